Source: an optimization exercise on an open RTL-to-GDS flow (aim: small area). Production flows keep margins and buffers that such runs may drop.
Function was checked by simulation only, so behaviour that the tests miss may differ from the original.
Order is by start time. A run may have started before the one above it ended, and the first run may already hold edits.
Not every run is shown, and edits may drop behaviour that the tests do not exercise.
The clock cells of runs 7 to 16 come from the design's own scripts or RTL, not from TritonCTS.
The clock input has no modelled driver; a real chip could not lean on it and would need a root buffer or a full tree.

$ cat design/flow/run.sh
#!/bin/bash
# synth_recipe.tcl (not shown) runs the flow's synth.tcl, then flattens the netlist and writes it again
# the make line also repeats each setting of config.mk as NAME=value (left out here)
make -C /OpenROAD-flow-scripts/flow DESIGN_CONFIG=/design/flow/config.mk WORK_HOME=/design/flow/orfs CLKGATE_MAP_FILE= SYNTH_SCRIPT=/design/flow/synth_recipe.tcl finish
$ cat design/flow/config.mk
export PLATFORM = sky130hd
export DESIGN_NAME = traffic_light_controller
export DESIGN_NICKNAME = traffic_light_controller
export VERILOG_FILES = /design/flow/design.v
export SDC_FILE = /design/flow/constraint.sdc
export NUM_CORES = 4
export LEC_CHECK = 0
export CAP_MARGIN = 20
export CORE_MARGIN = 2
export CORE_UTILIZATION = 40
export SLEW_MARGIN = 20
$ cat design/flow/constraint.sdc
create_clock -name core_clock -period 7.0 [get_ports {clk}]
set_input_delay 1.4000 -clock core_clock [delete_from_list [all_inputs] [get_ports {clk}]]
set_output_delay 1.4000 -clock core_clock [all_outputs]
set_load 0.01 [all_outputs]
$ cat design/flow/design.v
package light_package;
  typedef enum logic[1:0] {red, yellow, green} colors;
endpackage
import light_package ::*;            
module traffic_light_controller(
  input         clk, reset,
                e_left_sensor,   
                 e_str_sensor,
                w_left_sensor,
                 w_str_sensor,
                    ns_sensor,
  output light_package::colors e_left_light ,   
                 e_str_light ,
                w_left_light ,
                 w_str_light ,
                    ns_light );
  typedef enum {GRRRR, YRRRR, ZRRRR, HRRRR,
                RGRRR, RYRRR, RZRRR, RHRRR,
                RRGRR, RRYRR, RRZRR, RRHRR,
                RRRGR, RRRYR, RRRZR, RRRHR,
                RRRRG, RRRRY, RRRRZ, RRRRH} tlc_states;
  tlc_states    present_state, next_state;
  integer ctr5,  next_ctr5,       
          ctr10, next_ctr10;      
  always_ff @(posedge clk)
    if(reset) begin
      present_state <= RRRRH;       
      ctr5          <= 0;
      ctr10         <= 0;
    end
    else begin
      present_state <= next_state;
      ctr5          <= next_ctr5;
      ctr10         <= next_ctr10;
    end
logic  s_sn,  e_sn,  w_sn,  l_sn,  n_sn,
      sx_sn, ex_sn, wx_sn, lx_sn, nx_sn;
  always_comb begin
    next_state = HRRRR;           
    next_ctr5  = 0;
    next_ctr10 = 0;
     s_sn =  e_str_sensor &&  w_str_sensor ;
     e_sn = e_left_sensor &&  e_str_sensor ;
     w_sn = w_left_sensor &&  w_str_sensor ;
     l_sn = e_left_sensor && w_left_sensor ;
     n_sn = ns_sensor;
    sx_sn =  e_str_sensor ||  w_str_sensor ;
    ex_sn = e_left_sensor ||  e_str_sensor ;
    wx_sn = w_left_sensor ||  w_str_sensor ;
    lx_sn = e_left_sensor || w_left_sensor ;
    nx_sn = ns_sensor;
    case(present_state)
      GRRRR: begin
        next_ctr5  = ctr5  + (!s_sn || ctr5 > 0);
        next_ctr10 = ctr10 + (ex_sn || wx_sn || lx_sn || nx_sn || ctr10 > 0);
        next_state = (next_ctr5 == 5 || next_ctr10 == 10) ? YRRRR : GRRRR;
      end
      YRRRR: next_state = ZRRRR;
      ZRRRR: next_state = HRRRR;
      HRRRR: begin
             if (ex_sn) next_state = RGRRR;
        else if (wx_sn) next_state = RRGRR;
        else if (lx_sn) next_state = RRRGR;
        else if (nx_sn) next_state = RRRRG;
        else            next_state = HRRRR;
      end
      RGRRR: begin
        next_ctr5  = ctr5  + (!e_sn || ctr5 > 0);
        next_ctr10 = ctr10 + (wx_sn || lx_sn || nx_sn || sx_sn || ctr10 > 0);
        next_state = (next_ctr5 == 5 || next_ctr10 == 10) ? RYRRR : RGRRR;
      end
      RYRRR: next_state = RZRRR;
      RZRRR: next_state = RHRRR;
      RHRRR: begin
             if (wx_sn) next_state = RRGRR;
        else if (lx_sn) next_state = RRRGR;
        else if (nx_sn) next_state = RRRRG;
        else if (sx_sn) next_state = GRRRR;
        else            next_state = RHRRR;
      end
      RRGRR: begin
        next_ctr5  = ctr5  + (!w_sn || ctr5 > 0);
        next_ctr10 = ctr10 + (lx_sn || nx_sn || sx_sn || ex_sn || ctr10 > 0);
        next_state = (next_ctr5 == 5 || next_ctr10 == 10) ? RRYRR : RRGRR;
      end
      RRYRR: next_state = RRZRR;
      RRZRR: next_state = RRHRR;
      RRHRR: begin
             if (lx_sn) next_state = RRRGR;
        else if (nx_sn) next_state = RRRRG;
        else if (sx_sn) next_state = GRRRR;
        else if (ex_sn) next_state = RGRRR;
        else            next_state = RRHRR;
      end
      RRRGR: begin
        next_ctr5  = ctr5  + (!l_sn || ctr5 > 0);
        next_ctr10 = ctr10 + (nx_sn || sx_sn || ex_sn || wx_sn || ctr10 > 0);
        next_state = (next_ctr5 == 5 || next_ctr10 == 10) ? RRRYR : RRRGR;
      end
      RRRYR: next_state = RRRZR;
      RRRZR: next_state = RRRHR;
      RRRHR: begin
             if (nx_sn) next_state = RRRRG;
        else if (sx_sn) next_state = GRRRR;
        else if (ex_sn) next_state = RGRRR;
        else if (wx_sn) next_state = RRGRR;
        else            next_state = RRRHR;
      end
      RRRRG: begin
        next_ctr5  = ctr5  + (!n_sn || ctr5 > 0);
        next_ctr10 = ctr10 + (sx_sn || ex_sn || wx_sn || lx_sn || ctr10 > 0);
        next_state = (next_ctr5 == 5 || next_ctr10 == 10) ? RRRRY : RRRRG;
      end
      RRRRY: next_state = RRRRZ;
      RRRRZ: next_state = RRRRH;
      RRRRH: begin
             if (sx_sn) next_state = GRRRR;
        else if (ex_sn) next_state = RGRRR;
        else if (wx_sn) next_state = RRGRR;
        else if (lx_sn) next_state = RRRGR;
        else            next_state = RRRRH;
      end
    endcase
  end
  always_comb begin
    e_left_light = red;                  
     e_str_light = red;
    w_left_light = red;
     w_str_light = red;
        ns_light = red;
    case(present_state)       
      GRRRR: begin
          e_str_light = green;
          w_str_light = green;
        end
      YRRRR,ZRRRR: begin
          e_str_light = yellow;
          w_str_light = yellow;
        end
      RGRRR: begin
          e_left_light = green;
           e_str_light = green;
        end
      RYRRR,RZRRR: begin
          e_left_light = yellow;
           e_str_light = yellow;
        end
      RRGRR: begin
          w_left_light = green;
           w_str_light = green;
        end
      RRYRR,RRZRR: begin
          w_left_light = yellow;
           w_str_light = yellow;
        end
      RRRGR: begin
          e_left_light = green;
          w_left_light = green;
        end
      RRRYR,RRRZR: begin
          e_left_light = yellow;
          w_left_light = yellow;
        end
      RRRRG: begin
          ns_light = green;
        end
      RRRRY,RRRRZ: begin
          ns_light = yellow;
        end
    endcase
  end
endmodule
==> results.py, run 1 <==
metrics = {
    "global_route": {
        "grtUsageTotal_pct": 39.1,
        "grt.overflow.total": 0,
        "antenna_found_initial": 1,
        "grt_first_pass_wirelength_um": 87000,
        "grt_max_degree": 34,
        "grt_pass1_vias": 13600,
    },
    "critical_path": {
        "arrival_ps": 6400,
        "crit_required_ps": 7220,
        "end_kind": "flop",
        "r2r_slack_ps": 980,
        "cp_max_fo": 10,
        "crit_type": "in -> reg",
        "start_kind": "primary input",
    },
    "synth": {
        "yosysSeqAreaShare_pct": 13.9,
        "ys_warn_count": 1,
        "netlist_instances": 1760,
        "netlist_top_cells_count": "nor2_1, nand2_1, clkbuf_1",
        "synthFlopType": "dfxtp_1",
        "synth_nets": 1792,
        "synth_top_area_share_pct": 13.9,
        "ys_types": 75,
        "ys_ff_latch": 79,
        "synth_top_cells_by_area": "dfxtp_1, nor2_1, xnor2_1",
        "netlist.top_cell.by_area": "dfxtp_1",
        "netlist_area_mm2": 0.0113,
        "synth_edf_count": 0,
        "yosysMostFrequentCell": "nor2_1",
        "synth.avg_cell_area_um2": 6.45,
        "async_flop_share_pct": 0,
    },
    "routing": {
        "num_vias": 14800,
        "viasPerCell": 7.17,
        "first_iter_violations": 2268,
        "drc_errors": 0,
        "drtAntennaViolNets": 0,
        "routed_wl_um": 58600,
        "post_drt_wl_per_cell_um": 28.4,
        "dr.pass1.iters": 8,
    },
    "floorplan": {
        "row_count": 61,
        "die_x_um": 172,
        "die_area_mm2": 0.0297,
        "initial_utilization_pct": 40.7,
        "core-area_mm2": 0.0279,
        "io_pins": 17,
        "fp.dieH_um": 172,
    },
    "timing": {
        "final-setup-viol-count": 0,
        "finalCriticalPeriod_ps": 6180,
        "hold_viol_final": 0,
        "drv_slew": 0,
        "worstMarginPinSlew_ps": 1100,
        "post-route-period-util_pct": 88.2,
        "rsz0062_at_grt": "false",
        "tns_ps": 0,
        "skew_ps": 11.0,
        "fmaxAchievable_mhz": 162,
        "relSlewSlack_pct": 25.1,
    },
    "clocking": {
        "cts.reportedPaths.clkPinSlew_ps": 60,
        "cts.repair.resized": 0,
        "cts_buffer_depth": 2,
        "h-tree-depth": 3,
        "tritoncts.num_buffers": 9,
        "cts.sink_count": 79,
        "cts_hold_buf": 0,
        "insertion_delay_ps": 360,
        "post_cts_buffers": 0,
        "cts_tree": "yes",
        "cts_root_buffer": "clkbuf_16",
    },
    "cells_and_area": {
        "multi_input_area_mm2": 0.00905,
        "diodes": 0,
        "fill_cells": 2979,
        "drive_gt1_share_pct": 7.60,
        "area.growth.synth_to_final_pct": 7.39,
        "layout.area.seq_mm2": 0.00158,
        "fin_nets": 1714,
    },
    "outcome": {
        "status": "finished clean",
    },
    "hold_path": {
        "hold_path_class": "reg -> reg",
    },
    "placement": {
        "port_buffers": 16,
        "hpwl_um": 42000,
        "gp_congestion": 1.10,
    },
    "run": {
        "drv_cap": 0,
    },
}
[path summary, 6_finish.rpt]
check / startpoint / end / cells after the start
max: w_str_sensor / e_str_light[0] / 19
min: ctr10[30] / ctr10[30] / 2
max reg2reg: ctr5[14] / e_str_light[0] / 21
min reg2reg: ctr10[30] / ctr10[30] / 2
[final cells by class]
| class | count | area share (%) |
|---|---|---|
| clock buffer | 10 | 1.96 |
| clock inverter | 4 | 0.390 |
| inverter | 14 | 0.431 |
| multi-input combinational | 1485 | 74.3 |
| sequential | 79 | 13.0 |
| tap | 378 | 3.88 |
| timing repair buffer | 93 | 6.06 |
[layout by cell type, fill, tap and decap left out, types with 16 or more instances in the layout]
| cell type | count |
|---|---|
| o31ai_1 | 17 |
| ha_1 | 25 |
| and3_1 | 29 |
| buf_4 | 77 |
| a31oi_1 | 38 |
| nor3_1 | 94 |
| a21oi_1 | 132 |
| and4_1 | 23 |
| xnor2_1 | 76 |
| nand2_1 | 156 |
| mux2i_1 | 20 |
| o21ai_0 | 91 |
| nor4_1 | 50 |
| dfxtp_1 | 78 |
| or2_2 | 17 |
| o22ai_1 | 26 |
| a311oi_1 | 17 |
| a211oi_1 | 35 |
| nand3_1 | 84 |
| xor2_1 | 52 |
| and2_1 | 29 |
| nand4_1 | 85 |
| nor2_1 | 196 |
| clkdlybuf4s50_1 | 16 |
[cells by family after synthesis]
family / after synthesis / synth area share [%]
compound gates: 479 / 27.4
mux: 24 / 2.16
buf+inv: 196 / 6.70
flops: 79 / 13.9
xor+xnor: 128 / 9.88
fa+ha+maj: 25 / 2.76
simple gates: 829 / 37.2
[metrics by stage]
stage          cell area [µm²]  setup WS [ps]  hold slack (ps)  cells  util, %
2_1_floorplan            11300           1530              638   1760        -
3_3_place_gp             11900            650              614   2049     42.6
3_5_place_dp             11900            550              618   2049     42.6
4_1_cts                  12200            919              628   2063     43.7
5_1_grt                  12200            491              657   2063     43.7
6_report                 12200            824              633   2063     43.7
[state kept, by name (all words and copies together) (netlist names)]
name,count
ns_light,2
ctr5,32
w_left_light,2
w_str_light,2
e_left_light,2
present_state,5
ctr10,32
e_str_light,2
[routing by layer]
metal,vias up,global-route usage (%),wire length [µm]
met3,331,7.94,6450
li1,6463,-,-
met2,1127,60.6,25400
met5,-,0,13
met4,2,27.5,4880
met1,6869,48.5,21800
[worst max-delay path: stages]
cell,delay [ps]
clkdlybuf4s50_1,500
or2_2,380
or3_1,410
o21bai_1,260
or2_2,320
ha_1,260
ha_1,350
nand2_1,120
or3_1,230
nor3_2,110
a211oi_1,260
o2111ai_1,140
or4_1,530
o32a_1,350
nand4_1,130
a31oi_1,120
ha_1,380
nand2_1,100
nor2_1,50
Power of run 1 is not shown: the default activity estimate is doubtful for this run.
==> inputs of run 2 (changes only) <==
==> design/flow/design.v (replaced) <==
package light_package;
  typedef enum logic[1:0] {red, yellow, green} colors;
endpackage
import light_package ::*;
module traffic_light_controller(
  input         clk, reset,
                e_left_sensor,   
                 e_str_sensor,
                w_left_sensor,
                 w_str_sensor,
                    ns_sensor,
  output light_package::colors e_left_light ,   
                 e_str_light ,
                w_left_light ,
                 w_str_light ,
                    ns_light );
  localparam logic [2:0] MS = 3'b000, ME = 3'b001, MW = 3'b010,
                         ML = 3'b011, MN = 3'b111;
  localparam logic [3:0] PH = 4'd0, PZ = 4'd1, PY = 4'd2, PIDLE = 4'd12;
  logic [2:0] mov, next_mov;
  logic [3:0] ph,  next_ph;
  always_ff @(posedge clk)
    if (reset) begin
      mov <= MN;
      ph  <= PH;
    end else begin
      mov <= next_mov;
      ph  <= next_ph;
    end
  wire el = e_left_sensor, es = e_str_sensor, wl = w_left_sensor,
       ws = w_str_sensor,  ns = ns_sensor;
  wire sx = es | ws, ex = el | es, wx = wl | ws, lx = el | wl, nx = ns;
  logic own_all, other_any;
  always_comb begin
    case (mov)
      MS:      own_all = es & ws;
      ME:      own_all = el & es;
      MW:      own_all = wl & ws;
      ML:      own_all = el & wl;
      default: own_all = ns;
    endcase
    other_any = el | es | wl | ws | (ns & (mov != MN));
  end
  always_comb begin
    next_mov = mov;
    next_ph  = ph;
    if (ph == PH) begin
      next_ph = PIDLE;
      case (mov)
        MS:      if (ex) next_mov = ME; else if (wx) next_mov = MW; else if (lx) next_mov = ML; else if (nx) next_mov = MN; else next_ph = PH;
        ME:      if (wx) next_mov = MW; else if (lx) next_mov = ML; else if (nx) next_mov = MN; else if (sx) next_mov = MS; else next_ph = PH;
        MW:      if (lx) next_mov = ML; else if (nx) next_mov = MN; else if (sx) next_mov = MS; else if (ex) next_mov = ME; else next_ph = PH;
        ML:      if (nx) next_mov = MN; else if (sx) next_mov = MS; else if (ex) next_mov = ME; else if (wx) next_mov = MW; else next_ph = PH;
        default: if (sx) next_mov = MS; else if (ex) next_mov = ME; else if (wx) next_mov = MW; else if (lx) next_mov = ML; else next_ph = PH;
      endcase
    end else if (ph == PIDLE) begin
      if (!own_all)       next_ph = 4'd6;    
      else if (other_any) next_ph = 4'd11;   
    end else if (!own_all && ph > 4'd7)
      next_ph = 4'd6;
    else
      next_ph = ph - 4'd1;
  end
  wire g  = ph >= 4'd3;
  wire yz = (ph == PY) || (ph == PZ);
  wire a = mov[0], b = mov[1], n = mov[2];
  assign e_left_light = light_package::colors'({g & a & ~n, yz & a & ~n});
  assign w_left_light = light_package::colors'({g & b & ~n, yz & b & ~n});
  assign e_str_light  = light_package::colors'({g & ~b, yz & ~b});
  assign w_str_light  = light_package::colors'({g & ~a, yz & ~a});
  assign ns_light     = light_package::colors'({g & n, yz & n});
endmodule
==> design/flow/flow/run.sh (new file) <==
#!/bin/bash
# Standard ORFS layout with two changes:
#  - synthesis maps the logic with an area-oriented ABC script (flow/abc.script)
#    in place of ORFS's own; everything else in synthesis is the standard script;
#  - port buffers are sky130_fd_sc_hd__buf_1 cells.
set -euo pipefail
cd "$(dirname "$0")/.."
W=$PWD
rm -rf "$W/scripts_synth"
cp -r "$FLOW_HOME/scripts" "$W/scripts_synth"
cp "$W/flow/abc.script" "$W/scripts_synth/abc_area.script"
SCRIPTS_DIR="$W/scripts_synth" ABC_AREA=1 bash standard.sh synth > "$W/synth.log" 2>&1
export BUFFER_PORTS_ARGS="-buffer_cell sky130_fd_sc_hd__buf_1"
bash standard.sh > "$W/layout.log" 2>&1
==> design/flow/flow/abc.script (new file) <==
strash
&get -n
&deepsyn -T 30
&put
dch
amap
topo
stime -c
==> design/flow/standard.sh (new file) <==
#!/bin/bash
# synth_recipe.tcl (not shown) runs the flow's synth.tcl, then flattens the netlist and writes it again
# the make line also repeats each setting of config.mk as NAME=value (left out here)
make -C /OpenROAD-flow-scripts/flow DESIGN_CONFIG=/design/flow/config.mk WORK_HOME=/design/flow/orfs CLKGATE_MAP_FILE= SYNTH_SCRIPT=/design/flow/synth_recipe.tcl "${@:-finish}"
--- a/design/flow/config.mk
+++ b/design/flow/config.mk
@@ -8,4 +8,6 @@
 export CAP_MARGIN = 20
-export CORE_MARGIN = 2
+export CORE_AREA = 2.3 2.72 57.7 57.28
 export CORE_UTILIZATION = 40
+export CTS_BUF_LIST = sky130_fd_sc_hd__clkbuf_1
+export DIE_AREA = 0 0 60 60
 export SLEW_MARGIN = 20
removed: design/flow/run.sh
==> run 2 against run 1 <==
Compared with the run above: the run now fails in floorplan (2_1_floorplan).
==> results.py, run 2 <==
metrics = {
    "outcome": {
        "haltStage": "floorplan (2_1_floorplan)",
        "status": "aborted with a tool error",
        "tool.error": "Error: Floorplan initialization methods are mutually exclusive, pick one.",
    },
    "synth": {
        "ys_warn_count": 1,
    },
}
==> inputs of run 3 (changes only) <==
--- a/design/flow/config.mk
+++ b/design/flow/config.mk
@@ -9,4 +9,3 @@
 export CORE_AREA = 2.3 2.72 57.7 57.28
-export CORE_UTILIZATION = 40
-export CTS_BUF_LIST = sky130_fd_sc_hd__clkbuf_1
+export CTS_BUF_LIST = sky130_fd_sc_hd__clkbuf_2
 export DIE_AREA = 0 0 60 60
==> run 3 against run 2 <==
Compared with the run above: the run now finishes clean.
==> results.py, run 3 <==
metrics = {
    "global_route": {
        "grt_max_degree": 12,
        "antenna_found_initial": 0,
        "grt_pass1_vias": 513,
        "grt_first_pass_wirelength_um": 2040,
        "grtUsageTotal_pct": 7.94,
        "grt.overflow.total": 0,
    },
    "critical_path": {
        "cpLargestDelayFamily": "compound AO/OA/AOI/OAI gates",
        "cp.buffers_inverters": 2,
        "arrival_ps": 1600,
        "start_kind": "flop",
        "end_kind": "output pin",
        "cp_max_fo": 5,
        "cpPeakStageDelay_ps": 410,
        "crit_required_ps": 5600,
        "cp_slowest_cell": "o21ai_0",
        "cp_cell_sequence": "clkinv_1 -> ha_1 -> o21ai_0 -> nor2_1 -> buf_1",
        "crit_type": "reg -> out",
    },
    "timing": {
        "relSlewSlack_pct": 66.5,
        "fmaxAchievable_mhz": 333,
        "post-route-period-util_pct": 42.8,
        "tns_ps": 0,
        "skew_ps": 6.75,
        "final-setup-viol-count": 0,
        "rsz0062_at_grt": "false",
        "worstMarginPinSlew_ps": 497,
        "drv_slew": 0,
        "hold_viol_final": 0,
        "finalCriticalPeriod_ps": 3000,
    },
    "synth": {
        "yosys.area_share.adder_pct": 9.37,
        "ys_warn_count": 1,
        "netlist_instances": 80,
        "netlist.top_cell.by_area": "dfxtp_1",
        "synth.area.mux_share_pct": 0,
        "synth_xor_area_share_pct": 0,
        "synth_top_family_by_area": "simple AND/OR/NAND/NOR gates",
        "synth.avg_cell_area_um2": 6.68,
        "synth_top_cells_by_area": "dfxtp_1, nor2_1, ha_1",
        "synth-simple-area-share_pct": 29.7,
        "ys_ff_latch": 7,
        "synth_nets": 91,
        "netlist_top_cells_count": "nor2_1, clkinv_1, dfxtp_1",
        "synth_edf_count": 0,
        "yosysSeqAreaShare_pct": 26.2,
        "yosysMostFrequentCell": "nor2_1",
        "synth_compound_area_share_pct": 28.3,
        "netlist_area_um2": 534,
        "async_flop_share_pct": 0,
        "synthFlopType": "dfxtp_1",
        "ys_types": 24,
        "synth_top_area_share_pct": 26.2,
    },
    "cells_and_area": {
        "mostFrequentLayoutCells": "nor2_1, buf_1, clkinv_1",
        "largest_reg_flops": 4,
        "layout_commonest_cell": "nor2_1",
        "multi_input_area_um2": 360,
        "layout.area.seq_um2": 140,
        "drive_gt1_share_pct": 4.00,
        "fill_cells": 342,
        "largest_registers": "ph (4), mov (3)",
        "diodes": 0,
        "area.growth.synth_to_final_pct": 22.7,
        "regMostFlops": "ph",
        "fin_nets": 112,
    },
    "floorplan": {
        "fp.dieH_um": 60,
        "initial_utilization_pct": 17.8,
        "row_count": 20,
        "die_x_um": 60,
        "io_pins": 17,
        "core-area_mm2": 0.00300,
        "die_area_mm2": 0.00360,
    },
    "hold_path": {
        "hold_path_class": "reg -> reg",
    },
    "routing": {
        "drtAntennaViolNets": 0,
        "dr.pass1.iters": 4,
        "viasPerCell": 4.65,
        "drc_errors": 0,
        "num_vias": 619,
        "first_iter_violations": 43,
        "routed_wl_um": 1290,
        "post_drt_wl_per_cell_um": 9.71,
    },
    "clocking": {
        "cts.reportedPaths.clkPinSlew_ps": 70,
        "tritoncts.num_buffers": 3,
        "post_cts_buffers": 0,
        "cts_tree": "yes",
        "insertion_delay_ps": 240,
        "cts_hold_buf": 0,
        "cts.repair.resized": 0,
        "cts_buffer_depth": 2,
        "cts_root_buffer": "clkbuf_2",
        "cts.sink_count": 7,
        "h-tree-depth": 1,
    },
    "outcome": {
        "status": "finished clean",
    },
    "run": {
        "drv_cap": 0,
    },
    "placement": {
        "port_buffers": 16,
        "hpwl_um": 1030,
        "gp_congestion": 0.877,
    },
}
run 3: cell families (layout without fill, tap and decap cells):
group	Yosys count	count (layout)
DFF	7	7
and+or+nand+nor	38	38
buffers and inverters	9	29
adders and majority gates	4	4
AOI/OAI and AO/OA	22	22
run 3: metrics by stage:
stage | std cells | hold WS [ps] | setup slack (ps) | utilization, % | cell area, µm²
after floorplan | 80 | 538 | 4350 | - | 534
after global placement | 129 | 598 | 4140 | 21.2 | 636
after detailed placement | 129 | 590 | 4070 | 21.2 | 636
after CTS | 133 | 598 | 3990 | 21.8 | 656
after global routing | 133 | 634 | 3780 | 21.8 | 656
final | 133 | 596 | 4000 | 21.8 | 656
run 3: tightest hold or removal path, delay by kind of cell, from the launching register on:
kind,cells,cell delay (ps)
AOI/OAI and AO/OA,2,210
DFF,1,350
run 3: worst paths after layout:
check / start / end / slack, ps / depth (start not counted)
worst min register to register: ph[1] / ph[1] / 600 / 2
worst min-delay path: ph[1] / ph[1] / 600 / 2
worst max register to register: ph[0] / mov[1] / 5090 / 9
worst max-delay path: ph[0] / e_left_light[0] / 4000 / 5
run 3: layout make-up:
cell class	instances	area share, %
multi-input cells	64	55.0
clock buffers	4	3.05
well taps	33	6.30
repair buffers	16	9.16
inverters	9	5.15
flip-flops and latches	7	21.4
run 3: layer usage:
| layer | routed length (µm) | share of wire, % | global-route usage [%] | up-vias |
|---|---|---|---|---|
| met2 | 596 | 46 | 11.2 | 21 |
| met4 | 17 | 1.3 | 4.44 | 0 |
| met5 | 0 | 0 | 0 | - |
| met1 | 579 | 45 | 8.97 | 281 |
| li1 | - | - | - | 315 |
| met3 | 98 | 7.6 | 5.19 | 2 |
Power of run 3 is not shown: the default activity estimate is doubtful for this run.
==> inputs of run 4 (changes only) <==
--- a/design/flow/config.mk
+++ b/design/flow/config.mk
@@ -9,3 +9,3 @@
 export CORE_AREA = 2.3 2.72 57.7 57.28
-export CTS_BUF_LIST = sky130_fd_sc_hd__clkbuf_2
+export CTS_BUF_LIST = sky130_fd_sc_hd__clkbuf_1 sky130_fd_sc_hd__clkbuf_2
 export DIE_AREA = 0 0 60 60
==> run 4 against run 3 <==
Compared with the run above: sequential share of layout area about the same; global-route usage unchanged; still clean; critical endpoint unchanged; non-clock buffer count unchanged.
==> results.py, run 4 <==
metrics = {
    "outcome": {
        "status": "finished clean",
    },
    "placement": {
        "hpwl_um": 1030,
        "port_buffers": 16,
        "pre_cts_ws_ps": 4070,
        "place_area_um2": 636,
        "gp_congestion": 0.877,
    },
    "clocking": {
        "post_cts_buffers": 0,
        "cts_buffer_depth": 2,
        "cts_hold_buf": 0,
        "cts.reportedPaths.clkPinSlew_ps": 70,
        "cts.repair.resized": 0,
        "insertion_delay_ps": 240,
        "cts.sink_count": 7,
        "cts_tree": "yes",
        "cts_root_buffer": "clkbuf_2",
        "h-tree-depth": 1,
        "tritoncts.num_buffers": 3,
    },
    "routing": {
        "met2_length_um": 570,
        "drc_errors": 0,
        "routed_wl_um": 1310,
        "drtAntennaViolNets": 0,
        "dr.pass1.iters": 6,
        "dr.max_layer_used": "met4",
        "num_vias": 598,
        "post_drt_wl_per_cell_um": 9.87,
        "viasPerCell": 4.50,
        "wl_met1_um": 632,
        "first_iter_violations": 37,
        "routed-wl-met3_um": 84,
    },
    "timing": {
        "hold_viol_final": 0,
        "rsz0062_at_grt": "false",
        "worstMarginPinSlew_ps": 502,
        "tns_ps": 0,
        "post-route-period-util_pct": 42.9,
        "fmaxAchievable_mhz": 333,
        "relSlewSlack_pct": 66.2,
        "finalCriticalPeriod_ps": 3000,
        "final-setup-viol-count": 0,
        "drv_slew": 0,
        "skew_ps": 6.06,
        "setup_slack_ps": 4000,
    },
    "critical_path": {
        "end_kind": "output pin",
        "arrival_ps": 1600,
        "cp_slowest_cell": "o21ai_0",
        "cp_max_fo": 5,
        "cp_cell_sequence": "clkinv_1 -> ha_1 -> o21ai_0 -> nor2_1 -> buf_1",
        "cpPeakStageDelay_ps": 410,
        "crit_type": "reg -> out",
        "start_kind": "flop",
        "crit_required_ps": 5600,
    },
    "cells_and_area": {
        "final_util_pct": 21.8,
        "finalInstanceArea_um2": 654,
        "drive_gt1_share_pct": 3.00,
        "diodes": 0,
        "mostFrequentLayoutCells": "nor2_1, buf_1, clkinv_1",
        "layout_commonest_cell": "nor2_1",
        "area.growth.synth_to_final_pct": 22.5,
        "largest_reg_flops": 4,
        "largest_registers": "ph (4), mov (3)",
        "regMostFlops": "ph",
        "fin_nets": 112,
    },
    "global_route": {
        "grt_max_degree": 12,
        "grt_first_pass_wirelength_um": 2040,
        "grt_pass1_vias": 510,
        "antenna_found_initial": 0,
        "grt.overflow.total": 0,
        "grtUsageTotal_pct": 7.94,
    },
    "synth": {
        "netlist.top_cell.by_area": "dfxtp_1",
        "netlist_area_um2": 534,
        "yosysSeqAreaShare_pct": 26.2,
        "synth_nets": 91,
        "netlist_top_cells_count": "nor2_1, clkinv_1, dfxtp_1",
        "yosysMostFrequentCell": "nor2_1",
        "ys_warn_count": 1,
        "ys_types": 24,
        "synth.avg_cell_area_um2": 6.68,
        "synth_edf_count": 0,
        "async_flop_share_pct": 0,
        "synth_top_cells_by_area": "dfxtp_1, nor2_1, ha_1",
        "ys_ff_latch": 7,
        "netlist_instances": 80,
        "synthFlopType": "dfxtp_1",
        "synth_top_area_share_pct": 26.2,
    },
    "floorplan": {
        "core-area_mm2": 0.00300,
        "row_count": 20,
        "fp.dieH_um": 60,
        "die_area_mm2": 0.00360,
        "initial_utilization_pct": 17.8,
        "io_pins": 17,
        "die_x_um": 60,
    },
    "run": {
        "drv_cap": 0,
    },
    "hold_path": {
        "hold_path_class": "reg -> reg",
    },
}
## run 4: worst paths after layout
kind | cells past startpoint | end | start | slack [ps]
setup / recovery | 5 | e_left_light[0] | ph[0] | 4000
hold / removal | 2 | ph[1] | ph[1] | 590
setup reg to reg | 9 | mov[1] | ph[0] | 5060
hold reg to reg | 2 | ph[1] | ph[1] | 590
## run 4: critical path, delay by kind of cell (launching register included)
kind	cells	cell delay (ps)
AO/OA/AOI/OAI	1	410
flip-flops	1	360
AND/OR/NAND/NOR	1	100
adder cells (fa/ha/maj)	1	210
buffers and inverters	2	290
## run 4: per-layer routing
layer / track usage (%) / vias to the layer above
li1: - / 315
met2: 11.2 / 14
met4: 4.44 / 0
met1: 8.97 / 265
met3: 5.19 / 4
met5: 0 / -
## run 4: logic make-up (layout without fill, tap and decap cells)
group                      count (synthesis)  count (layout)  share of synthesized area [%]
and+or+nand+nor                           38              38                           29.7
adders and majority gates                  4               4                           9.37
AOI/OAI and AO/OA                         22              22                           28.3
DFF                                        7               7                           26.2
buffers and inverters                      9              29                           6.32
## run 4: area by class of cell
class,instances,area (µm²)
Clock buffer,4,18.8
Inverter,9,33.8
Multi-Input combinational cell,64,360
Timing Repair Buffer,16,60.1
Sequential cell,7,140
Fill cell,344,2350
Tap cell,33,41.3
## run 4: stage by stage
stage	hold slack (ps)	instances
after floorplan	538	80
after global placement	598	129
after detailed placement	590	129
after CTS	598	133
after global routing	634	133
final	595	133
Power of run 4 is not shown: the default activity estimate is doubtful for this run.
==> inputs of run 5 (changes only) <==
--- a/design/flow/config.mk
+++ b/design/flow/config.mk
@@ -10,2 +10,4 @@
 export CTS_BUF_LIST = sky130_fd_sc_hd__clkbuf_1 sky130_fd_sc_hd__clkbuf_2
+export CTS_CLUSTER_DIAMETER = 100
+export CTS_CLUSTER_SIZE = 10
 export DIE_AREA = 0 0 60 60
==> run 5 against run 4 <==
Compared with the run above: still clean; global-route usage did not move; cell count did not move; worst setup slack did not move; cell area did not move; core utilization did not move; clock-buffer cell count did not move; non-clock buffer count did not move; first-iteration DRC count did not move; worst hold slack did not move.
==> results.py, run 5 <==
metrics = {
    "floorplan": {
        "io_pins": 17,
        "fp.dieH_um": 60,
        "die_x_um": 60,
        "core-area_mm2": 0.00300,
        "row_count": 20,
        "initial_utilization_pct": 17.8,
        "die_area_mm2": 0.00360,
    },
    "cells_and_area": {
        "area.growth.synth_to_final_pct": 22.5,
        "regMostFlops": "ph",
        "fill_cells": 344,
        "largest_registers": "ph (4), mov (3)",
        "layout.area.seq_um2": 140,
        "diodes": 0,
        "mostFrequentLayoutCells": "nor2_1, buf_1, clkinv_1",
        "finalInstanceArea_um2": 654,
        "fin_nets": 112,
        "stdcell_count": 133,
        "layout_commonest_cell": "nor2_1",
        "multi_input_area_um2": 360,
        "largest_reg_flops": 4,
        "drive_gt1_share_pct": 3.00,
    },
    "run": {
        "drv_cap": 0,
    },
    "clocking": {
        "cts_tree": "yes",
        "post_cts_buffers": 0,
        "cts_root_buffer": "clkbuf_2",
        "cts_buffer_depth": 2,
        "cts_hold_buf": 0,
        "h-tree-depth": 1,
        "cts.sink_count": 7,
        "cts.repair.resized": 0,
        "insertion_delay_ps": 240,
        "tritoncts.num_buffers": 3,
        "cts.reportedPaths.clkPinSlew_ps": 70,
    },
    "critical_path": {
        "regToRegStartpoint": "ph[0]",
        "arrival_ps": 1600,
        "cp-startpoint": "ph[0]",
        "start_kind": "flop",
        "cp_slowest_cell": "o21ai_0",
        "crit_type": "reg -> out",
        "end_kind": "output pin",
        "crit_required_ps": 5600,
        "cpPeakStageDelay_ps": 410,
        "cp_max_fo": 5,
        "cp_cell_sequence": "clkinv_1 -> ha_1 -> o21ai_0 -> nor2_1 -> buf_1",
    },
    "outcome": {
        "status": "finished clean",
    },
    "timing": {
        "hold_viol_final": 0,
        "skew_ps": 6.06,
        "worstMarginPinSlew_ps": 502,
        "tns_ps": 0,
        "relSlewSlack_pct": 66.2,
        "drv_slew": 0,
        "final-setup-viol-count": 0,
        "finalCriticalPeriod_ps": 3000,
        "rsz0062_at_grt": "false",
        "fmaxAchievable_mhz": 333,
        "post-route-period-util_pct": 42.9,
    },
    "synth": {
        "yosysMostFrequentCell": "nor2_1",
        "ys_types": 24,
        "ys_warn_count": 1,
        "async_flop_share_pct": 0,
        "synth_edf_count": 0,
        "ys_ff_latch": 7,
        "netlist_instances": 80,
        "yosysSeqAreaShare_pct": 26.2,
        "synth_top_cells_by_area": "dfxtp_1, nor2_1, ha_1",
        "netlist_top_cells_count": "nor2_1, clkinv_1, dfxtp_1",
        "synthFlopType": "dfxtp_1",
        "netlist_area_um2": 534,
        "synth_top_area_share_pct": 26.2,
        "synth_nets": 91,
        "synth.avg_cell_area_um2": 6.68,
        "netlist.top_cell.by_area": "dfxtp_1",
    },
    "routing": {
        "first_iter_violations": 37,
        "routed_wl_um": 1310,
        "num_vias": 598,
        "drc_errors": 0,
        "drtAntennaViolNets": 0,
        "post_drt_wl_per_cell_um": 9.87,
        "dr.pass1.iters": 6,
        "viasPerCell": 4.50,
    },
    "global_route": {
        "grt_first_pass_wirelength_um": 2040,
        "grtUsageTotal_pct": 7.94,
        "grt.overflow.total": 0,
        "grt_pass1_vias": 510,
        "antenna_found_initial": 0,
        "grt_max_degree": 12,
    },
    "hold_path": {
        "hold_path_class": "reg -> reg",
        "min_from": "ph[1]",
    },
    "placement": {
        "place_area_um2": 636,
        "port_buffers": 16,
        "dp_cells": 129,
        "gp_congestion": 0.877,
        "hpwl_um": 1030,
    },
}
run 5: cell counts after synthesis:
Identical to the previous run, type by type.
run 5: critical path: cells and delay by family (launching register included):
kind,cells,cell delay (ps)
adder cells (fa/ha/maj),1,210
AO/OA/AOI/OAI,1,410
buffers and inverters,2,290
flip-flops,1,360
AND/OR/NAND/NOR,1,100
run 5: routing by layer:
layer	up-vias	track usage [%]	wire, µm
met5	-	0	0
met4	0	4.44	26
met3	4	5.19	84
met2	14	11.2	570
met1	265	8.97	632
li1	315	-	-
run 5: layout make-up:
cell class | count | area share (%)
inverter | 9 | 5.16
sequential | 7 | 21.4
tap | 33 | 6.31
multi-input combinational | 64 | 55.1
timing repair buffer | 16 | 9.18
clock buffer | 4 | 2.87
run 5: stage by stage:
stage | setup WS, ps | hold WS (ps) | util (%)
after detailed placement | 4070 | 590 | 21.2
after global placement | 4140 | 598 | 21.2
final | 4000 | 595 | 21.8
after CTS | 3990 | 598 | 21.8
after floorplan | 4350 | 538 | -
after global routing | 3780 | 634 | 21.8
run 5: kinds of logic after synthesis:
| kind of cell | Yosys count | share of synthesized area [%] |
|---|---|---|
| simple gates | 38 | 29.7 |
| compound gates | 22 | 28.3 |
| buf+inv | 9 | 6.32 |
| flops | 7 | 26.2 |
| fa+ha+maj | 4 | 9.37 |
run 5: path summary, 6_finish.rpt:
kind / slack, ps / endpoint / cells after the start
min: 590 / ph[1] / 2
min reg2reg: 590 / ph[1] / 2
max reg2reg: 5060 / mov[1] / 9
max: 4000 / e_left_light[0] / 5
Power of run 5 is not shown: the default activity estimate is doubtful for this run.
==> inputs of run 6 (changes only) <==
--- a/design/flow/flow/run.sh
+++ b/design/flow/flow/run.sh
@@ -13,2 +13,3 @@
 export BUFFER_PORTS_ARGS="-buffer_cell sky130_fd_sc_hd__buf_1"
+export CTS_ARGS="-buf_list sky130_fd_sc_hd__clkbuf_2 -root_buf sky130_fd_sc_hd__clkbuf_2 -repair_clock_nets"
 bash standard.sh > "$W/layout.log" 2>&1
--- a/design/flow/config.mk
+++ b/design/flow/config.mk
@@ -10,4 +10,2 @@
 export CTS_BUF_LIST = sky130_fd_sc_hd__clkbuf_1 sky130_fd_sc_hd__clkbuf_2
-export CTS_CLUSTER_DIAMETER = 100
-export CTS_CLUSTER_SIZE = 10
 export DIE_AREA = 0 0 60 60
==> run 6 against run 5 <==
Compared with the run above: still clean on timing, DRC and antenna; first-iteration DRC count rose by 16%; worst setup slack better by 1.6 ps; non-clock buffer count unchanged; routed wire length fell by 1.7%; worst hold slack improved by 1.2 ps; via count rose by 3.5%; clock skew rose by 0.69 ps; critical path type unchanged; critical endpoint unchanged; highest routed layer unchanged.
==> results.py, run 6 <==
metrics = {
    "routing": {
        "viasPerCell": 4.65,
        "first_iter_violations": 43,
        "drtAntennaViolNets": 0,
        "post_drt_wl_per_cell_um": 9.71,
        "drc_errors": 0,
        "num_vias": 619,
        "dr.pass1.iters": 4,
        "routed_wl_um": 1290,
    },
    "cells_and_area": {
        "fin_nets": 112,
        "drive_gt1_share_pct": 4.00,
        "layout_commonest_cell": "nor2_1",
        "area.growth.synth_to_final_pct": 22.7,
        "regMostFlops": "ph",
        "mostFrequentLayoutCells": "nor2_1, buf_1, clkinv_1",
        "diodes": 0,
        "largest_registers": "ph (4), mov (3)",
        "fill_cells": 342,
        "largest_reg_flops": 4,
    },
    "critical_path": {
        "end_kind": "output pin",
        "crit_required_ps": 5600,
        "arrival_ps": 1600,
        "worstReg2RegEnd": "mov[1]",
        "cp_slowest_cell": "o21ai_0",
        "cp_max_fo": 5,
        "cp.buffers_inverters": 2,
        "start_kind": "flop",
        "endpoint": "e_left_light[0]",
        "cpLargestDelayFamily": "compound AO/OA/AOI/OAI gates",
        "crit_type": "reg -> out",
        "cp_cell_sequence": "clkinv_1 -> ha_1 -> o21ai_0 -> nor2_1 -> buf_1",
        "regToRegStartpoint": "ph[0]",
        "cp-startpoint": "ph[0]",
        "cp.depth": 5,
        "cpPeakStageDelay_ps": 410,
        "r2r_cells": 9,
        "r2r_slack_ps": 5090,
    },
    "global_route": {
        "grt_first_pass_wirelength_um": 2040,
        "grt_pass1_vias": 513,
        "grt.overflow.total": 0,
        "grtUsageTotal_pct": 7.94,
        "antenna_found_initial": 0,
        "grt_max_degree": 12,
    },
    "synth": {
        "synthFlopType": "dfxtp_1",
        "synth_nets": 91,
        "netlist_instances": 80,
        "netlist_top_cells_count": "nor2_1, clkinv_1, dfxtp_1",
        "synth_top_area_share_pct": 26.2,
        "synth_top_cells_by_area": "dfxtp_1, nor2_1, ha_1",
        "async_flop_share_pct": 0,
        "ys_ff_latch": 7,
        "synth_edf_count": 0,
        "netlist_area_um2": 534,
        "netlist.top_cell.by_area": "dfxtp_1",
        "yosysSeqAreaShare_pct": 26.2,
        "yosysMostFrequentCell": "nor2_1",
        "ys_types": 24,
        "synth.avg_cell_area_um2": 6.68,
        "ys_warn_count": 1,
    },
    "clocking": {
        "cts_hold_buf": 0,
        "cts.sink_count": 7,
        "tritoncts.num_buffers": 3,
        "cts_tree": "yes",
        "post_cts_buffers": 0,
        "cts.reportedPaths.clkPinSlew_ps": 70,
        "cts_root_buffer": "clkbuf_2",
        "h-tree-depth": 1,
        "insertion_delay_ps": 240,
        "cts_buffer_depth": 2,
        "cts.repair.resized": 0,
    },
    "timing": {
        "worstMarginPinSlew_ps": 497,
        "finalCriticalPeriod_ps": 3000,
        "rsz0062_at_grt": "false",
        "final-setup-viol-count": 0,
        "tns_ps": 0,
        "skew_ps": 6.75,
        "drv_slew": 0,
        "hold_viol_final": 0,
        "setup_slack_ps": 4000,
        "post-route-period-util_pct": 42.8,
        "fmaxAchievable_mhz": 333,
        "relSlewSlack_pct": 66.5,
    },
    "placement": {
        "port_buffers": 16,
        "pre_cts_ws_ps": 4070,
        "gp_congestion": 0.877,
        "hpwl_um": 1030,
    },
    "floorplan": {
        "initial_utilization_pct": 17.8,
        "die_area_mm2": 0.00360,
        "core-area_mm2": 0.00300,
        "io_pins": 17,
        "fp.dieH_um": 60,
        "row_count": 20,
        "die_x_um": 60,
    },
    "outcome": {
        "status": "finished clean",
    },
    "run": {
        "drv_cap": 0,
    },
    "hold_path": {
        "hold_path_class": "reg -> reg",
    },
}
==> run 6: changes by cell type in the layout (fill, tap and decap cells not counted) <==
| cell | delta |
|---|---|
| clkbuf_1 | -1 |
| clkbuf_2 | +1 |
==> run 6: layout make-up <==
type	count	area (µm²)	area share, %
Timing Repair Buffer	16	60.1	9.16
Inverter	9	33.8	5.15
Tap cell	33	41.3	6.30
Sequential cell	7	140	21.4
Multi-Input combinational cell	64	360	55.0
Clock buffer	4	20.0	3.05
==> run 6: cell families after synthesis <==
family,share of synthesized area [%]
buf+inv,6.32
compound gates,28.3
fa+ha+maj,9.37
flops,26.2
simple gates,29.7
==> run 6: metal layers <==
layer	up-vias	track usage, %	part of all wire, %
met1	281	8.97	45
met2	21	11.2	46
met5	-	0	0
li1	315	-	-
met4	0	4.44	1.3
met3	2	5.19	7.6
==> run 6: how the worst min path moves through the flow <==
stage	slack, ps	end	start	cells past startpoint
after global routing	630	ph[1]	ph[1]	2
after CTS	600	ph[1]	ph[1]	2
after global placement	600	ph[1]	ph[1]	2
after detailed placement	590	ph[1]	ph[2]	2
after floorplan	540	ph[1]	ph[2]	2
final	600	ph[1]	ph[1]	2
==> run 6: worst min-delay path, cell delays in order (launching register included) <==
cell and delay [ps]:
dfxtp_1 350, o21ai_0 170, a31oi_1 40
==> run 6: stage by stage <==
step           hold slack [ps]  area (µm²)  instances  utilization [%]
2_1_floorplan              538         534         80                -
6_report                   596         656        133             21.8
4_1_cts                    598         656        133             21.8
5_1_grt                    634         656        133             21.8
3_3_place_gp               598         636        129             21.2
3_5_place_dp               590         636        129             21.2
Power of run 6 is not shown: the default activity estimate is doubtful for this run.
==> inputs of run 7 (changes only) <==
==> design/flow/flow/run.sh (replaced) <==
#!/bin/bash
# Standard ORFS layout with three changes:
#  - synthesis maps the logic with an area-oriented ABC script (flow/abc.script)
#    in place of ORFS's own; everything else in synthesis is the standard script;
#  - port buffers are sky130_fd_sc_hd__buf_1 cells;
#  - the clock tree is a single buffer (flow/cts_simple.tcl) in place of
#    TritonCTS's tree; the rest of the CTS step (repair, placement) is standard.
set -euo pipefail
cd "$(dirname "$0")/.."
W=$PWD
rm -rf "$W/scripts_mod"
cp -r "$FLOW_HOME/scripts" "$W/scripts_mod"
cp "$W/flow/abc.script" "$W/scripts_mod/abc_area.script"
python3 - "$W/scripts_mod/cts.tcl" "$W/flow/cts_simple.tcl" <<'PY'
import sys
p, s = sys.argv[1], sys.argv[2]
t = open(p).read()
old = "log_cmd clock_tree_synthesis {*}$cts_args"
assert old in t
open(p, "w").write(t.replace(old, "source " + s))
PY
export SCRIPTS_DIR="$W/scripts_mod"
export SIMPLE_CTS_BUF=sky130_fd_sc_hd__clkbuf_4
export BUFFER_PORTS_ARGS="-buffer_cell sky130_fd_sc_hd__buf_1"
ABC_AREA=1 bash standard.sh synth > "$W/synth.log" 2>&1
bash standard.sh > "$W/layout.log" 2>&1
==> design/flow/flow/cts_simple.tcl (new file) <==
# Clock tree for a handful of flip-flops: one clock buffer, placed at the
# centroid of the flip-flops, drives every clock pin.
set block [ord::get_db_block]
set sx 0.0; set sy 0.0; set n 0
foreach inst [$block getInsts] {
  if {[string match "sky130_fd_sc_hd__df*" [[$inst getMaster] getName]]} {
    set loc [$inst getLocation]
    set sx [expr {$sx + [lindex $loc 0]}]
    set sy [expr {$sy + [lindex $loc 1]}]
    incr n
  }
}
set dbu [$block getDbUnitsPerMicron]
set x [expr {$sx / $n / $dbu}]
set y [expr {$sy / $n / $dbu}]
puts "simple CTS: $n flip-flops, buffer at $x $y"
insert_buffer -buffer_cell $::env(SIMPLE_CTS_BUF) -net [get_nets clk] -location [list $x $y] -buffer_name clkbuf_root -net_name clk_root
set_propagated_clock [all_clocks]
report_clock_skew
==> run 7 against run 6 <==
Compared with the run above: die area unchanged; global-route usage down 1.2 points; cell area down 1.9%; area after synthesis unchanged; worst hold slack better by 5.1 ps; critical path type unchanged; routed wire length up 0.23%.
==> results.py, run 7 <==
metrics = {
    "outcome": {
        "status": "finished clean",
    },
    "synth": {
        "synth_edf_count": 0,
        "netlist_top_cells_count": "nor2_1, clkinv_1, dfxtp_1",
        "ys_warn_count": 1,
        "synth_top_area_share_pct": 26.2,
        "netlist_area_um2": 534,
        "netlist.top_cell.by_area": "dfxtp_1",
        "async_flop_share_pct": 0,
        "synth_nets": 91,
        "ys_types": 24,
        "synth.avg_cell_area_um2": 6.68,
        "ys_ff_latch": 7,
        "yosysMostFrequentCell": "nor2_1",
        "yosysSeqAreaShare_pct": 26.2,
        "netlist_instances": 80,
        "synth_top_cells_by_area": "dfxtp_1, nor2_1, ha_1",
        "synthFlopType": "dfxtp_1",
    },
    "timing": {
        "setup_slack_ps": 4070,
        "skew_ps": 0.0945,
        "fmaxAchievable_mhz": 341,
        "worstMarginPinSlew_ps": 499,
        "post-route-period-util_pct": 41.9,
        "tns_ps": 0,
        "hold_viol_final": 0,
        "finalCriticalPeriod_ps": 2930,
        "final-setup-viol-count": 0,
        "rsz0062_at_grt": "false",
        "drv_slew": 0,
        "relSlewSlack_pct": 66.4,
    },
    "critical_path": {
        "cp_slowest_cell": "o21ai_0",
        "cpPeakStageDelay_ps": 410,
        "cpLargestDelayFamily": "compound AO/OA/AOI/OAI gates",
        "cp_max_fo": 5,
        "r2r_slack_ps": 5070,
        "crit_required_ps": 5600,
        "cp_cell_sequence": "clkinv_1 -> ha_1 -> o21ai_0 -> nor2_1 -> buf_1",
        "arrival_ps": 1530,
        "end_kind": "output pin",
        "crit_type": "reg -> out",
        "cp.buffers_inverters": 2,
        "start_kind": "flop",
    },
    "cells_and_area": {
        "largest_registers": "ph (4), mov (3)",
        "regMostFlops": "ph",
        "drive_gt1_share_pct": 1.03,
        "finalInstanceArea_um2": 643,
        "largest_reg_flops": 4,
        "stdcell_count": 130,
        "diodes": 0,
        "area.growth.synth_to_final_pct": 20.4,
        "layout_commonest_cell": "nor2_1",
        "mostFrequentLayoutCells": "nor2_1, buf_1, clkinv_1",
        "fin_nets": 110,
    },
    "floorplan": {
        "initial_utilization_pct": 17.8,
        "core-area_mm2": 0.00300,
        "fp.dieH_um": 60,
        "row_count": 20,
        "io_pins": 17,
        "die_area_mm2": 0.00360,
        "die_x_um": 60,
    },
    "routing": {
        "first_iter_violations": 43,
        "drtAntennaViolNets": 0,
        "dr.pass1.iters": 4,
        "num_vias": 598,
        "post_drt_wl_per_cell_um": 9.95,
        "viasPerCell": 4.60,
        "routed_wl_um": 1290,
        "drc_errors": 0,
    },
    "placement": {
        "hpwl_um": 1030,
        "port_buffers": 16,
        "gp_congestion": 0.877,
        "place_area_um2": 636,
        "pre_cts_ws_ps": 4070,
        "dp_cells": 129,
    },
    "global_route": {
        "grt_max_degree": 12,
        "grt.overflow.total": 0,
        "grt_pass1_vias": 494,
        "antenna_found_initial": 0,
        "grt_first_pass_wirelength_um": 1990,
        "grtUsageTotal_pct": 6.79,
    },
    "clocking": {
        "cts_hold_buf": 0,
        "cts.repair.resized": 0,
        "insertion_delay_ps": 150,
        "post_cts_buffers": 0,
        "cts.reportedPaths.clkPinSlew_ps": 90,
    },
    "hold_path": {
        "hold_path_class": "reg -> reg",
    },
    "run": {
        "drv_cap": 0,
    },
}
==> run 7: cell counts after synthesis <==
Identical to the previous run, type by type.
==> run 7: cell families (layout without fill, tap and decap cells) <==
kind of cell	Yosys count	in the layout	synth area share, %
and+or+nand+nor	38	38	29.7
AOI/OAI and AO/OA	22	22	28.3
buffers and inverters	9	26	6.32
DFF	7	7	26.2
adders and majority gates	4	4	9.37
==> run 7: worst paths after layout <==
path | from | cells past startpoint | endpoint
min | ph[1] | 2 | ph[1]
max | ph[0] | 5 | e_left_light[0]
max reg2reg | ph[0] | 9 | mov[1]
min reg2reg | ph[1] | 2 | ph[1]
==> run 7: final cells by class, without the clock buffers <==
| class | instances | area [µm²] |
|---|---|---|
| Inverter | 9 | 33.8 |
| Timing Repair Buffer | 16 | 60.1 |
| Tap cell | 33 | 41.3 |
| Sequential cell | 7 | 140 |
| Multi-Input combinational cell | 64 | 360 |
| Fill cell | 347 | 2360 |
==> run 7: through the flow <==
stage               hold WS [ps]  utilization, %
detailed placement           590            21.2
global route                 634            21.4
global placement             598            21.2
finish                       601            21.4
CTS                          600            21.4
floorplan                    538               -
==> run 7: metal layers <==
| layer | global-route usage (%) | vias up | routed length (µm) |
|---|---|---|---|
| met5 | 0 | - | 0 |
| met4 | 1.59 | 0 | 17 |
| met3 | 1.08 | 2 | 48 |
| met2 | 11.5 | 6 | 611 |
| met1 | 8.97 | 274 | 617 |
| li1 | - | 316 | - |
==> run 7: worst min-delay path, stage by stage (launching register included) <==
cell and delay [ps]:
dfxtp_1 350, o21ai_0 170, a31oi_1 40
Power of run 7 is not shown: the default activity estimate is doubtful for this run.
==> inputs of run 8 (changes only) <==
==> design/flow/design.v (replaced) <==
package light_package;
  typedef enum logic[1:0] {red, yellow, green} colors;
endpackage
import light_package ::*;
module traffic_light_controller(
  input         clk, reset,
                e_left_sensor,   
                 e_str_sensor,
                w_left_sensor,
                 w_str_sensor,
                    ns_sensor,
  output light_package::colors e_left_light ,   
                 e_str_light ,
                w_left_light ,
                 w_str_light ,
                    ns_light );
  logic [2:0] mov, next_mov;
  logic [3:0] ph,  next_ph;
  always_ff @(posedge clk)
    if (reset) begin
      mov <= 3'd3;
      ph  <= 4'd0;
    end else begin
      mov <= next_mov;
      ph  <= next_ph;
    end
  wire el = e_left_sensor, es = e_str_sensor, wl = w_left_sensor,
       ws = w_str_sensor,  ns = ns_sensor;
  wire h = (~ph[0] & ~ph[1] & ~ph[3]);
  wire g = (ph[0]) | (ph[1]);
  wire yz = (~ph[0] & ~ph[1] & ph[3]);
  wire not_n = (~mov[1]) | (~mov[0]) | (mov[2]);
  wire own_all = (mov[0] & mov[1] & ~mov[2] & ns) | (~mov[0] & mov[1] & el & es) | (mov[2] & el & wl) | (mov[0] & ~mov[1] & es & ws) | (~mov[0] & ~mov[1] & wl & ws);
  wire other_any = el | es | wl | ws | (ns & not_n);
  assign next_ph[0] = (ph[0] & ~ph[2]) | (~ph[0] & ph[2] & ~ph[3]) | (ph[0] & ph[1] & ph[3]) | (~ph[1] & ~ph[3] & other_any) | (ph[0] & ~ph[1] & ~own_all) | (~ph[1] & ph[2] & ~ph[3]);
  assign next_ph[1] = (ph[0] & ~own_all) | (ph[0] & ph[2]) | (ph[0] & ~ph[1] & other_any) | (~ph[0] & ph[1] & ~ph[3]);
  assign next_ph[2] = (ph[1] & ~ph[2]) | (ph[0] & ph[3]) | (~ph[0] & ph[1]) | (ph[0] & ~ph[1] & ~own_all);
  assign next_ph[3] = (~ph[0] & ph[1]) | (~ph[1] & ph[2] & ~ph[3]) | (~ph[0] & ph[2]) | (ph[0] & ~ph[2] & ~own_all) | (ph[1] & ~ph[2] & ph[3]) | (~ph[1] & ph[2] & ~own_all);
  assign next_mov[0] = (mov[0] & ~h) | (mov[0] & ~el & ~es & ~wl & ~ws) | (~mov[0] & el & ~wl & ~ws & h) | (~mov[0] & ~mov[1] & wl & h) | (mov[0] & mov[1] & es) | (~mov[0] & ~mov[1] & ws & h) | (mov[0] & mov[1] & ws) | (mov[2] & ns) | (~mov[0] & ~wl & ~ws & ns & h) | (~mov[0] & es & ~wl & ~ws & h);
  assign next_mov[1] = (mov[1] & ~h) | (mov[1] & ~es & ~wl & ~ws) | (mov[0] & ~mov[1] & es & h) | (~mov[0] & ~mov[1] & wl & h) | (~mov[1] & el & h) | (mov[2] & ns) | (~mov[0] & ~mov[1] & ns & h) | (mov[0] & mov[1] & el & ~es & ~ws) | (~mov[0] & el & ~wl & ~ws & h) | (~mov[0] & mov[1] & ~wl & ~ws & ns) | (~mov[1] & ~wl & ~ws & ns & h);
  assign next_mov[2] = (mov[2] & ~h) | (mov[2] & ~el & ~es & ~wl & ~ws & ~ns) | (~mov[0] & el & ~wl & ~ws & h) | (~mov[0] & ~mov[1] & wl & h) | (~mov[0] & ~mov[1] & el & h);
  wire u_el = (~mov[0] & mov[1]) | (mov[2]);
  wire u_es = (mov[0] & ~mov[1]) | (~mov[0] & mov[1]);
  wire u_wl = (~mov[0] & ~mov[1]) | (mov[2]);
  wire u_ws = (~mov[1]);
  wire u_ns = (mov[0] & mov[1] & ~mov[2]);
  assign e_left_light = light_package::colors'({g & u_el, yz & u_el});
  assign e_str_light  = light_package::colors'({g & u_es, yz & u_es});
  assign w_left_light = light_package::colors'({g & u_wl, yz & u_wl});
  assign w_str_light  = light_package::colors'({g & u_ws, yz & u_ws});
  assign ns_light     = light_package::colors'({g & u_ns, yz & u_ns});
endmodule
==> run 8 against run 7 <==
Compared with the run above: still clean; core utilization increased by 0.46 points; clock skew about the same; worst hold slack lost 79 ps; worst setup slack better by 68 ps; die area is the same; cell count is 2.3% higher; synthesized cell count up 3.8%; routed wire length grew 3.9%; fmax up 2.4%; largest cell class unchanged; highest routed layer unchanged.
==> results.py, run 8 <==
metrics = {
    "synth": {
        "netlist_top_cells_count": "nor2_1, clkinv_1, a21oi_1",
        "ys_types": 20,
        "ys_warn_count": 1,
        "netlist.top_cell.by_area": "dfxtp_1",
        "synthFlopType": "dfxtp_1",
        "netlist_instances": 83,
        "synth_edf_count": 0,
        "netlist_area_um2": 548,
        "synth.avg_cell_area_um2": 6.60,
        "async_flop_share_pct": 0,
        "ys_ff_latch": 7,
        "synth_top_cells_by_area": "dfxtp_1, nor2_1, a21oi_1",
        "synth_top_area_share_pct": 25.6,
        "synth_nets": 94,
        "yosysSeqAreaShare_pct": 25.6,
        "yosysMostFrequentCell": "nor2_1",
    },
    "timing": {
        "drv_slew": 0,
        "finalCriticalPeriod_ps": 2860,
        "relSlewSlack_pct": 73.5,
        "tns_ps": 0,
        "worstMarginPinSlew_ps": 387,
        "skew_ps": 0.180,
        "hold_viol_final": 0,
        "worst_hold_slack_ps": 523,
        "final-setup-viol-count": 0,
        "fmaxAchievable_mhz": 349,
        "post-route-period-util_pct": 40.9,
        "rsz0062_at_grt": "false",
    },
    "cells_and_area": {
        "largest_reg_flops": 4,
        "regMostFlops": "ph",
        "final_util_pct": 21.9,
        "largest_registers": "ph (4), mov (3)",
        "fin_nets": 113,
        "layout_commonest_cell": "nor2_1",
        "drive_gt1_share_pct": 1.00,
        "mostFrequentLayoutCells": "nor2_1, buf_1, clkinv_1",
        "fill_cells": 342,
        "area.growth.synth_to_final_pct": 19.9,
        "diodes": 0,
    },
    "placement": {
        "gp_congestion": 0.879,
        "port_buffers": 16,
        "hpwl_um": 1160,
    },
    "critical_path": {
        "cp_slowest_cell": "a222oi_1",
        "cpLargestDelayFamily": "compound AO/OA/AOI/OAI gates",
        "crit_type": "in -> reg",
        "arrival_ps": 2880,
        "cpPeakStageDelay_ps": 340,
        "cp_cell_sequence": "buf_1 -> a22o_1 -> a222oi_1 -> or2_0 -> o22ai_1 -> nor2b_1 -> a2111oi_0",
        "cp_max_fo": 6,
        "crit_required_ps": 7010,
        "start_kind": "primary input",
        "cp.buffers_inverters": 1,
        "end_kind": "flop",
    },
    "clocking": {
        "cts_hold_buf": 0,
        "cts.repair.resized": 0,
        "insertion_delay_ps": 140,
        "cts.reportedPaths.clkPinSlew_ps": 80,
        "post_cts_buffers": 0,
    },
    "routing": {
        "dr.pass1.iters": 4,
        "drc_errors": 0,
        "viasPerCell": 4.67,
        "routed_wl_um": 1350,
        "drtAntennaViolNets": 0,
        "first_iter_violations": 19,
        "post_drt_wl_per_cell_um": 10.1,
        "num_vias": 621,
    },
    "floorplan": {
        "fp.dieH_um": 60,
        "die_x_um": 60,
        "core-area_mm2": 0.00300,
        "die_area_mm2": 0.00360,
        "initial_utilization_pct": 18.3,
        "io_pins": 17,
        "row_count": 20,
    },
    "run": {
        "drv_cap": 0,
    },
    "global_route": {
        "grt_max_degree": 9,
        "grtUsageTotal_pct": 8.34,
        "grt_pass1_vias": 563,
        "antenna_found_initial": 0,
        "grt.overflow.total": 0,
        "grt_first_pass_wirelength_um": 2420,
    },
    "hold_path": {
        "hold_path_class": "reg -> reg",
    },
    "outcome": {
        "status": "finished clean",
    },
}
==> run 8: changes by cell type in the layout (fill, tap and decap cells not counted), sizes merged, moves of 2 or more <==
cell	change
a2111oi	+2
a211oi	-2
a21oi	+11
a22o	+2
clkinv	+5
nor2	-7
nor3	+3
o22a	-2
o22ai	-2
==> run 8: path summary, 6_finish.rpt <==
path                      start  slack, ps  cells past startpoint      to
setup / recovery  w_left_sensor       4140                      7   ph[3]
hold / removal           mov[2]        520                      2  mov[2]
setup reg to reg         mov[1]       4720                      8   ph[3]
hold reg to reg          mov[2]        520                      2  mov[2]
==> run 8: kinds of logic after synthesis <==
family          synth area share, %
simple gates                   22.6
compound gates                 33.1
buf+inv                        9.59
flops                          25.6
fa+ha+maj                      9.13
==> run 8: cell type report, without the clock buffers <==
cell class | count | area (µm²) | share of cell area, %
multi-input combinational | 62 | 355 | 54.1
sequential | 7 | 140 | 21.3
tap | 33 | 41.3 | 6.29
inverter | 14 | 52.6 | 8.00
timing repair buffer | 16 | 60.1 | 9.14
==> run 8: routing by layer <==
| layer | wire (µm) | GRT usage (%) | vias up |
|---|---|---|---|
| met1 | 688 | 12.4 | 269 |
| li1 | - | - | 322 |
| met2 | 564 | 14.0 | 28 |
| met3 | 65 | 0 | 2 |
| met4 | 27 | 0.952 | 0 |
| met5 | 0 | 0 | - |
==> run 8: worst min-delay path, stage by stage, from the launching register on <==
cell,delay [ps]
dfxtp_1,330
nor2_1,100
nor3_1,50
==> run 8: metrics by stage <==
| stage | area, µm² | instances | setup WS, ps |
|---|---|---|---|
| 2_1_floorplan | 548 | 83 | 4350 |
| 3_5_place_dp | 649 | 132 | 4000 |
| 6_report | 657 | 133 | 4140 |
| 4_1_cts | 657 | 133 | 4160 |
| 3_3_place_gp | 649 | 132 | 4090 |
| 5_1_grt | 657 | 133 | 3880 |
Power of run 8 is not shown: the default activity estimate is doubtful for this run.
==> inputs of run 9 (changes only) <==
--- a/design/flow/flow/run.sh
+++ b/design/flow/flow/run.sh
@@ -24,3 +24,3 @@
 export BUFFER_PORTS_ARGS="-buffer_cell sky130_fd_sc_hd__buf_1"
-ABC_AREA=1 bash standard.sh synth > "$W/synth.log" 2>&1
+ADDER_MAP_FILE= ABC_AREA=1 bash standard.sh synth > "$W/synth.log" 2>&1
 bash standard.sh > "$W/layout.log" 2>&1
==> run 9 against run 8 <==
Compared with the run above: still clean on timing, DRC and antenna; cell count is 9.0% lower; flip-flop and latch count stayed put; die area stayed put; sequential share of layout area is 3.4 points higher; synthesized cell count is 14% lower; area after synthesis is 16% lower; critical path type is now reg -> out.
==> results.py, run 9 <==
metrics = {
    "outcome": {
        "status": "finished clean",
    },
    "cells_and_area": {
        "finalInstanceArea_um2": 567,
        "largest_reg_flops": 4,
        "drive_gt1_share_pct": 1.14,
        "area.growth.synth_to_final_pct": 23.8,
        "diodes": 0,
        "regMostFlops": "ph",
        "largest_registers": "ph (4), mov (3)",
        "layout_commonest_cell": "nor2_1",
        "mostFrequentLayoutCells": "nor2_1, buf_1, clkinv_1, dfxtp_1, a21oi_1",
        "stdcell_count": 121,
        "fin_nets": 97,
    },
    "synth": {
        "synth_nets": 78,
        "synth_top_area_share_pct": 30.6,
        "netlist.top_cell.by_area": "dfxtp_1",
        "yosysSeqAreaShare_pct": 30.6,
        "synthFlopType": "dfxtp_1",
        "ys_types": 21,
        "synth_top_cells_by_area": "dfxtp_1, nor2_1, clkinv_1",
        "netlist_area_um2": 458,
        "synth_edf_count": 0,
        "synth.avg_cell_area_um2": 6.45,
        "netlist_top_cells_count": "nor2_1, clkinv_1, dfxtp_1",
        "netlist_instances": 71,
        "async_flop_share_pct": 0,
        "ys_ff_latch": 7,
        "yosysMostFrequentCell": "nor2_1",
        "ys_warn_count": 1,
    },
    "clocking": {
        "cts.repair.resized": 0,
        "post_cts_buffers": 0,
        "insertion_delay_ps": 140,
        "cts_hold_buf": 0,
        "cts.reportedPaths.clkPinSlew_ps": 80,
    },
    "routing": {
        "num_vias": 539,
        "first_iter_violations": 16,
        "dr.pass1.iters": 4,
        "drc_errors": 0,
        "routed_wl_um": 1100,
        "viasPerCell": 4.45,
        "drtAntennaViolNets": 0,
        "post_drt_wl_per_cell_um": 9.09,
    },
    "floorplan": {
        "row_count": 20,
        "die_x_um": 60,
        "initial_utilization_pct": 15.2,
        "fp.dieH_um": 60,
        "die_area_mm2": 0.00360,
        "io_pins": 17,
        "core-area_mm2": 0.00300,
    },
    "critical_path": {
        "cp-startpoint": "ph[1]",
        "end_kind": "output pin",
        "arrival_ps": 1450,
        "regToRegStartpoint": "mov[0]",
        "crit_type": "reg -> out",
        "start_kind": "flop",
        "crit_required_ps": 5600,
        "cp_max_fo": 8,
    },
    "placement": {
        "port_buffers": 16,
        "dp_cells": 120,
        "place_area_um2": 559,
        "gp_congestion": 0.820,
        "hpwl_um": 933,
    },
    "global_route": {
        "grt_first_pass_wirelength_um": 1820,
        "grt_pass1_vias": 451,
        "antenna_found_initial": 0,
        "grt_max_degree": 9,
        "grt.overflow.total": 0,
        "grtUsageTotal_pct": 6.21,
    },
    "timing": {
        "skew_ps": 0.254,
        "hold_viol_final": 0,
        "tns_ps": 0,
        "rsz0062_at_grt": "false",
        "finalCriticalPeriod_ps": 2850,
        "fmaxAchievable_mhz": 350,
        "final-setup-viol-count": 0,
        "drv_slew": 0,
        "post-route-period-util_pct": 40.8,
        "worstMarginPinSlew_ps": 496,
        "relSlewSlack_pct": 66.8,
    },
    "hold_path": {
        "min_from": "ph[2]",
        "hold_path_class": "reg -> reg",
    },
    "run": {
        "drv_cap": 0,
    },
}
## run 9: changes by cell type in the layout (fill, tap and decap cells not counted), moves of 2 or more
cell | previous run | this run
o22a_1 | 0 | 2
nor2_1 | 19 | 29
clkinv_1 | 14 | 7
a22o_1 | 2 | 0
a21oi_1 | 11 | 5
ha_1 | 4 | 0
o21ai_0 | 5 | 1
nor3_1 | 3 | 0
## run 9: final cells by class, without the clock buffers
cell class | count | area [µm²]
Fill cell | 344 | 2440
Multi-Input combinational cell | 57 | 292
Sequential cell | 7 | 140
Timing Repair Buffer | 16 | 60.1
Tap cell | 33 | 41.3
Inverter | 7 | 26.3
## run 9: worst max-delay path, cell delays in order, from the launching register on
cell     delay, ps
dfxtp_1        380
nor2_1         430
nand2_1        210
nor2_1         140
buf_1          150
## run 9: cell families after synthesis
logic type / share of synthesized area (%)
AND/OR/NAND/NOR: 35.2
AO/OA/AOI/OAI: 28.4
flip-flops: 30.6
buffers and inverters: 5.74
## run 9: worst paths after layout
kind / slack, ps / cells past startpoint / end
setup / recovery: 4150 / 4 / w_left_light[0]
hold / removal: 530 / 2 / ph[3]
setup reg to reg: 4990 / 7 / ph[3]
hold reg to reg: 530 / 2 / ph[3]
## run 9: through the flow
| step | hold slack, ps | utilization (%) | setup slack (ps) |
|---|---|---|---|
| finish | 527 | 18.9 | 4150 |
| global route | 550 | 18.9 | 4000 |
| CTS | 519 | 18.9 | 4140 |
| detailed placement | 506 | 18.6 | 4190 |
| global placement | 513 | 18.6 | 4260 |
| floorplan | 484 | - | 4450 |
## run 9: routing by layer
metal / track usage (%) / vias to the layer above / wire length, µm
met3: 0.866 / 0 / 77
met1: 8.45 / 239 / 522
met5: 0 / - / 0
met4: 0.317 / 0 / 0
li1: - / 281 / -
met2: 10.9 / 19 / 500
Power of run 9 is not shown: the default activity estimate is doubtful for this run.
==> inputs of run 10 (changes only) <==
==> design/flow/design.v: back to that of run 2 <==
==> run 10 against run 9 <==
Compared with the run above: register-to-register slack better by 100 ps; via count down 1.7%; sequential share of layout area is 0.39 points higher; critical path depth stayed put; largest cell class unchanged.
==> results.py, run 10 <==
metrics = {
    "outcome": {
        "status": "finished clean",
    },
    "critical_path": {
        "arrival_ps": 1670,
        "end_kind": "output pin",
        "cp_max_fo": 6,
        "start_kind": "flop",
        "r2r_cells": 9,
        "crit_required_ps": 5600,
        "crit_type": "reg -> out",
    },
    "synth": {
        "synth_top_cells_by_area": "dfxtp_1, nor2_1, clkinv_1",
        "yosys.area_share.adder_pct": 0,
        "yosysMostFrequentCell": "nor2_1",
        "synth_nets": 78,
        "synth_edf_count": 0,
        "yosysSeqAreaShare_pct": 31.2,
        "synth_top_family_by_area": "simple AND/OR/NAND/NOR gates",
        "netlist_top_cells_count": "nor2_1, clkinv_1, nand2_1",
        "synth.area.mux_share_pct": 0,
        "ys_ff_latch": 7,
        "ys_warn_count": 1,
        "synth_compound_area_share_pct": 28.4,
        "synth.avg_cell_area_um2": 6.33,
        "ys_types": 19,
        "async_flop_share_pct": 0,
        "synth_top_area_share_pct": 31.2,
        "netlist.top_cell.by_area": "dfxtp_1",
        "synthFlopType": "dfxtp_1",
        "synth_xor_area_share_pct": 0,
        "synth-simple-area-share_pct": 32.9,
        "netlist_instances": 71,
        "netlist_area_um2": 449,
    },
    "timing": {
        "tns_ps": 0,
        "drv_slew": 0,
        "finalCriticalPeriod_ps": 3070,
        "fmaxAchievable_mhz": 326,
        "post-route-period-util_pct": 43.8,
        "worstMarginPinSlew_ps": 676,
        "skew_ps": 0.138,
        "hold_viol_final": 0,
        "relSlewSlack_pct": 54.7,
        "final-setup-viol-count": 0,
        "rsz0062_at_grt": "false",
    },
    "routing": {
        "routed_wl_um": 1110,
        "post_drt_wl_per_cell_um": 9.20,
        "first_iter_violations": 47,
        "dr.pass1.iters": 4,
        "num_vias": 530,
        "viasPerCell": 4.38,
        "drtAntennaViolNets": 0,
        "drc_errors": 0,
    },
    "cells_and_area": {
        "layout.area.seq_um2": 140,
        "final_util_pct": 18.6,
        "multi_input_area_um2": 275,
        "fin_nets": 97,
        "largest_reg_flops": 4,
        "drive_gt1_share_pct": 1.14,
        "regMostFlops": "ph",
        "layout_commonest_cell": "nor2_1",
        "diodes": 0,
        "fill_cells": 351,
        "largest_registers": "ph (4), mov (3)",
        "mostFrequentLayoutCells": "nor2_1, buf_1, clkinv_1, nand2_1, dfxtp_1",
        "stdcell_count": 121,
        "area.growth.synth_to_final_pct": 24.2,
    },
    "global_route": {
        "grt.overflow.total": 0,
        "met3_usage_pct": 1.30,
        "met1_usage_pct": 8.56,
        "grt_first_pass_wirelength_um": 1840,
        "use_met2_pct": 9.94,
        "antenna_found_initial": 0,
        "grtUsageTotal_pct": 6.16,
        "grt_max_degree": 10,
        "busiest_layer": "met2",
        "grt_pass1_vias": 456,
    },
    "placement": {
        "port_buffers": 16,
        "hpwl_um": 948,
        "dp_cells": 120,
        "gp_congestion": 0.821,
    },
    "floorplan": {
        "io_pins": 17,
        "die_area_mm2": 0.00360,
        "fp.dieH_um": 60,
        "initial_utilization_pct": 15.0,
        "row_count": 20,
        "core-area_mm2": 0.00300,
        "die_x_um": 60,
    },
    "hold_path": {
        "hold_path_class": "reg -> reg",
        "whs_path_depth": 2,
    },
    "clocking": {
        "cts.repair.resized": 0,
        "cts_hold_buf": 0,
        "cts.reportedPaths.clkPinSlew_ps": 70,
        "post_cts_buffers": 0,
        "insertion_delay_ps": 140,
    },
    "run": {
        "drv_cap": 0,
    },
}
==> run 10: cell types whose count changed after synthesis, sizes merged, moves of 2 or more <==
cell    previous run  this run
nand2              4         9
o21ai              1         4
clkinv             7         9
a21oi              5         2
nor2              29        23
o21bai             2         0
nor3               0         2
o21a               0         2
nor2b              2         0
o22a               2         0
==> run 10: cells by family (layout without fill, tap and decap cells) <==
kind of cell           after synthesis  count (layout)
AOI/OAI and AO/OA                   18              18
buffers and inverters                9              26
DFF                                  7               7
and+or+nand+nor                     37              37
==> run 10: worst max-delay path, stage by stage (launching register included) <==
cell and delay (ps):
dfxtp_1 360, a211oi_1 600, nand2_1 250, nor2_1 150
buf_1 170
==> run 10: path summary, 6_finish.rpt <==
check,startpoint,endpoint,slack (ps)
max,ph[3],e_left_light[0],3930
min,ph[2],ph[2],520
max reg2reg,ph[0],mov[0],5090
min reg2reg,ph[2],ph[2],520
==> run 10: per-stage QoR <==
stage	hold WS, ps	cell area (µm²)	setup slack (ps)
5_1_grt	559	558	3780
6_report	524	558	3930
4_1_cts	516	558	3930
3_5_place_dp	505	551	3980
3_3_place_gp	497	551	4010
2_1_floorplan	473	449	4330
==> run 10: metal layers <==
layer  routed length (µm)  vias up
met5                    0        -
met2                  459       20
li1                     -      279
met3                  100        2
met1                  544      229
met4                    8        0
==> run 10: final cells by class, without the clock buffers <==
cell class / instances / area share, %
Inverter: 9 / 6.05
Multi-Input combinational cell: 55 / 49.3
Sequential cell: 7 / 25.1
Tap cell: 33 / 7.40
Timing Repair Buffer: 16 / 10.8
Power of run 10 is not shown: the default activity estimate is doubtful for this run.
==> inputs of run 11 (changes only) <==
--- a/design/flow/design.v
+++ b/design/flow/design.v
@@ -21,9 +21,15 @@
   logic [3:0] ph,  next_ph;
+  localparam logic [2:0] MOV_INV = 3'd0;
+  localparam logic [3:0] PH_INV  = 4'd15;
+  logic [2:0] mov_q;
+  logic [3:0] ph_q;
+  assign mov = mov_q ^ MOV_INV;
+  assign ph  = ph_q  ^ PH_INV;
   always_ff @(posedge clk)
     if (reset) begin
-      mov <= MN;
-      ph  <= PH;
+      mov_q <= MN ^ MOV_INV;
+      ph_q  <= PH ^ PH_INV;
     end else begin
-      mov <= next_mov;
-      ph  <= next_ph;
+      mov_q <= next_mov ^ MOV_INV;
+      ph_q  <= next_ph ^ PH_INV;
     end
==> design/flow/flow/abc.script (replaced) <==
strash
&get -n
&deepsyn -J 100 -S 1
&put
dch
amap
topo
stime -c
--- a/design/flow/config.mk
+++ b/design/flow/config.mk
@@ -9,3 +9,2 @@
 export CORE_AREA = 2.3 2.72 57.7 57.28
-export CTS_BUF_LIST = sky130_fd_sc_hd__clkbuf_1 sky130_fd_sc_hd__clkbuf_2
 export DIE_AREA = 0 0 60 60
==> run 11 against run 10 <==
Compared with the run above: global-route usage is 0.44 points higher; cell count is 1.7% higher; still clean; core utilization is 0.58 points higher; clock skew hardly changed; register-to-register slack better by 30 ps; via count is 3.8% higher; worst hold slack worse by 3.1 ps; die area stayed put.
==> results.py, run 11 <==
metrics = {
    "critical_path": {
        "r2r_slack_ps": 5120,
        "start_kind": "primary input",
        "cp-startpoint": "w_left_sensor",
        "regToRegStartpoint": "mov_q[1]",
        "arrival_ps": 3190,
        "crit_type": "in -> reg",
        "r2r_cells": 6,
        "crit_required_ps": 7030,
        "endpoint": "ph_q[0]",
        "end_kind": "flop",
        "worstReg2RegEnd": "ph_q[0]",
        "cp_max_fo": 4,
    },
    "timing": {
        "worstMarginPinSlew_ps": 594,
        "rsz0062_at_grt": "false",
        "skew_ps": 0.208,
        "fmaxAchievable_mhz": 317,
        "relSlewSlack_pct": 60.1,
        "drv_slew": 0,
        "tns_ps": 0,
        "finalCriticalPeriod_ps": 3160,
        "final-setup-viol-count": 0,
        "post-route-period-util_pct": 45.1,
        "hold_viol_final": 0,
    },
    "routing": {
        "met2_length_um": 546,
        "routed_wl_um": 1200,
        "drtAntennaViolNets": 0,
        "routed-wl-met3_um": 63,
        "num_vias": 550,
        "first_iter_violations": 48,
        "dr.max_layer_used": "met4",
        "post_drt_wl_per_cell_um": 9.76,
        "dr.pass1.iters": 4,
        "viasPerCell": 4.47,
        "wl_met1_um": 577,
        "drc_errors": 0,
    },
    "synth": {
        "ys_warn_count": 1,
        "synthFlopType": "dfxtp_1",
        "yosysMostFrequentCell": "nor2_1",
        "netlist_area_um2": 467,
        "yosysSeqAreaShare_pct": 30.0,
        "synth_top_cells_by_area": "dfxtp_1, nor2_1, clkinv_1",
        "netlist.top_cell.by_area": "dfxtp_1",
        "ys_ff_latch": 7,
        "netlist_top_cells_count": "nor2_1, clkinv_1, dfxtp_1",
        "netlist_instances": 73,
        "ys_types": 20,
        "synth_nets": 80,
        "synth.avg_cell_area_um2": 6.39,
        "async_flop_share_pct": 0,
        "synth_edf_count": 0,
        "synth_top_area_share_pct": 30.0,
    },
    "global_route": {
        "grtUsageTotal_pct": 6.60,
        "grt_pass1_vias": 494,
        "grt_first_pass_wirelength_um": 1980,
        "grt_max_degree": 8,
        "antenna_found_initial": 0,
        "grt.overflow.total": 0,
    },
    "cells_and_area": {
        "area.growth.synth_to_final_pct": 23.3,
        "diodes": 0,
        "largest_reg_flops": 4,
        "regMostFlops": "ph_q",
        "fin_nets": 99,
        "largest_registers": "ph_q (4), mov_q (3)",
        "fill_cells": 353,
        "layout_commonest_cell": "nor2_1",
        "drive_gt1_share_pct": 1.11,
        "mostFrequentLayoutCells": "nor2_1, buf_1, clkinv_1",
    },
    "placement": {
        "hpwl_um": 1020,
        "gp_congestion": 0.822,
        "port_buffers": 16,
    },
    "hold_path": {
        "hold_path_class": "reg -> reg",
        "min_from": "ph_q[0]",
        "whs_path_depth": 1,
    },
    "outcome": {
        "status": "finished clean",
    },
    "floorplan": {
        "die_x_um": 60,
        "io_pins": 17,
        "fp.dieH_um": 60,
        "initial_utilization_pct": 15.5,
        "row_count": 20,
        "die_area_mm2": 0.00360,
        "core-area_mm2": 0.00300,
    },
    "run": {
        "drv_cap": 0,
    },
    "clocking": {
        "cts.reportedPaths.clkPinSlew_ps": 80,
        "insertion_delay_ps": 140,
        "cts.repair.resized": 0,
        "post_cts_buffers": 0,
        "cts_hold_buf": 0,
    },
}
==> run 11: changes by cell type in the layout (fill, tap and decap cells not counted), moves of 2 or more <==
cell and delta:
nand3_1 +2, o21ai_0 -2, nor3_1 +2, clkinv_1 +2, o21a_1 -2, o32a_1 +2, nand2_1 -4
==> run 11: cell type report, without the clock buffers <==
cell class              instances  area (µm²)  share of cell area (%)
multi-input cells              55         285                    49.6
inverters                      11        41.3                    7.17
repair buffers                 16        60.1                    10.4
well taps                      33        41.3                    7.17
flip-flops and latches          7         140                    24.3
==> run 11: kinds of logic after synthesis <==
logic type / Yosys count / share of synthesized area, %
flops: 7 / 30.0
buf+inv: 11 / 8.85
compound gates: 16 / 25.7
simple gates: 39 / 35.4
==> run 11: worst max-delay path, stage by stage <==
cell and delay [ps]:
buf_1 110, or3_1 410, nor2_1 160, o21ai_0 140, nand3_1 130, clkinv_1 100, a31oi_1 200, o221ai_1 150
or3b_1 390
==> run 11: worst min-delay path by stage <==
stage / endpoint / slack [ps]
2_1_floorplan: ph_q[0] / 470
5_1_grt: ph_q[0] / 550
3_5_place_dp: ph_q[0] / 500
4_1_cts: ph_q[0] / 520
6_report: ph_q[0] / 520
3_3_place_gp: ph_q[0] / 490
==> run 11: through the flow <==
| step | instances | worst slack (ps) | hold slack [ps] | util (%) | instance area, µm² |
|---|---|---|---|---|---|
| 3_5_place_dp | 122 | 3710 | 495 | 18.9 | 568 |
| 5_1_grt | 123 | 3600 | 552 | 19.2 | 576 |
| 2_1_floorplan | 73 | 4030 | 475 | - | 467 |
| 6_report | 123 | 3840 | 521 | 19.2 | 576 |
| 4_1_cts | 123 | 3800 | 520 | 19.2 | 576 |
| 3_3_place_gp | 122 | 3680 | 494 | 18.9 | 568 |
==> run 11: routing by layer <==
layer | vias to the layer above | global-route usage, %
met5 | - | 0
met4 | 0 | 1.90
met3 | 2 | 0.866
met2 | 12 | 10.7
met1 | 245 | 9.07
li1 | 291 | -
Power of run 11 is not shown: the default activity estimate is doubtful for this run.
==> inputs of run 12 (changes only) <==
--- a/design/flow/flow/run.sh
+++ b/design/flow/flow/run.sh
@@ -22,3 +22,3 @@
 export SCRIPTS_DIR="$W/scripts_mod"
-export SIMPLE_CTS_BUF=sky130_fd_sc_hd__clkbuf_4
+export SIMPLE_CTS_BUF=sky130_fd_sc_hd__buf_2
 export BUFFER_PORTS_ARGS="-buffer_cell sky130_fd_sc_hd__buf_1"
--- a/design/flow/config.mk
+++ b/design/flow/config.mk
@@ -10,2 +10,3 @@
 export DIE_AREA = 0 0 60 60
+export PLACE_DENSITY = 0.9
 export SLEW_MARGIN = 20
==> run 12 against run 11 <==
Compared with the run above: core utilization shrank 0.083 points; still clean; global-route usage grew 0.58 points; die area is the same; fmax grew 0.65%; highest routed layer unchanged; first-iteration DRC count shrank 79%; routed wire length grew 3.6%; flip-flop and latch count is the same; worst hold slack lost 1.5 ps; synthesized cell count is the same; cell area shrank 0.43%; via count grew 2.9%; clock skew is essentially flat.
==> results.py, run 12 <==
metrics = {
    "synth": {
        "ys_warn_count": 1,
        "synth_nets": 80,
        "yosysMostFrequentCell": "nor2_1",
        "netlist_area_um2": 467,
        "synth_compound_area_share_pct": 25.7,
        "synth_top_area_share_pct": 30.0,
        "yosysSeqAreaShare_pct": 30.0,
        "synth.avg_cell_area_um2": 6.39,
        "yosys.area_share.adder_pct": 0,
        "synth_top_family_by_area": "simple AND/OR/NAND/NOR gates",
        "synth-simple-area-share_pct": 35.4,
        "ys_types": 20,
        "synth_edf_count": 0,
        "synth_xor_area_share_pct": 0,
        "synth.area.mux_share_pct": 0,
        "netlist.top_cell.by_area": "dfxtp_1",
        "netlist_top_cells_count": "nor2_1, clkinv_1, dfxtp_1",
        "synthFlopType": "dfxtp_1",
        "ys_ff_latch": 7,
        "netlist_instances": 73,
        "async_flop_share_pct": 0,
        "synth_top_cells_by_area": "dfxtp_1, nor2_1, clkinv_1",
    },
    "critical_path": {
        "crit_required_ps": 5600,
        "arrival_ps": 1740,
        "cpLargestDelayFamily": "simple AND/OR/NAND/NOR gates",
        "cp_slowest_cell": "nor3_1",
        "cp_cell_sequence": "clkinv_1 -> nor3_1 -> nand2_1 -> nor2_1 -> buf_1",
        "cp.depth": 5,
        "end_kind": "output pin",
        "cpPeakStageDelay_ps": 530,
        "crit_type": "reg -> out",
        "start_kind": "flop",
        "cp_max_fo": 6,
        "r2r_cells": 6,
        "cp.buffers_inverters": 2,
    },
    "placement": {
        "gp_congestion": 0.971,
        "hpwl_um": 1000,
        "port_buffers": 16,
    },
    "floorplan": {
        "fp.dieH_um": 60,
        "die_x_um": 60,
        "initial_utilization_pct": 15.5,
        "row_count": 20,
        "die_area_mm2": 0.00360,
        "io_pins": 17,
        "core-area_mm2": 0.00300,
    },
    "global_route": {
        "grt.overflow.total": 0,
        "antenna_found_initial": 0,
        "grt_first_pass_wirelength_um": 2160,
        "grtUsageTotal_pct": 7.18,
        "grt_max_degree": 8,
        "grt_pass1_vias": 518,
    },
    "routing": {
        "first_iter_violations": 10,
        "viasPerCell": 4.60,
        "post_drt_wl_per_cell_um": 10.1,
        "num_vias": 566,
        "drc_errors": 0,
        "drtAntennaViolNets": 0,
        "routed_wl_um": 1240,
        "dr.pass1.iters": 5,
    },
    "timing": {
        "fmaxAchievable_mhz": 319,
        "relSlewSlack_pct": 61.7,
        "worstMarginPinSlew_ps": 570,
        "final-setup-viol-count": 0,
        "tns_ps": 0,
        "post-route-period-util_pct": 44.8,
        "rsz0062_at_grt": "false",
        "drv_slew": 0,
        "finalCriticalPeriod_ps": 3140,
        "hold_viol_final": 0,
        "skew_ps": 0.251,
    },
    "outcome": {
        "status": "finished clean",
    },
    "cells_and_area": {
        "diodes": 0,
        "drive_gt1_share_pct": 1.11,
        "mostFrequentLayoutCells": "nor2_1, buf_1, clkinv_1",
        "regMostFlops": "ph_q",
        "area.growth.synth_to_final_pct": 22.8,
        "largest_reg_flops": 4,
        "fill_cells": 359,
        "layout_commonest_cell": "nor2_1",
        "fin_nets": 99,
        "largest_registers": "ph_q (4), mov_q (3)",
    },
    "clocking": {
        "cts.reportedPaths.clkPinSlew_ps": 110,
        "cts_hold_buf": 0,
        "cts.repair.resized": 0,
        "post_cts_buffers": 0,
        "insertion_delay_ps": 140,
    },
    "hold_path": {
        "whs_path_depth": 1,
        "hold_path_class": "reg -> reg",
    },
    "run": {
        "drv_cap": 0,
    },
}
==> run 12: changes by cell type in the layout (fill, tap and decap cells not counted) <==
cell	change
buf_2	+1
clkbuf_4	-1
==> run 12: kinds of logic (layout without fill, tap and decap cells) <==
family                 count (synthesis)  in the layout
AOI/OAI and AO/OA                     16             16
buffers and inverters                 11             28
DFF                                    7              7
and+or+nand+nor                       39             39
==> run 12: worst paths after layout <==
check	slack [ps]	startpoint	end
worst max-delay path	3860	ph_q[3]	e_left_light[0]
worst min-delay path	520	ph_q[0]	ph_q[0]
worst max register to register	5140	mov_q[1]	ph_q[0]
worst min register to register	520	ph_q[0]	ph_q[0]
==> run 12: worst register-to-register path: stages, from the launching register on <==
cell,delay (ps)
dfxtp_1,460
clkinv_1,180
a32oi_1,240
o22ai_1,130
a31oi_1,220
o221ai_1,140
or3b_1,370
==> run 12: layout make-up, without the clock buffers <==
class	instances	area, µm²	share of cell area (%)
inverter	11	41.3	7.21
multi-input combinational	55	285	49.8
sequential	7	140	24.5
tap	33	41.3	7.21
timing repair buffer	16	60.1	10.5
==> run 12: routing by layer <==
metal  global-route usage [%]  vias to the layer above  part of all wire, %
met1                     9.47                      261                   46
met3                    0.866                        2                  3.9
met5                        0                        -                    0
met4                    0.952                        0                  1.0
li1                         -                      291                    -
met2                     12.7                       12                   49
==> run 12: metrics by stage <==
step	setup slack (ps)	instances	cell area [µm²]	util [%]	hold WS [ps]
after floorplan	4030	73	467	-	475
final	3860	123	573	19.1	520
after global routing	3670	123	573	19.1	547
after CTS	3880	123	573	19.1	523
after detailed placement	3720	122	568	18.9	497
after global placement	3780	122	568	18.9	486
Power of run 12 is not shown: the default activity estimate is doubtful for this run.
==> inputs of run 13 (changes only) <==
--- a/design/flow/design.v
+++ b/design/flow/design.v
@@ -22,3 +22,3 @@
   localparam logic [2:0] MOV_INV = 3'd0;
-  localparam logic [3:0] PH_INV  = 4'd15;
+  localparam logic [3:0] PH_INV  = 4'd9;
   logic [2:0] mov_q;
--- a/design/flow/flow/run.sh
+++ b/design/flow/flow/run.sh
@@ -22,3 +22,3 @@
 export SCRIPTS_DIR="$W/scripts_mod"
-export SIMPLE_CTS_BUF=sky130_fd_sc_hd__buf_2
+export SIMPLE_CTS_BUF=sky130_fd_sc_hd__clkbuf_4
 export BUFFER_PORTS_ARGS="-buffer_cell sky130_fd_sc_hd__buf_1"
==> design/flow/flow/abc.script (replaced) <==
strash
&get -n
&deepsyn -J 100 -S 7
&put
dch
amap
topo
stime -c
--- a/design/flow/config.mk
+++ b/design/flow/config.mk
@@ -10,3 +10,2 @@
 export DIE_AREA = 0 0 60 60
-export PLACE_DENSITY = 0.9
 export SLEW_MARGIN = 20
==> run 13 against run 12 <==
Compared with the run above: area after synthesis shrank 8.3%; cell area shrank 6.3%; critical path type unchanged; sequential share of layout area rose by 1.7 points; worst setup slack got worse by 37 ps; routed wire length is 7.2% lower; global-route usage down 1.1 points.
==> results.py, run 13 <==
metrics = {
    "outcome": {
        "status": "finished clean",
    },
    "global_route": {
        "grt_max_degree": 9,
        "grt_pass1_vias": 446,
        "grt.overflow.total": 0,
        "antenna_found_initial": 0,
        "grtUsageTotal_pct": 6.13,
        "grt_first_pass_wirelength_um": 1820,
    },
    "critical_path": {
        "crit_required_ps": 5600,
        "cpLargestDelayFamily": "compound AO/OA/AOI/OAI gates",
        "cp_cell_sequence": "clkinv_1 -> a211oi_1 -> nand2_1 -> nor3_1 -> buf_1",
        "end_kind": "output pin",
        "cp_slowest_cell": "a211oi_1",
        "r2r_cells": 10,
        "worstReg2RegEnd": "mov_q[2]",
        "r2r_slack_ps": 5200,
        "start_kind": "flop",
        "regToRegStartpoint": "ph_q[0]",
        "arrival_ps": 1770,
        "cp.buffers_inverters": 2,
        "cpPeakStageDelay_ps": 530,
        "crit_type": "reg -> out",
        "cp_max_fo": 6,
    },
    "floorplan": {
        "row_count": 20,
        "die_area_mm2": 0.00360,
        "core-area_mm2": 0.00300,
        "fp.dieH_um": 60,
        "io_pins": 17,
        "die_x_um": 60,
        "initial_utilization_pct": 14.2,
    },
    "timing": {
        "worstMarginPinSlew_ps": 817,
        "fmaxAchievable_mhz": 315,
        "tns_ps": 0,
        "final-setup-viol-count": 0,
        "post-route-period-util_pct": 45.3,
        "drv_slew": 0,
        "skew_ps": 0.564,
        "rsz0062_at_grt": "false",
        "relSlewSlack_pct": 44.9,
        "finalCriticalPeriod_ps": 3170,
        "hold_viol_final": 0,
    },
    "placement": {
        "gp_congestion": 0.715,
        "hpwl_um": 955,
        "port_buffers": 16,
    },
    "synth": {
        "synth-simple-area-share_pct": 29.8,
        "yosys.area_share.adder_pct": 0,
        "synth_top_cells_by_area": "dfxtp_1, nor2_1, clkinv_1",
        "synth_compound_area_share_pct": 30.4,
        "synth_top_area_share_pct": 32.7,
        "netlist_instances": 66,
        "ys_types": 19,
        "synth_top_family_by_area": "compound AO/OA/AOI/OAI gates",
        "yosysMostFrequentCell": "nor2_1",
        "synth_edf_count": 0,
        "synthFlopType": "dfxtp_1",
        "synth.avg_cell_area_um2": 6.48,
        "yosysSeqAreaShare_pct": 32.7,
        "netlist.top_cell.by_area": "dfxtp_1",
        "netlist_top_cells_count": "nor2_1, clkinv_1, dfxtp_1",
        "netlist_area_um2": 428,
        "synth_xor_area_share_pct": 0,
        "ys_warn_count": 1,
        "synth_nets": 73,
        "synth.area.mux_share_pct": 0,
        "async_flop_share_pct": 0,
        "ys_ff_latch": 7,
    },
    "routing": {
        "routed_wl_um": 1150,
        "dr.pass1.iters": 4,
        "drc_errors": 0,
        "viasPerCell": 4.42,
        "post_drt_wl_per_cell_um": 9.95,
        "first_iter_violations": 13,
        "drtAntennaViolNets": 0,
        "num_vias": 513,
    },
    "hold_path": {
        "min_from": "ph_q[0]",
        "whs_path_depth": 3,
        "holdPathEnd": "ph_q[0]",
        "hold_path_class": "reg -> reg",
    },
    "cells_and_area": {
        "largest_reg_flops": 4,
        "layout_commonest_cell": "nor2_1",
        "fin_nets": 92,
        "drive_gt1_share_pct": 1.20,
        "fill_cells": 352,
        "area.growth.synth_to_final_pct": 25.4,
        "regMostFlops": "ph_q",
        "diodes": 0,
        "largest_registers": "ph_q (4), mov_q (3)",
        "mostFrequentLayoutCells": "nor2_1, buf_1, clkinv_1",
    },
    "clocking": {
        "cts.repair.resized": 0,
        "post_cts_buffers": 0,
        "cts_hold_buf": 0,
        "cts.reportedPaths.clkPinSlew_ps": 70,
        "insertion_delay_ps": 140,
    },
    "run": {
        "drv_cap": 0,
    },
}
==> run 13: cell count changes after synthesis, moves of 2 or more <==
cell,change
clkinv_1,-3
o32a_1,-2
o211ai_1,+2
a21oi_1,+2
nand3_1,-2
nor2_1,-6
o21ai_0,+3
==> run 13: through the flow <==
step / instances / hold slack [ps] / utilization [%] / setup slack, ps / area [µm²]
after floorplan: 66 / 461 / - / 4210 / 428
after global placement: 115 / 484 / 17.6 / 4090 / 529
after detailed placement: 115 / 485 / 17.6 / 4000 / 529
after CTS: 116 / 504 / 17.9 / 3830 / 537
after global routing: 116 / 551 / 17.9 / 3710 / 537
final: 116 / 497 / 17.9 / 3830 / 537
==> run 13: metal layers <==
layer / vias up / GRT usage (%) / share of wire, %
li1: 268 / - / -
met5: - / 0 / 0
met4: 0 / 1.90 / 1.6
met1: 225 / 8.72 / 49
met2: 18 / 9.78 / 45
met3: 2 / 0.433 / 4.0
==> run 13: cell type report, without the clock buffers <==
class                      count  area [µm²]  share of cell area (%)
inverter                       8        30.0                    5.59
multi-input combinational     51         258                    48.0
sequential                     7         140                    26.1
tap                           33        41.3                    7.69
timing repair buffer          16        60.1                    11.2
==> run 13: worst max-delay path by stage <==
stage,start,slack (ps),cells past startpoint,endpoint
after floorplan,ph_q[3],4210,4,e_left_light[0]
after global placement,ph_q[3],4090,5,e_left_light[0]
after detailed placement,ph_q[3],4000,5,w_left_light[0]
after CTS,ph_q[3],3830,5,w_left_light[0]
after global routing,ph_q[3],3710,5,w_left_light[0]
final,ph_q[3],3830,5,w_left_light[0]
==> run 13: kinds of logic (layout without fill, tap and decap cells) <==
group | count (synthesis) | after routing
AOI/OAI and AO/OA | 20 | 20
DFF | 7 | 7
buffers and inverters | 8 | 25
and+or+nand+nor | 31 | 31
==> run 13: tightest hold or removal path, stage by stage, from the launching register on <==
cell      delay (ps)
dfxtp_1          300
clkinv_1          70
nor2_1            50
nand2_1           50
Power of run 13 is not shown: the default activity estimate is doubtful for this run.
==> inputs of run 14 (changes only) <==
--- a/design/flow/flow/run.sh
+++ b/design/flow/flow/run.sh
@@ -22,3 +22,3 @@
 export SCRIPTS_DIR="$W/scripts_mod"
-export SIMPLE_CTS_BUF=sky130_fd_sc_hd__clkbuf_4
+export SIMPLE_CTS_BUF=sky130_fd_sc_hd__buf_2
 export BUFFER_PORTS_ARGS="-buffer_cell sky130_fd_sc_hd__buf_1"
--- a/design/flow/config.mk
+++ b/design/flow/config.mk
@@ -10,2 +10,3 @@
 export DIE_AREA = 0 0 60 60
+export PLACE_DENSITY = 0.9
 export SLEW_MARGIN = 20
==> run 14 against run 13 <==
Compared with the run above: global-route usage up 0.54 points; first-iteration DRC count grew 38%; worst hold slack improved by 16 ps; routed wire length up 1.9%; critical path type unchanged; highest routed layer unchanged.
==> results.py, run 14 <==
metrics = {
    "outcome": {
        "status": "finished clean",
    },
    "global_route": {
        "met1_usage_pct": 8.87,
        "antenna_found_initial": 0,
        "grt_pass1_vias": 481,
        "grt_first_pass_wirelength_um": 1970,
        "met3_usage_pct": 0.866,
        "grtUsageTotal_pct": 6.66,
        "busiest_layer": "met2",
        "grt.overflow.total": 0,
        "grt_max_degree": 9,
        "use_met2_pct": 11.0,
    },
    "floorplan": {
        "io_pins": 17,
        "die_x_um": 60,
        "row_count": 20,
        "initial_utilization_pct": 14.2,
        "core-area_mm2": 0.00300,
        "die_area_mm2": 0.00360,
        "fp.dieH_um": 60,
    },
    "synth": {
        "synth_edf_count": 0,
        "netlist_top_cells_count": "nor2_1, clkinv_1, dfxtp_1",
        "synth.avg_cell_area_um2": 6.48,
        "ys_types": 19,
        "netlist_instances": 66,
        "synth_top_cells_by_area": "dfxtp_1, nor2_1, clkinv_1",
        "netlist_area_um2": 428,
        "ys_warn_count": 1,
        "synthFlopType": "dfxtp_1",
        "netlist.top_cell.by_area": "dfxtp_1",
        "yosysSeqAreaShare_pct": 32.7,
        "synth_top_area_share_pct": 32.7,
        "yosysMostFrequentCell": "nor2_1",
        "synth_nets": 73,
        "ys_ff_latch": 7,
        "async_flop_share_pct": 0,
    },
    "timing": {
        "finalCriticalPeriod_ps": 3260,
        "final-setup-viol-count": 0,
        "hold_viol_final": 0,
        "post-route-period-util_pct": 46.6,
        "skew_ps": 0.152,
        "setup_slack_ps": 3740,
        "drv_slew": 0,
        "rsz0062_at_grt": "false",
        "relSlewSlack_pct": 47.7,
        "fmaxAchievable_mhz": 307,
        "worstMarginPinSlew_ps": 775,
        "tns_ps": 0,
    },
    "critical_path": {
        "end_kind": "output pin",
        "start_kind": "flop",
        "r2r_slack_ps": 5140,
        "crit_type": "reg -> out",
        "cp-startpoint": "ph_q[3]",
        "arrival_ps": 1860,
        "regToRegStartpoint": "ph_q[0]",
        "r2r_cells": 10,
        "worstReg2RegEnd": "mov_q[2]",
        "cp_max_fo": 6,
        "endpoint": "e_left_light[0]",
        "crit_required_ps": 5600,
    },
    "placement": {
        "port_buffers": 16,
        "hpwl_um": 980,
        "gp_congestion": 0.944,
        "place_area_um2": 529,
        "pre_cts_ws_ps": 3920,
    },
    "routing": {
        "post_drt_wl_per_cell_um": 10.1,
        "dr.pass1.iters": 4,
        "drc_errors": 0,
        "num_vias": 554,
        "first_iter_violations": 18,
        "viasPerCell": 4.78,
        "routed_wl_um": 1180,
        "drtAntennaViolNets": 0,
    },
    "clocking": {
        "cts_hold_buf": 0,
        "post_cts_buffers": 0,
        "cts.repair.resized": 0,
        "insertion_delay_ps": 150,
        "cts.reportedPaths.clkPinSlew_ps": 120,
    },
    "cells_and_area": {
        "largest_registers": "ph_q (4), mov_q (3)",
        "diodes": 0,
        "fill_cells": 351,
        "largest_reg_flops": 4,
        "layout_commonest_cell": "nor2_1",
        "mostFrequentLayoutCells": "nor2_1, buf_1, clkinv_1",
        "area.growth.synth_to_final_pct": 24.9,
        "regMostFlops": "ph_q",
        "fin_nets": 92,
        "drive_gt1_share_pct": 1.20,
        "finalInstanceArea_um2": 534,
    },
    "hold_path": {
        "hold_path_class": "reg -> reg",
        "min_from": "ph_q[0]",
    },
    "run": {
        "drv_cap": 0,
    },
}
## run 14: cell counts after synthesis
No cell type changed its count.
## run 14: worst min-delay path by stage
stage / depth (start not counted) / to
2_1_floorplan: 3 / ph_q[0]
3_3_place_gp: 3 / ph_q[0]
3_5_place_dp: 3 / ph_q[0]
4_1_cts: 3 / ph_q[0]
5_1_grt: 3 / ph_q[0]
6_report: 3 / ph_q[0]
## run 14: stage by stage
stage / instances / hold slack (ps) / util (%)
global placement: 115 / 482 / 17.6
CTS: 116 / 517 / 17.8
detailed placement: 115 / 491 / 17.6
global route: 116 / 547 / 17.8
finish: 116 / 513 / 17.8
floorplan: 66 / 461 / -
## run 14: critical path, cell delays in order (launching register included)
cell      delay, ps
dfxtp_1         400
clkinv_1        130
a211oi_1        530
nand2_1         250
nor3_1          220
buf_1           180
## run 14: metal layers
metal / vias up / share of wire (%)
met4: 0 / 1.6
met3: 4 / 9.0
met1: 250 / 43
met5: - / 0
li1: 274 / -
met2: 26 / 47
## run 14: cells by family after synthesis
group / synth area share, %
buffers and inverters: 7.02
AO/OA/AOI/OAI: 30.4
flip-flops: 32.7
AND/OR/NAND/NOR: 29.8
## run 14: area by class of cell, without the clock buffers
cell class / count / area [µm²] / share of cell area, %
flip-flops and latches: 7 / 140 / 26.2
inverters: 8 / 30.0 / 5.62
repair buffers: 16 / 60.1 / 11.2
well taps: 33 / 41.3 / 7.73
multi-input cells: 51 / 258 / 48.2
Power of run 14 is not shown: the default activity estimate is doubtful for this run.
==> inputs of run 15 (changes only) <==
--- a/design/flow/design.v
+++ b/design/flow/design.v
@@ -17,3 +17,3 @@
   localparam logic [2:0] MS = 3'b000, ME = 3'b001, MW = 3'b010,
-                         ML = 3'b011, MN = 3'b111;
+                         ML = 3'b011, MN = 3'b100;
   localparam logic [3:0] PH = 4'd0, PZ = 4'd1, PY = 4'd2, PIDLE = 4'd12;
@@ -22,3 +22,3 @@
   localparam logic [2:0] MOV_INV = 3'd0;
-  localparam logic [3:0] PH_INV  = 4'd9;
+  localparam logic [3:0] PH_INV  = 4'd15;
   logic [2:0] mov_q;
@@ -72,6 +72,6 @@
   wire a = mov[0], b = mov[1], n = mov[2];
-  assign e_left_light = light_package::colors'({g & a & ~n, yz & a & ~n});
-  assign w_left_light = light_package::colors'({g & b & ~n, yz & b & ~n});
-  assign e_str_light  = light_package::colors'({g & ~b, yz & ~b});
-  assign w_str_light  = light_package::colors'({g & ~a, yz & ~a});
+  assign e_left_light = light_package::colors'({g & a, yz & a});
+  assign w_left_light = light_package::colors'({g & b, yz & b});
+  assign e_str_light  = light_package::colors'({g & ~b & ~n, yz & ~b & ~n});
+  assign w_str_light  = light_package::colors'({g & ~a & ~n, yz & ~a & ~n});
   assign ns_light     = light_package::colors'({g & n, yz & n});
--- a/design/flow/flow/run.sh
+++ b/design/flow/flow/run.sh
@@ -1,8 +1,12 @@
 #!/bin/bash
-# Standard ORFS layout with three changes:
+# Standard ORFS layout with these changes:
 #  - synthesis maps the logic with an area-oriented ABC script (flow/abc.script)
-#    in place of ORFS's own; everything else in synthesis is the standard script;
+#    in place of ORFS's own, and leaves adders to ABC (no half/full-adder cell
+#    extraction); everything else in synthesis is the standard script;
 #  - port buffers are sky130_fd_sc_hd__buf_1 cells;
-#  - the clock tree is a single buffer (flow/cts_simple.tcl) in place of
-#    TritonCTS's tree; the rest of the CTS step (repair, placement) is standard.
+#  - the clock tree is a single buffer (flow/cts_simple.tcl, a buf_2 placed at
+#    the flip-flops' centroid) in place of TritonCTS's tree; the rest of the
+#    CTS step (repair, placement) is standard.
+# Each tool's output goes to synth.log and layout.log here, and ORFS's own
+# per-step logs under orfs/logs/.
 set -euo pipefail
==> design/flow/flow/abc.script (replaced) <==
strash
&get -n
&deepsyn -J 100 -S 2
&put
dch
amap
topo
stime -c
==> run 15 against run 14 <==
Compared with the run above: cell count did not move; worst hold slack got worse by 68 ps; global-route usage fell by 0.89 points; worst setup slack improved by 320 ps; area after synthesis fell by 2.9%; critical path depth rose by 4; cell area fell by 2.3%.
==> results.py, run 15 <==
metrics = {
    "synth": {
        "synth_nets": 73,
        "netlist_area_um2": 415,
        "ys_ff_latch": 7,
        "yosysMostFrequentCell": "nor2_1",
        "synth_top_area_share_pct": 33.7,
        "ys_types": 17,
        "synth_edf_count": 0,
        "netlist_top_cells_count": "nor2_1, clkinv_1, nand2_1",
        "synth_top_cells_by_area": "dfxtp_1, nor2_1, o21ai_0",
        "synthFlopType": "dfxtp_1",
        "yosysSeqAreaShare_pct": 33.7,
        "async_flop_share_pct": 0,
        "synth.avg_cell_area_um2": 6.29,
        "netlist.top_cell.by_area": "dfxtp_1",
        "netlist_instances": 66,
        "ys_warn_count": 1,
    },
    "critical_path": {
        "r2r_cells": 7,
        "cp_max_fo": 5,
        "crit_required_ps": 7040,
        "r2r_slack_ps": 4960,
        "start_kind": "primary input",
        "worstReg2RegEnd": "mov_q[2]",
        "cp-startpoint": "ns_sensor",
        "endpoint": "mov_q[2]",
        "arrival_ps": 2980,
        "regToRegStartpoint": "mov_q[2]",
        "crit_type": "in -> reg",
        "end_kind": "flop",
    },
    "routing": {
        "dr.max_layer_used": "met4",
        "num_vias": 532,
        "first_iter_violations": 26,
        "viasPerCell": 4.59,
        "drc_errors": 0,
        "met2_length_um": 465,
        "drtAntennaViolNets": 0,
        "post_drt_wl_per_cell_um": 9.27,
        "dr.pass1.iters": 4,
        "wl_met1_um": 527,
        "routed-wl-met3_um": 69,
        "routed_wl_um": 1080,
    },
    "timing": {
        "tns_ps": 0,
        "relSlewSlack_pct": 66.3,
        "skew_ps": 0.605,
        "hold_viol_final": 0,
        "finalCriticalPeriod_ps": 2940,
        "drv_slew": 0,
        "final-setup-viol-count": 0,
        "rsz0062_at_grt": "false",
        "worstMarginPinSlew_ps": 500,
        "fmaxAchievable_mhz": 340,
        "post-route-period-util_pct": 42.0,
    },
    "cells_and_area": {
        "regMostFlops": "ph_q",
        "mostFrequentLayoutCells": "nor2_1, buf_1, nand2_1, clkinv_1, o21ai_0",
        "largest_registers": "ph_q (4), mov_q (3)",
        "area.growth.synth_to_final_pct": 25.6,
        "largest_reg_flops": 4,
        "fin_nets": 92,
        "diodes": 0,
        "layout_commonest_cell": "nor2_1",
        "drive_gt1_share_pct": 1.20,
    },
    "global_route": {
        "grt.overflow.total": 0,
        "antenna_found_initial": 0,
        "grt_first_pass_wirelength_um": 1700,
        "grt_max_degree": 8,
        "grtUsageTotal_pct": 5.77,
        "grt_pass1_vias": 400,
    },
    "clocking": {
        "cts_hold_buf": 0,
        "cts.repair.resized": 0,
        "post_cts_buffers": 0,
        "insertion_delay_ps": 140,
        "cts.reportedPaths.clkPinSlew_ps": 110,
    },
    "floorplan": {
        "row_count": 20,
        "io_pins": 17,
        "fp.dieH_um": 60,
        "initial_utilization_pct": 13.8,
        "die_x_um": 60,
        "die_area_mm2": 0.00360,
        "core-area_mm2": 0.00300,
    },
    "run": {
        "drv_cap": 0,
    },
    "placement": {
        "gp_congestion": 0.846,
        "hpwl_um": 899,
        "port_buffers": 16,
    },
    "hold_path": {
        "hold_path_class": "reg -> reg",
    },
    "outcome": {
        "status": "finished clean",
    },
}
==> run 15: cell count changes in the layout (fill, tap and decap cells not counted), moves of 2 or more <==
cell      change
o21ai_0       +3
nand2_1       +4
o22ai_1       -2
clkinv_1      +2
nor3_1        -3
==> run 15: worst min-delay path by stage <==
stage,endpoint,startpoint,cells after the start,slack (ps)
finish,ph_q[0],ph_q[0],1,450
global route,ph_q[0],ph_q[0],1,480
CTS,ph_q[0],ph_q[0],1,450
global placement,ph_q[0],ph_q[0],1,420
floorplan,ph_q[0],ph_q[0],1,410
detailed placement,ph_q[0],ph_q[0],1,430
==> run 15: routing by layer <==
metal	track usage, %	vias up
met5	0	-
met4	0.635	0
met3	0.649	2
met2	9.01	27
met1	8.71	240
li1	-	263
==> run 15: stage by stage <==
stage	cell area, µm²	utilization [%]	instances	setup WS, ps	hold slack (ps)
2_1_floorplan	415	-	66	4180	408
3_3_place_gp	517	17.2	115	3920	421
3_5_place_dp	517	17.2	115	3890	427
4_1_cts	522	17.4	116	4070	454
5_1_grt	522	17.4	116	3920	482
6_report	522	17.4	116	4060	445
==> run 15: cell type report, without the clock buffers <==
cell class / count / area [µm²]
fillers: 342 / 2480
well taps: 33 / 41.3
inverters: 10 / 37.5
multi-input cells: 49 / 238
repair buffers: 16 / 60.1
flip-flops and latches: 7 / 140
==> run 15: kinds of logic after synthesis <==
logic type / synth area share (%)
buffers and inverters: 9.04
DFF: 33.7
and+or+nand+nor: 29.5
AOI/OAI and AO/OA: 27.7
==> run 15: worst max-delay path: stages <==
cell and delay (ps):
buf_1 70, clkinv_1 50, nor2_1 50, nor3_1 230
nand2_1 110, o21ai_0 420, a21oi_1 130, a21boi_0 180
a221o_1 340
Power of run 15 is not shown: the default activity estimate is doubtful for this run.
==> inputs of run 16 (changes only) <==
--- a/design/flow/design.v
+++ b/design/flow/design.v
@@ -22,3 +22,3 @@
   localparam logic [2:0] MOV_INV = 3'd0;
-  localparam logic [3:0] PH_INV  = 4'd15;
+  localparam logic [3:0] PH_INV  = 4'd2;
   logic [2:0] mov_q;
==> design/flow/flow/abc.script (replaced) <==
strash
&get -n
&deepsyn -J 100 -S 13
&put
dch
amap
topo
stime -c
==> run 16 against run 15 <==
Compared with the run above: highest routed layer is now met3; core utilization did not move; die area is the same; cell area stayed put; register-to-register slack got worse by 210 ps; first-iteration DRC count up 23%; fmax down 9.2%; cell count shrank 1.7%; routed wire length up 1.5%; flip-flop and latch count stayed put; via count fell by 5.6%.
==> results.py, run 16 <==
metrics = {
    "outcome": {
        "status": "finished clean",
    },
    "critical_path": {
        "arrival_ps": 3320,
        "cp_cell_sequence": "buf_1 -> nor3_1 -> a2111oi_1 -> o21ai_0 -> o21bai_1 -> nor3_1 -> nor2_1 -> o21ai_0",
        "cp_slowest_cell": "a2111oi_1",
        "cpLargestDelayFamily": "compound AO/OA/AOI/OAI gates",
        "cp-startpoint": "e_left_sensor",
        "end_kind": "flop",
        "cpPeakStageDelay_ps": 800,
        "crit_required_ps": 7080,
        "cp_max_fo": 5,
        "regToRegStartpoint": "mov_q[2]",
        "crit_type": "in -> reg",
        "cp.buffers_inverters": 1,
        "start_kind": "primary input",
    },
    "cells_and_area": {
        "mostFrequentLayoutCells": "nor2_1, buf_1, clkinv_1",
        "largest_registers": "ph_q (4), mov_q (3)",
        "layout_commonest_cell": "nor2_1",
        "area.growth.synth_to_final_pct": 26.0,
        "largest_reg_flops": 4,
        "regMostFlops": "ph_q",
        "fill_cells": 342,
        "diodes": 0,
        "drive_gt1_share_pct": 1.23,
        "layout.area.seq_um2": 140,
        "fin_nets": 90,
        "multi_input_area_um2": 238,
    },
    "hold_path": {
        "min_from": "ph_q[1]",
        "hold_path_class": "reg -> reg",
    },
    "placement": {
        "gp_congestion": 0.833,
        "hpwl_um": 912,
        "port_buffers": 16,
    },
    "synth": {
        "synthFlopType": "dfxtp_1",
        "synth_top_cells_by_area": "dfxtp_1, nor2_1, clkinv_1",
        "synth_edf_count": 0,
        "netlist_top_cells_count": "nor2_1, clkinv_1, dfxtp_1",
        "netlist_instances": 64,
        "synth_nets": 71,
        "netlist_area_um2": 414,
        "ys_ff_latch": 7,
        "yosysSeqAreaShare_pct": 33.8,
        "netlist.top_cell.by_area": "dfxtp_1",
        "async_flop_share_pct": 0,
        "synth_top_area_share_pct": 33.8,
        "yosysMostFrequentCell": "nor2_1",
        "ys_types": 14,
        "synth.avg_cell_area_um2": 6.47,
        "ys_warn_count": 1,
    },
    "timing": {
        "post-route-period-util_pct": 46.2,
        "relSlewSlack_pct": 42.8,
        "final-setup-viol-count": 0,
        "drv_slew": 0,
        "tns_ps": 0,
        "finalCriticalPeriod_ps": 3240,
        "hold_viol_final": 0,
        "fmaxAchievable_mhz": 309,
        "rsz0062_at_grt": "false",
        "worstMarginPinSlew_ps": 856,
        "skew_ps": 0.0391,
    },
    "floorplan": {
        "io_pins": 17,
        "row_count": 20,
        "initial_utilization_pct": 13.8,
        "die_x_um": 60,
        "fp.dieH_um": 60,
        "die_area_mm2": 0.00360,
        "core-area_mm2": 0.00300,
    },
    "clocking": {
        "cts_hold_buf": 0,
        "insertion_delay_ps": 140,
        "cts.repair.resized": 0,
        "cts.reportedPaths.clkPinSlew_ps": 120,
        "post_cts_buffers": 0,
    },
    "routing": {
        "num_vias": 502,
        "routed_wl_um": 1090,
        "first_iter_violations": 32,
        "drtAntennaViolNets": 0,
        "dr.pass1.iters": 5,
        "viasPerCell": 4.40,
        "drc_errors": 0,
        "post_drt_wl_per_cell_um": 9.57,
    },
    "global_route": {
        "grt_first_pass_wirelength_um": 1680,
        "grt_max_degree": 8,
        "grt.overflow.total": 0,
        "grt_pass1_vias": 383,
        "antenna_found_initial": 0,
        "grtUsageTotal_pct": 5.81,
    },
    "run": {
        "drv_cap": 0,
    },
}
## run 16: worst paths after layout
path | endpoint | slack, ps | cells after the start
worst min register to register | ph_q[0] | 470 | 1
worst max register to register | mov_q[2] | 4750 | 8
worst max-delay path | mov_q[2] | 3760 | 8
worst min-delay path | ph_q[0] | 470 | 1
## run 16: per-stage QoR
| stage | instances | worst slack, ps | cell area [µm²] | hold WS, ps | utilization, % |
|---|---|---|---|---|---|
| finish | 114 | 3760 | 522 | 473 | 17.4 |
| global route | 114 | 3450 | 522 | 504 | 17.4 |
| CTS | 114 | 3520 | 520 | 468 | 17.3 |
| detailed placement | 113 | 3340 | 515 | 450 | 17.2 |
| global placement | 113 | 3430 | 515 | 442 | 17.2 |
| floorplan | 64 | 4000 | 414 | 427 | - |
## run 16: per-layer routing
layer	vias to the layer above	GRT usage (%)	routed length (µm)
met4	0	0.317	0
met1	233	7.53	466
met3	0	0.866	66
met2	12	10.6	558
met5	-	0	0
li1	257	-	-
## run 16: cells by family (layout without fill, tap and decap cells)
family | after synthesis | in the layout | synth area share, %
flops | 7 | 7 | 33.8
buf+inv | 10 | 27 | 9.06
simple gates | 28 | 28 | 26.6
compound gates | 19 | 19 | 30.5
## run 16: area by class of cell, without the clock buffers
type	count	area share [%]
inverter	10	7.19
sequential	7	26.9
timing repair buffer	16	11.5
tap	33	7.91
multi-input combinational	47	45.6
## run 16: worst reg2reg max path: stages, from the launching register on
cell,delay [ps]
dfxtp_1,360
clkinv_1,120
a21oi_1,120
a2111oi_1,750
o21ai_0,320
o21bai_1,260
nor3_1,140
nor2_1,50
o21ai_0,60
Power of run 16 is not shown: the default activity estimate is doubtful for this run.

-- re-timing with driven ports --
The flow's constraints put no driver on any port. The routed layouts listed below were extracted and timed again, unchanged, in two steps. Step 1 (the two cells are an assumption about what drives the block):
set clk [get_ports {clk}]
set_driving_cell -lib_cell sky130_fd_sc_hd__clkbuf_16 $clk
set_driving_cell -lib_cell sky130_fd_sc_hd__buf_2 [delete_from_list [all_inputs] $clk]
Step 2, shift: input delay + t, output delay - t, t = (earliest + latest rising clock arrival at the registers) / 2. This alone moves slack from input paths to output paths. a / b / c = ideal ports / drivers / drivers and shift; a / b = the first two.
| run | shift t [ns] | setup slack, ns | worst setup path at the end | worst data-port slew with drivers (ns) | cell pins on the clock port's net |
|---|---|---|---|---|---|
| run 1 | 0.407 | 0.824 / 0.852 / 0.444 | input to register | 0.03 | 1 |
| run 3 | 0.253 | 4.001 / 3.980 / 4.074 | input to register | 0.03 | 1 |
| run 4 | 0.254 | 3.999 / 3.977 / 4.028 | input to register | 0.03 | 1 |
| run 5 | 0.254 | 3.999 / 3.977 / 4.028 | input to register | 0.03 | 1 |
| run 6 | 0.253 | 4.001 / 3.980 / 4.074 | input to register | 0.03 | 1 |
| run 7 | 0.170 | 4.069 / 4.049 / 4.059 | input to register | 0.03 | 1 |
| run 8 | 0.161 | 4.137 / 4.137 / 3.976 | input to register | 0.03 | 1 |
| run 9 | 0.160 | 4.147 / 4.128 / 4.145 | input to register | 0.03 | 1 |
| run 10 | 0.161 | 3.931 / 3.912 / 3.952 | input to register | 0.03 | 1 |
| run 11 | 0.164 | 3.842 / 3.826 / 3.672 | input to register | 0.03 | 1 |
| run 12 | 0.162 | 3.863 / 3.843 / 3.735 | input to register | 0.03 | 1 |
| run 13 | 0.157 | 3.826 / 3.807 / 3.964 | register to output | 0.04 | 1 |
| run 14 | 0.166 | 3.740 / 3.721 / 3.887 | register to output | 0.03 | 1 |
| run 15 | 0.162 | 4.063 / 4.064 / 3.902 | input to register | 0.03 | 1 |
| run 16 | 0.163 | 3.764 / 3.758 / 3.596 | input to register | 0.04 | 1 |
After both steps every run listed still meets setup and hold. The setup slack of run 1, which loses most, moves by +0.028 ns with the drivers and by -0.380 ns with both steps.
